This design comes from an exercise in tuning for small area on the open sky130 flow, not from production work.
Where RTL was checked, it was by simulation tests only, not by an equivalence proof against the original.
Order is by start time. A run may have started before the one above it ended, and the first run may already hold edits.
Some runs may be left out. An edit can pass the tests and still lose a function that they never use.
For runs 1 to 6, only the layout was checked, not whether the RTL still works.
Power and IR drop assume default switching activity.

[flow/design.v]
`timescale 1ns / 1ps
module ddr_ctrl_top(
    input  wire         ui_clk,
    input  wire         rst,
    input  wire         wr_start,
    input  wire [255:0] wr_ddr_data,
    output wire         data_req,
    output wire         wr_done,
    input  wire         rd_start,
    output wire         rd_data_vld,
    output wire [255:0] rd_ddr_data,
    output wire         rd_done,
    output wire         ddr_busy,
    input  wire         app_rdy,
    output wire [2:0]   app_cmd,
    output wire         app_en,
    output wire [28:0]  app_addr,
    input  wire         app_wdf_rdy,
    output wire [255:0] app_wdf_data,
    output wire         app_wdf_wren,
    output wire         app_wdf_end,
    output wire [31:0]  app_wdf_mask,
    input  wire [255:0] app_rd_data,
    input  wire         app_rd_data_vld,
    input  wire         app_rd_data_end
);
reg         wx, wren, wen, wdone;
reg         rp, rr, rdone;
reg  [5:0]  wcnt;
reg  [16:0] waddr;
reg  [16:0] raddr;
reg         vld;
reg [255:0] rdata;
wire w_idle  = ~wx & ~wren & ~wen;
wire w_wait  =  wx & ~wren & ~wen;
wire w_first = ~wx &  wren & ~wen;
wire w_cmd   = ~wx &  wen;           
wire r_idle  = ~rp & ~rr;
wire r_wait  =  rp & ~rr;
wire r_cmd   = ~rp &  rr;            
wire arbit   = ~(wren | wen | wdone | rr | rdone);
wire w_inc   = w_cmd & app_rdy;
wire r_inc   = r_cmd & app_rdy;
wire beat    = wren & app_wdf_rdy;
wire end_cmd = w_inc & (&waddr[5:0]);
wire end_dat = beat & (&wcnt);
wire end_rd  = r_inc & (&raddr[5:0]);
wire wr_end  = (end_cmd | (wx & wren)) & (end_dat | ~wren);
function [16:0] step;
    input [16:0] q;
    input        inc;
    reg   [16:0] t;
    integer      i;
    begin
        t[0] = inc;
        for (i = 1; i < 17; i = i + 1) t[i] = t[i-1] & q[i-1];
        step = q ^ t;
        step[15] = q[15] ^ (t[15] & ~q[16]);
        step[16] = q[16] ? ~(t[15]) : t[16];
    end
endfunction
always @(posedge ui_clk) begin
    if (rst) begin
        wx    <= 1'b0;
        wren  <= 1'b0;
        wen   <= 1'b0;
        wdone <= 1'b0;
        rp    <= 1'b0;
        rr    <= 1'b0;
        rdone <= 1'b0;
        wcnt  <= 6'd0;
        waddr <= 17'd0;
        raddr <= 17'd0;
        vld   <= 1'b0;
    end
    else begin
        wx    <= (w_idle & wr_start) | w_wait | (wren & ~end_dat & (wx | end_cmd));
        wren  <= (wx & wen & ~wren) | (wren & ~end_dat);
        wen   <= (w_wait & arbit) | w_first | (w_cmd & ~end_cmd);
        wdone <= wr_end;
        rp    <= ~rr & (rp | rd_start);
        rr    <= (r_wait & arbit & ~w_wait) | (rp & rr) | (r_cmd & ~end_rd);
        rdone <= end_rd;
        wcnt  <= wcnt + {5'd0, beat};
        waddr <= step(waddr, w_inc);
        raddr <= step(raddr, r_inc);
        vld   <= app_rd_data_vld;
    end
end
always @(posedge ui_clk) rdata <= app_rd_data;
assign data_req     = beat;
assign wr_done      = wdone;
assign rd_done      = rdone;
assign rd_data_vld  = vld;
assign rd_ddr_data  = rdata;
assign ddr_busy     = wren | w_cmd | r_cmd;
assign app_en       = w_cmd | r_cmd;
assign app_cmd      = {2'b00, rr};
assign app_addr     = {9'd0, wen ? waddr : raddr, 3'd0};
assign app_wdf_data = wr_ddr_data;
assign app_wdf_wren = wren;
assign app_wdf_end  = wren;
assign app_wdf_mask = 32'd0;
endmodule  
[flow/run.sh]
#!/bin/bash
# synth_recipe.tcl (not shown) runs the flow's synth.tcl, then flattens the netlist and writes it again
# the make line also repeats each setting of config.mk as NAME=value (left out here)
make -C /OpenROAD-flow-scripts/flow DESIGN_CONFIG=/design/flow/config.mk WORK_HOME=/design/flow/orfs CLKGATE_MAP_FILE= SYNTH_SCRIPT=/design/flow/synth_recipe.tcl finish
[flow/config.mk]
export PLATFORM = sky130hd
export DESIGN_NAME = ddr_ctrl_top
export DESIGN_NICKNAME = ddr_ctrl_top
export VERILOG_FILES = /design/flow/design.v
export SDC_FILE = /design/flow/constraint.sdc
export NUM_CORES = 4
export LEC_CHECK = 0
export CAP_MARGIN = 20
export CORE_AREA = 4 4 196 196
export DIE_AREA = 0 0 200 200
export SLEW_MARGIN = 20
[flow/constraint.sdc]
create_clock -name core_clock -period 10.0 [get_ports {ui_clk}]
set_input_delay 2.0000 -clock core_clock [delete_from_list [all_inputs] [get_ports {ui_clk}]]
set_output_delay 2.0000 -clock core_clock [all_outputs]
set_load 0.01 [all_outputs]
==> run_results.csv, run 1 <==
group,metric,value,unit
synth,synth-edff-count,0,
outcome,stop_error,"[ERROR PPL-0024] Number of IO pins (1104) exceeds maximum number of available positions (718). Increase the die perimeter from 800.00um to 1501.44um.",
synth,async_reset_ff_share,0,%
synth,synthAdderAreaFrac,4.19,%
synth,synthCells,761,
synth,yosysSeqAreaShare,63.6,%
synth,avgSynthCellArea,12.6,µm²
outcome,stop_stage,"3_2_place_iop",
synth,synth_compound_area_share,1.09,%
synth,yosysWarnings,1,
synth,synthSimpleGateAreaFrac,4.17,%
synth,synth.ff_latch_count,304,
synth,synth_area,9560,µm²
outcome,outcome,"aborted with a tool error",
synth,synth_xor_area_share,0.458,%
synth,ys_types,33,
die,die_w,200,µm
die,fp-row-count,70,
die,fp.dieH,200,µm
synth,synth_top_family_by_area,"buffers and inverters",
die,start_util,26.2,%
synth,synth_mux_area_share,2.00,%
synth,synthFlopType,"dfxtp_1",
synth_stat cells, types with 2 or more instances:
| cell | instances | share of area, % |
|---|---|---|
| ha_1 | 32 | 4.2 |
| mux2_2 | 17 | 2.0 |
| clkbuf_1 | 5 | 0.20 |
| buf_4 | 304 | 24 |
| nand2_1 | 4 | 0.16 |
| nor2b_1 | 37 | 2.4 |
| xnor2_1 | 3 | 0.27 |
| nand3_1 | 4 | 0.21 |
| xor2_1 | 2 | 0.18 |
| nand3b_1 | 2 | 0.16 |
| nor2_1 | 10 | 0.39 |
| dfxtp_1 | 304 | 64 |
| inv_1 | 6 | 0.24 |
| nor3_1 | 5 | 0.26 |
| nand4_1 | 3 | 0.20 |
| a21oi_1 | 4 | 0.21 |
| o21ai_0 | 2 | 0.10 |
| buf_2 | 2 | 0.10 |
cells by family after synthesis:
logic type,Yosys count
adders and majority gates,32
xor gates and xnor gates,5
DFF,304
buffers and inverters,317
other,1
and+or+nand+nor,70
AOI/OAI and AO/OA,15
muxes,17
==> run 2: changes to the inputs <==
--- a/flow/config.mk
+++ b/flow/config.mk
@@ -7,5 +7,8 @@
 export LEC_CHECK = 0
 export CAP_MARGIN = 20
 export CORE_AREA = 4 4 196 196
+export CTS_BUF_LIST = sky130_fd_sc_hd__clkbuf_4 sky130_fd_sc_hd__clkbuf_2
+export CTS_CLUSTER_DIAMETER = 60
+export CTS_CLUSTER_SIZE = 30
 export DIE_AREA = 0 0 200 200
 export SLEW_MARGIN = 20
==> run 2 against run 1 <==
Against the previous run: the flow again stops in 3_2_place_iop; area after synthesis unchanged; synthesized cell count unchanged.
==> run_results.csv, run 2 <==
group,metric,value,unit
outcome,outcome,"aborted with a tool error",
outcome,stop_stage,"3_2_place_iop",
outcome,stop_error,"[ERROR PPL-0024] Number of IO pins (1104) exceeds maximum number of available positions (718). Increase the die perimeter from 800.00um to 1501.44um.",
synth,yosysWarnings,1,
synth,async_reset_ff_share,0,%
synth,synthCells,761,
synth,synth.ff_latch_count,304,
die,fp-row-count,70,
synth,avgSynthCellArea,12.6,µm²
synth,yosys-top-cells-count,"buf_4 (304), dfxtp_1 (304), nor2b_1 (37)",
synth,yosysSeqAreaShare,63.6,%
synth,synthFlopType,"dfxtp_1",
synth,synth_top_area_cell,"dfxtp_1",
die,fp.dieH,200,µm
synth,synth_top_area_share,63.6,%
synth,synth_area_leaders,"dfxtp_1 (64%), buf_4 (24%), ha_1 (4.2%)",
synth,synth-edff-count,0,
synth,synth_area,9560,µm²
die,start_util,26.2,%
synth,ys_types,33,
die,die_w,200,µm
==> run 2: cell counts after synthesis <==
Identical to the previous run, type by type.
==> run 2: cells by family after synthesis <==
group / share of synthesized area [%]
buffers and inverters: 24.4
DFF: 63.6
and+or+nand+nor: 4.17
adders and majority gates: 4.19
muxes: 2.00
AOI/OAI and AO/OA: 1.09
xor gates and xnor gates: 0.458
other: 0.0392
==> run 3: changes to the inputs <==
==> flow/config.mk (replaced) <==
export PLATFORM = sky130hd
export DESIGN_NAME = ddr_ctrl_top
export DESIGN_NICKNAME = ddr_ctrl_top
export VERILOG_FILES = /design/flow/design.v
export SDC_FILE = /design/flow/constraint.sdc
export NUM_CORES = 4
export LEC_CHECK = 0
export CAP_MARGIN = 20
export CORE_AREA = 4 4 376 376
export DIE_AREA = 0 0 380 380
export SLEW_MARGIN = 20
==> run 3 against run 2 <==
Against the previous run: now clean on timing, DRC and antenna; area after synthesis unchanged; synthesized cell count unchanged.
==> run_results.csv, run 3 <==
group,metric,value,unit
run,max_cap_viol_count,0,
timing,finalClockSkew,0.0333,ns
synth,synthFlopType,"dfxtp_1",
clock_network,post_cts_resized,0,
die,fp.dieH,380,µm
global_route,first_global_vias,6689,
worst_setup_path,slowest_stage,"clkdlybuf4s50_1",
placed_design,postPlaceCellArea,15100,µm²
layout,fin_area,16600,µm²
clock_network,cts.clk_slew.worst_paths,0.06,ns
synth,yosysSeqAreaShare,63.6,%
timing,rsz0062_at_grt,"false",
outcome,outcome,"finished clean",
timing,finalMaxSlewViolations,0,
timing,finalWorstSetupSlack,4.68,ns
synth,async_reset_ff_share,0,%
clock_network,cts-root-buf,"clkbuf_16",
placed_design,dp_cells,2834,
die,die_w,380,µm
routing,vias_per_cell,2.19,
routing,post-route-drc-count,0,
placed_design,post-dp-hpwl,61300,µm
pwr,power.density,190,nW/µm²
global_route,grt_max_degree,51,
layout,finalNonFillerCells,2942,
synth,yosysWarnings,1,
placed_design,portBuffers,544,
synth,synth_area,9560,µm²
routing,wl,69000,µm
timing,fin_crit_sh,53.2,%
die,start_util,6.95,%
clock_network,numCtsBuffers,42,
worst_setup_path,crit_fanout,2,
synth,synth_area_leaders,"dfxtp_1 (64%), buf_4 (24%), ha_1 (4.2%)",
pwr,ir_drop,0.124,mV
clock_network,htree_levels,2,
worst_setup_path,worst-path-buf-inv,2,
synth,synth-edff-count,0,
worst_setup_path,start_kind,"input port",
synth,synthCells,761,
layout,nets,1636,
clock_network,cts_tree,"done",
worst_setup_path,cp-end-kind,"register",
synth,synth_top_area_cell,"dfxtp_1",
global_route,grt_util_all_layers,9.16,%
clock_network,postCtsHoldBufs,0,
layout,fin_util,12.0,%
synth,synth.ff_latch_count,304,
timing,maxSlewHeadroom,31.9,%
clock_network,clockBufferDepth,3,
routing,wire_per_inst,23.4,µm
worst_setup_path,path_cells,"clkdlybuf4s50_1 > nand3b_1 > inv_1 > ha_1 > ha_1 > ha_1 > ha_1 > ha_1 > ha_1 > ha_1 > ha_1 > ha_1 > ha_1 > ha_1 > ha_1 > ha_1 > ha_1 > ha_1 > nor2b_1 > a21oi_1 > nor2_1",
routing,vias,6457,
layout,largestRegisters,"rdata x256, raddr x17, waddr x17",
timing,tightest_slew,1.02,ns
placed_design,pre_cts_ws,4.05,ns
routing,ant_nets,0,
die,die-area,144000,µm²
die,fp-row-count,136,
global_route,grt_overflow,0,
worst_setup_path,crit_top_cell,"ha_1",
layout,top_register,"rdata",
timing,finalHoldViolations,0,
min_path,min-delay-path-class,"register to register",
timing,setup_viol,0,
worst_setup_path,slowest_delay,0.44,ns
layout,syn2layout_area_growth,73.2,%
synth,avgSynthCellArea,12.6,µm²
worst_setup_path,reg2reg_depth,20,
die,ioPinCount,1104,
layout,drive_gt1_share,7.89,%
pwr,p_leak,6.13,nW
worst_setup_path,cp.depth,21,
min_path,whs_path_depth,2,
layout,largest_reg_flops,256,
timing,finalSetupTns,0,ns
placed_design,place_congestion,0.776,
synth,synth_top_area_share,63.6,%
die,core,137000,µm²
clock_network,clk_latency,0.62,ns
routing,initialDrtViolationCount,212,
synth,ys_types,33,
global_route,antenna_found_initial,96,
layout,final_common_cell,"clkdlybuf4s50_1",
worst_setup_path,arrival,5.77,ns
routing,dr.pass1.iters,4,
global_route,grt_pass1_wl,82600,µm
clock_network,cts_setup_buffers,0,
synth,yosys-top-cells-count,"buf_4 (304), dfxtp_1 (304), nor2b_1 (37)",
worst_setup_path,cp_top_family,"adder cells",
worst_setup_path,cp.required,10.45,ns
timing,max_freq,188,MHz
layout,final_cell_mix,"clkdlybuf4s50_1 (543), dfxtp_1 (304), conb_1 (46), clkbuf_16 (42), nor2b_1 (37)",
clock_network,clock_sinks,304,
worst_setup_path,critical_path_class,"input port to register",
timing,period_needed,5.32,ns
## run 3: cells by family (layout without fill, tap and decap cells)
| logic type | Yosys count | count (layout) | synth area share, % |
|---|---|---|---|
| flops | 304 | 304 | 63.6 |
| buf+inv | 317 | 627 | 24.4 |
| compound gates | 15 | 15 | 1.09 |
| other cells | 1 | 78 | 0.0392 |
| xor+xnor | 5 | 5 | 0.458 |
| mux | 17 | 17 | 2.00 |
| simple gates | 70 | 70 | 4.17 |
| fa+ha+maj | 32 | 32 | 4.19 |
## run 3: per-stage QoR
stage	hold slack [ns]	power, mW
floorplan	0.455	1.51
global placement	0.475	1.67
detailed placement	0.481	1.67
CTS	0.491	3.26
global route	0.525	3.30
finish	0.490	3.14
## run 3: metal layers
layer  routed length (µm)  global-route usage, %  part of all wire (%)  vias to the layer above
li1                     -                      -                     -                     2772
met1                18100                   6.67                    26                     2735
met2                29500                   13.8                    43                      657
met3                18400                   12.1                    27                      211
met4                 2350                   3.15                   3.4                       82
met5                  545                 0.0331                  0.79                        -
## run 3: layout make-up
type | count | area (µm²)
antenna | 32 | 80.1
clock buffer | 57 | 1180
clock inverter | 19 | 188
fill | 15590 | 121000
inverter | 6 | 22.5
multi-input combinational | 185 | 1310
sequential | 304 | 6090
tap | 1794 | 2240
timing repair buffer | 545 | 5450
## run 3: worst paths after layout
| kind | from | end | slack, ns |
|---|---|---|---|
| hold / removal | raddr[3] | rdone | 0.49 |
| setup reg to reg | wen | waddr[16] | 5.72 |
| setup / recovery | app_rdy | waddr[16] | 4.68 |
| hold reg to reg | raddr[3] | rdone | 0.49 |
## run 3: tightest hold or removal path: cells and delay by family, from the launching register on
family           cells  cell delay (ns)
flip-flops           1             0.32
AND/OR/NAND/NOR      2             0.15
## run 3: where the power goes
| part | switching, mW | internal [mW] |
|---|---|---|
| Combinational | 0.129 | 0.201 |
| Clock | 0.645 | 0.861 |
| Sequential | 0.0303 | 1.27 |
==> run 4: changes to the inputs <==
==> flow/flow/run.sh (new file) <==
#!/bin/bash
# Standard ORFS layout, with the port buffers made from the smallest buffer
# cell (sky130_fd_sc_hd__buf_1) instead of the one buffer_ports picks itself.
set -euo pipefail
export BUFFER_PORTS_ARGS="-buffer_cell sky130_fd_sc_hd__buf_1"
bash standard.sh > standard_flow.log 2>&1
==> flow/standard.sh (new file) <==
#!/bin/bash
# synth_recipe.tcl (not shown) runs the flow's synth.tcl, then flattens the netlist and writes it again
# the make line also repeats each setting of config.mk as NAME=value (left out here)
make -C /OpenROAD-flow-scripts/flow DESIGN_CONFIG=/design/flow/config.mk WORK_HOME=/design/flow/orfs CLKGATE_MAP_FILE= SYNTH_SCRIPT=/design/flow/synth_recipe.tcl "${@:-finish}"
removed: flow/run.sh
==> run 4 against run 3 <==
Against the previous run: design area shrank 20%; hold slack better by 0.0043 ns; fmax increased by 7.1%; power fell by 3.2%; critical path depth did not move; combinational power fell by 43%; die area did not move; via count rose by 1.3%; final cell count grew 0.20%; critical path type unchanged; critical endpoint is now waddr[15]; largest power group unchanged.
==> run_results.csv, run 4 <==
group,metric,value,unit
synth,async_reset_ff_share,0,%
synth,avgSynthCellArea,12.6,µm²
layout,final_cell_mix,"buf_1 (543), dfxtp_1 (304), conb_1 (46), clkbuf_16 (41), nor2b_1 (37)",
synth,synthCells,761,
timing,max_freq,201,MHz
clock_network,cts_setup_buffers,0,
worst_setup_path,critical_path_class,"input port to register",
worst_setup_path,cp-end-kind,"register",
synth,ys_types,33,
pwr,power.density,230,nW/µm²
timing,finalClockSkew,0.0122,ns
worst_setup_path,reg2reg_depth,20,
layout,final_common_cell,"buf_1",
worst_setup_path,crit_start,"app_rdy",
layout,regArea,6090,µm²
routing,ant_nets,0,
pwr,p_seq_share,42.9,%
synth,synth_area,9560,µm²
layout,largest_reg_flops,256,
timing,worst_hold_slack,0.495,ns
clock_network,cts_tree,"done",
layout,top_register,"rdata",
synth,synth.ff_latch_count,304,
timing,finalSetupTns,0,ns
timing,finalHoldViolations,0,
layout,multi_input_area,1310,µm²
min_path,worstHoldEndpoint,"wcnt[5]",
clock_network,cts.clk_slew.worst_paths,0.05,ns
clock_network,postCtsHoldBufs,0,
layout,drive_gt1_share,7.91,%
layout,syn2layout_area_growth,38.4,%
synth,synth_area_leaders,"dfxtp_1 (64%), buf_4 (24%), ha_1 (4.2%)",
layout,largestRegisters,"rdata x256, raddr x17, waddr x17",
outcome,outcome,"finished clean",
global_route,antenna_found_initial,108,
placed_design,post-dp-hpwl,61200,µm
worst_setup_path,cp.required,10.46,ns
clock_network,numCtsBuffers,41,
synth,yosys-top-cells-count,"buf_4 (304), dfxtp_1 (304), nor2b_1 (37)",
global_route,grt_max_degree,51,
worst_setup_path,rr_startpoint,"wen",
timing,setup_viol,0,
global_route,first_global_vias,6657,
min_path,whs_path_depth,2,
synth,synth-edff-count,0,
placed_design,postPlaceCellArea,11700,µm²
die,fp-row-count,136,
die,ioPinCount,1104,
routing,wire_per_inst,23.2,µm
placed_design,portBuffers,544,
pwr,switchingPower,0.787,mW
timing,rsz0062_at_grt,"false",
synth,synth_top_area_share,63.6,%
die,core,137000,µm²
global_route,grt_pass1_wl,81200,µm
routing,dr.pass1.iters,4,
global_route,grt_overflow,0,
synth,synthFlopType,"dfxtp_1",
run,max_cap_viol_count,0,
layout,n_fill_cell,15917,
routing,post-route-drc-count,0,
synth,yosysSeqAreaShare,63.6,%
min_path,min-delay-path-class,"register to register",
timing,maxSlewHeadroom,31.5,%
layout,nets,1635,
pwr,clkPwrFrac,50.9,%
clock_network,clock_sinks,304,
worst_setup_path,start_kind,"input port",
clock_network,clockBufferDepth,3,
synth,yosysWarnings,1,
worst_setup_path,rr_endpoint,"waddr[15]",
routing,vias_per_cell,2.22,
global_route,grt_util_all_layers,9.05,%
timing,fin_crit_sh,49.7,%
pwr,ir_drop,0.128,mV
pwr,sw_frac_of_total,25.9,%
worst_setup_path,crit_fanout,2,
pwr,combPwrFrac,6.2,%
clock_network,cts-root-buf,"clkbuf_16",
placed_design,place_congestion,0.810,
timing,tightest_slew,1.03,ns
pwr,p_int,2.25,mW
die,start_util,6.95,%
timing,finalMaxSlewViolations,0,
clock_network,clk_latency,0.60,ns
layout,fin_area,13200,µm²
pwr,p_leak,4.68,nW
worst_setup_path,reg2reg_slack,5.70,ns
worst_setup_path,arrival,5.42,ns
synth,synth_top_area_cell,"dfxtp_1",
routing,wl,68400,µm
layout,fin_util,9.63,%
min_path,hold_start,"wcnt[5]",
pwr,finalPower,3.04,mW
routing,vias,6544,
timing,period_needed,4.97,ns
die,die-area,144000,µm²
die,fp.dieH,380,µm
routing,initialDrtViolationCount,225,
die,die_w,380,µm
clock_network,post_cts_resized,0,
clock_network,htree_levels,2,
run 4: cell types whose count changed in the layout (fill, tap and decap cells not counted), sizes merged:
cell           change
bufinv             +3
clkinvlp           -1
clkbuf             -4
buf              +542
inv                -1
diode             +10
clkdlybuf4s50    -543
run 4: layout make-up:
type | instances | share of cell area [%]
sequential | 304 | 46.0
tap | 1794 | 17.0
timing repair buffer | 545 | 15.5
multi-input combinational | 185 | 9.91
clock buffer | 52 | 8.59
clock inverter | 20 | 2.09
antenna | 42 | 0.794
inverter | 6 | 0.170
run 4: metal layers:
| metal | wire length (µm) | global-route usage [%] |
|---|---|---|
| met4 | 2370 | 3.38 |
| met1 | 18000 | 6.35 |
| met2 | 28800 | 13.3 |
| met3 | 18600 | 12.6 |
| met5 | 561 | 0.0331 |
run 4: worst max-delay path by stage:
stage                            to  cells after the start
after floorplan           raddr[16]                     20
after global placement    waddr[15]                     21
after detailed placement  waddr[16]                     21
after CTS                 waddr[15]                     21
after global routing      waddr[15]                     21
final                     waddr[15]                     21
run 4: cells by family after synthesis:
logic type,share of synthesized area [%]
xor gates and xnor gates,0.458
AOI/OAI and AO/OA,1.09
DFF,63.6
muxes,2.00
adders and majority gates,4.19
buffers and inverters,24.4
other,0.0392
and+or+nand+nor,4.17
run 4: through the flow:
| stage | cells | worst slack [ns] |
|---|---|---|
| after floorplan | 806 | 4.85 |
| after global placement | 2834 | 4.40 |
| after detailed placement | 2834 | 4.39 |
| after CTS | 2906 | 5.07 |
| after global routing | 2909 | 4.81 |
| final | 2948 | 5.03 |
run 4: power groups by stage:
stage | combinational, mW | sequential [mW] | clock (mW)
floorplan | 0.162 | 1.35 | 0
global placement | 0.201 | 1.33 | 0
detailed placement | 0.203 | 1.33 | 0
CTS | 0.203 | 1.30 | 1.65
global route | 0.209 | 1.31 | 1.68
finish | 0.189 | 1.30 | 1.55
run 4: critical path: stages:
cell and delay [ns]:
buf_1 0.09, nand3b_1 0.12, inv_1 0.07, ha_1 0.18
ha_1 0.18, ha_1 0.18, ha_1 0.18, ha_1 0.18
ha_1 0.18, ha_1 0.21, ha_1 0.20, ha_1 0.18
ha_1 0.18, ha_1 0.19, ha_1 0.19, ha_1 0.19
ha_1 0.18, ha_1 0.19, nor2b_1 0.16, xnor2_1 0.16
nor2_1 0.05
==> run 5: changes to the inputs <==
--- a/flow/design.v
+++ b/flow/design.v
@@ -96,7 +96,7 @@
 assign ddr_busy     = wren | w_cmd | r_cmd;
 assign app_en       = w_cmd | r_cmd;
 assign app_cmd      = {2'b00, rr};
-assign app_addr     = {9'd0, wen ? waddr : raddr, 3'd0};
+assign app_addr     = {9'd0, ({17{wen}} & waddr) | ({17{rr}} & raddr), 3'd0};
 assign app_wdf_data = wr_ddr_data;
 assign app_wdf_wren = wren;
 assign app_wdf_end  = wren;
==> flow/flow/run.sh (replaced) <==
#!/bin/bash
# Standard ORFS layout, with the port buffers made from the smallest buffer
# cell (sky130_fd_sc_hd__buf_1) instead of the one buffer_ports picks itself,
# and a clock tree of fewer, larger sink clusters without dummy loads.
set -euo pipefail
export BUFFER_PORTS_ARGS="-buffer_cell sky130_fd_sc_hd__buf_1"
export CTS_ARGS="-sink_clustering_enable -repair_clock_nets -dont_use_dummy_load -buf_list sky130_fd_sc_hd__clkbuf_16 -sink_clustering_size 30 -sink_clustering_max_diameter 100"
bash standard.sh > standard_flow.log 2>&1
==> run 5 against run 4 <==
Against the previous run: still clean on timing, DRC and antenna; via count is 0.32% higher; hold slack about the same; register-to-register slack better by 0.12 ns; core utilization decreased by 0.58 points; synthesized cell count is 0.13% lower; sequential share of layout area is 3.0 points higher; flip-flop and latch count stayed put; count of clock-buffer cells in the layout shrank 26; fmax increased by 0.83%; combinational power down 6%; die area stayed put; design area decreased by 6.0%; critical path type unchanged; largest power group is now sequential cells.
==> run_results.csv, run 5 <==
group,metric,value,unit
global_route,grt_pass1_wl,84500,µm
die,start_util,6.93,%
routing,vias,6565,
synth,avgSynthCellArea,12.5,µm²
die,die_w,380,µm
worst_setup_path,slowest_delay,0.21,ns
synth,synth_top_area_share,63.8,%
worst_setup_path,critical_path_class,"input port to register",
synth,synth_area,9530,µm²
routing,dr.pass1.iters,4,
clock_network,clock_sinks,304,
timing,max_freq,203,MHz
global_route,grt_overflow,0,
placed_design,place_congestion,0.788,
layout,final_cell_mix,"buf_1 (542), dfxtp_1 (304), conb_1 (46), nor2b_1 (37), ha_1 (32)",
pwr,p_leak,4.29,nW
worst_setup_path,reg2reg_slack,5.82,ns
global_route,grt_max_degree,48,
worst_setup_path,reg2reg_depth,20,
routing,vias_per_cell,2.26,
layout,final_common_cell,"buf_1",
synth,ys_types,34,
worst_setup_path,endpoint,"waddr[16]",
timing,maxSlewHeadroom,41.3,%
synth,yosys-top-cells-count,"buf_4 (304), dfxtp_1 (304), nor2b_1 (37)",
layout,nets,1617,
synth,synth_area_leaders,"dfxtp_1 (64%), buf_4 (24%), ha_1 (4.2%)",
outcome,outcome,"finished clean",
layout,multi_input_area,1270,µm²
clock_network,numCtsBuffers,26,
layout,largest_reg_flops,256,
routing,wire_per_inst,24.6,µm
timing,period_needed,4.93,ns
clock_network,postCtsHoldBufs,0,
timing,finalHoldViolations,0,
worst_setup_path,rr_startpoint,"rr",
die,die-area,144000,µm²
clock_network,cts_setup_buffers,0,
layout,largestRegisters,"rdata x256, raddr x17, waddr x17",
pwr,ir_drop,0.138,mV
worst_setup_path,cp.required,10.47,ns
placed_design,portBuffers,544,
worst_setup_path,cp_top_family,"adder cells",
worst_setup_path,cp.depth,20,
timing,fin_crit_sh,49.3,%
clock_network,post_cts_resized,0,
global_route,grt_util_all_layers,9.36,%
synth,yosysSeqAreaShare,63.8,%
die,core,137000,µm²
routing,wl,71300,µm
synth,yosysWarnings,1,
worst_setup_path,rr_endpoint,"raddr[16]",
timing,tightest_slew,0.879,ns
clock_network,cts_tree,"done",
placed_design,post-dp-hpwl,64900,µm
layout,regArea,6090,µm²
synth,synthCells,760,
global_route,antenna_found_initial,119,
clock_network,htree_levels,1,
worst_setup_path,arrival,5.40,ns
worst_setup_path,crit_start,"app_rdy",
clock_network,cts-root-buf,"clkbuf_16",
timing,finalSetupTns,0,ns
routing,initialDrtViolationCount,311,
worst_setup_path,worst-path-buf-inv,1,
synth,synth.ff_latch_count,304,
clock_network,clockBufferDepth,3,
worst_setup_path,cp-end-kind,"register",
run,max_cap_viol_count,0,
synth,synth-edff-count,0,
global_route,first_global_vias,6641,
timing,setup_viol,0,
min_path,min-delay-path-class,"register to register",
layout,syn2layout_area_growth,30.4,%
clock_network,clk_latency,0.63,ns
die,ioPinCount,1104,
worst_setup_path,path_cells,"buf_1 > and3b_2 > ha_1 > ha_1 > ha_1 > ha_1 > ha_1 > ha_1 > ha_1 > ha_1 > ha_1 > ha_1 > ha_1 > ha_1 > ha_1 > ha_1 > ha_1 > nor2b_1 > a21oi_1 > nor2_1",
clock_network,cts.clk_slew.worst_paths,0.07,ns
die,fp-row-count,136,
synth,synth_top_area_cell,"dfxtp_1",
pwr,power.density,194,nW/µm²
worst_setup_path,crit_fanout,2,
die,fp.dieH,380,µm
layout,top_register,"rdata",
timing,finalClockSkew,0.0463,ns
synth,synthFlopType,"dfxtp_1",
synth,async_reset_ff_share,0,%
worst_setup_path,slowest_stage,"and3b_2",
worst_setup_path,start_kind,"input port",
routing,post-route-drc-count,0,
timing,finalMaxSlewViolations,0,
routing,ant_nets,0,
placed_design,dp_cells,2831,
layout,drive_gt1_share,3.20,%
layout,n_fill_cell,15986,
worst_setup_path,crit_top_cell,"ha_1",
layout,finalNonFillerCells,2899,
timing,rsz0062_at_grt,"false",
## run 5: area by class of cell
cell class	count	share of cell area (%)
Sequential cell	304	48.9
Antenna cell	42	0.845
Inverter	5	0.151
Timing Repair Buffer	545	16.5
Clock buffer	26	5.23
Multi-Input combinational cell	183	10.3
Tap cell	1794	18.1
## run 5: routing by layer
metal  vias to the layer above  part of all wire [%]  GRT usage (%)
met3                       245                    26           12.0
met4                       112                   2.9           2.66
met5                         -                  0.99          0.231
met1                      2844                    25           6.50
met2                       630                    45           15.0
li1                       2734                     -              -
## run 5: worst register-to-register path: cells and delay by family (launching register included)
family | cells | cell delay [ns]
compound gates | 1 | 0.14
fa+ha+maj | 15 | 2.70
flops | 1 | 0.61
buf+inv | 1 | 0.07
simple gates | 3 | 0.50
## run 5: kinds of logic (layout without fill, tap and decap cells)
logic type | Yosys count | count (layout) | synth area share (%)
xor+xnor | 5 | 5 | 0.459
other cells | 1 | 88 | 0.0393
simple gates | 68 | 68 | 4.21
fa+ha+maj | 32 | 32 | 4.20
compound gates | 32 | 32 | 2.69
buf+inv | 318 | 576 | 24.6
flops | 304 | 304 | 63.8
## run 5: worst min-delay path by stage
stage                     startpoint       to  slack, ns  cells past startpoint
after global placement       wcnt[5]  wcnt[5]       0.47                      2
after CTS                    wcnt[5]  wcnt[5]       0.49                      2
final                        wcnt[5]  wcnt[5]       0.49                      2
after detailed placement     wcnt[5]  wcnt[5]       0.48                      2
after global routing              wx    wdone       0.55                      2
after floorplan                   rp       rr       0.46                      2
## run 5: through the flow
| step | power [mW] | util [%] | setup WS, ns | cell area [µm²] | hold slack, ns |
|---|---|---|---|---|---|
| final | 2.42 | 9.04 | 5.07 | 12400 | 0.494 |
| after global routing | 2.54 | 8.97 | 4.93 | 12300 | 0.549 |
| after CTS | 2.51 | 8.97 | 5.11 | 12300 | 0.493 |
| after detailed placement | 1.52 | 8.49 | 4.43 | 11700 | 0.483 |
| after global placement | 1.52 | 8.49 | 4.43 | 11700 | 0.472 |
| after floorplan | 1.50 | - | 4.80 | 9700 | 0.457 |
## run 5: where the power goes
group          total, mW  switching, mW  internal (mW)
registers           1.30         0.0316           1.27
logic              0.177          0.123         0.0540
clock network      0.936          0.483          0.453
total               2.42          0.637           1.78
==> run 6: changes to the inputs <==
==> flow/flow/run.sh (replaced) <==
#!/bin/bash
# Standard ORFS layout, with the port buffers made from the smallest buffer
# cell (sky130_fd_sc_hd__buf_1) instead of the one buffer_ports picks itself,
# and a clock tree of fewer, larger sink clusters without dummy loads.
set -euo pipefail
export BUFFER_PORTS_ARGS="-buffer_cell sky130_fd_sc_hd__buf_1"
export CTS_ARGS="-sink_clustering_enable -repair_clock_nets -dont_use_dummy_load -buf_list sky130_fd_sc_hd__clkbuf_8 -sink_clustering_size 20 -sink_clustering_max_diameter 80"
bash standard.sh > standard_flow.log 2>&1
==> run 6 against run 5 <==
Against the previous run: final cell count is 0.48% higher; fmax is 0.37% lower; design area shrank 1.3%; die area unchanged; flip-flop and latch count unchanged; synthesized cell count unchanged; largest power group unchanged; highest routed layer unchanged.
==> run_results.csv, run 6 <==
group,metric,value,unit
routing,post-route-drc-count,0,
pwr,clkPwrFrac,34.3,%
global_route,antenna_found_initial,121,
layout,drive_gt1_share,3.92,%
worst_setup_path,arrival,5.41,ns
worst_setup_path,crit_top_cell,"ha_1",
global_route,first_global_vias,6734,
synth,synth.ff_latch_count,304,
die,ioPinCount,1104,
clock_network,cts-root-buf,"clkbuf_8",
timing,period_needed,4.95,ns
worst_setup_path,path_cells,"buf_1 > and3b_2 > ha_1 > ha_1 > ha_1 > ha_1 > ha_1 > ha_1 > ha_1 > ha_1 > ha_1 > ha_1 > ha_1 > ha_1 > ha_1 > ha_1 > ha_1 > nor2b_1 > a21oi_1 > nor2_1",
pwr,power.density,184,nW/µm²
global_route,grt_pass1_wl,85000,µm
worst_setup_path,slowest_delay,0.21,ns
die,fp.dieH,380,µm
worst_setup_path,cp-end-kind,"register",
synth,synth-edff-count,0,
synth,yosysWarnings,1,
die,core,137000,µm²
routing,wire_per_inst,24.6,µm
synth,synth_area,9530,µm²
clock_network,clk_latency,0.62,ns
timing,worst_hold_slack,0.494,ns
synth,synthCells,760,
routing,vias,6567,
worst_setup_path,slowest_stage,"and3b_2",
clock_network,cts_tree,"done",
synth,synth_top_area_share,63.8,%
layout,syn2layout_area_growth,28.7,%
layout,n_fill_cell,16002,
min_path,min-delay-path-class,"register to register",
clock_network,htree_levels,2,
routing,wl,71700,µm
clock_network,postCtsHoldBufs,0,
synth,synth_top_area_cell,"dfxtp_1",
layout,largest_reg_flops,256,
die,die-area,144000,µm²
worst_setup_path,crit_fanout,2,
pwr,switchingPower,0.627,mW
routing,initialDrtViolationCount,242,
synth,avgSynthCellArea,12.5,µm²
layout,final_cell_mix,"buf_1 (542), dfxtp_1 (304), conb_1 (46), nor2b_1 (37), clkbuf_8 (34)",
timing,finalHoldViolations,0,
routing,ant_nets,0,
synth,yosysSeqAreaShare,63.8,%
clock_network,post_cts_resized,0,
timing,finalClockSkew,0.0313,ns
run,max_cap_viol_count,0,
pwr,p_int,1.63,mW
worst_setup_path,critical_path_class,"input port to register",
synth,synth_area_leaders,"dfxtp_1 (64%), buf_4 (24%), ha_1 (4.2%)",
worst_setup_path,start_kind,"input port",
synth,synthFlopType,"dfxtp_1",
timing,finalSetupTns,0,ns
routing,vias_per_cell,2.25,
timing,tightest_slew,0.879,ns
timing,rsz0062_at_grt,"false",
outcome,outcome,"finished clean",
worst_setup_path,reg2reg_slack,5.80,ns
pwr,p_seq_share,57.8,%
clock_network,clockBufferDepth,3,
synth,yosys-top-cells-count,"buf_4 (304), dfxtp_1 (304), nor2b_1 (37)",
global_route,grt_max_degree,48,
layout,final_common_cell,"buf_1",
worst_setup_path,cp.required,10.46,ns
timing,fin_crit_sh,49.5,%
timing,max_freq,202,MHz
global_route,grt_util_all_layers,9.48,%
synth,async_reset_ff_share,0,%
placed_design,place_congestion,0.788,
timing,finalMaxSlewViolations,0,
timing,setup_viol,0,
layout,top_register,"rdata",
clock_network,cts_setup_buffers,0,
die,die_w,380,µm
layout,nets,1625,
synth,ys_types,34,
global_route,grt_overflow,0,
timing,maxSlewHeadroom,41.3,%
clock_network,numCtsBuffers,34,
pwr,ir_drop,0.0978,mV
clock_network,clock_sinks,304,
pwr,sw_frac_of_total,27.8,%
placed_design,post-dp-hpwl,64900,µm
routing,dr.pass1.iters,4,
die,start_util,6.93,%
die,fp-row-count,136,
layout,largestRegisters,"rdata x256, raddr x17, waddr x17",
pwr,combPwrFrac,7.9,%
placed_design,portBuffers,544,
clock_network,cts.clk_slew.worst_paths,0.08,ns
pwr,p_leak,4.21,nW
[run 6: cell counts after synthesis]
Identical to the previous run, type by type.
[run 6: power by group through the flow]
| stage | combinational (mW) | clock [mW] | sequential (mW) |
|---|---|---|---|
| final | 0.177 | 0.774 | 1.30 |
| after global placement | 0.188 | 0 | 1.33 |
| after global routing | 0.194 | 0.892 | 1.31 |
| after floorplan | 0.155 | 0 | 1.35 |
| after detailed placement | 0.191 | 0 | 1.33 |
| after CTS | 0.191 | 0.866 | 1.30 |
[run 6: routing by layer]
layer  track usage [%]  up-vias  wire (µm)
li1                  -     2747          -
met1              6.35     2836      17700
met2              14.9      638      32000
met3              12.6      236      18800
met4              3.29      110       2470
met5             0.231        -        703
[run 6: cell families (layout without fill, tap and decap cells)]
group | after synthesis | after routing | synth area share, %
xor+xnor | 5 | 5 | 0.459
compound gates | 32 | 32 | 2.69
buf+inv | 318 | 584 | 24.6
other cells | 1 | 94 | 0.0393
flops | 304 | 304 | 63.8
simple gates | 68 | 68 | 4.21
fa+ha+maj | 32 | 32 | 4.20
[run 6: path summary, 6_finish.rpt]
| check | cells after the start | endpoint | startpoint |
|---|---|---|---|
| setup / recovery | 20 | waddr[16] | app_rdy |
| hold / removal | 2 | wcnt[5] | wcnt[5] |
| setup reg to reg | 19 | waddr[16] | wen |
| hold reg to reg | 2 | wcnt[5] | wcnt[5] |
[run 6: per-stage QoR]
step	instances	cell area (µm²)	power, mW	setup slack [ns]	util, %
finish	2913	12300	2.25	5.05	8.92
global placement	2831	11700	1.52	4.43	8.49
detailed placement	2831	11700	1.52	4.43	8.49
CTS	2865	12100	2.36	5.15	8.83
floorplan	805	9700	1.50	4.80	-
global route	2867	12200	2.40	4.96	8.84
[run 6: cell type report]
class	count	area, µm²	share of cell area, %
diodes	48	120	0.979
inverters	5	18.8	0.153
clock buffers	34	468	3.81
repair buffers	545	2050	16.7
well taps	1794	2240	18.3
multi-input cells	183	1270	10.4
flip-flops and latches	304	6090	49.6
[run 6: worst max-delay path: cells and delay by family]
| family | cells | cell delay, ns |
|---|---|---|
| and+or+nand+nor | 3 | 0.41 |
| buffers and inverters | 1 | 0.09 |
| AOI/OAI and AO/OA | 1 | 0.16 |
| adders and majority gates | 15 | 2.76 |
==> run 7: changes to the inputs <==
--- a/flow/design.v
+++ b/flow/design.v
@@ -42,23 +42,32 @@
 wire w_inc   = w_cmd & app_rdy;
 wire r_inc   = r_cmd & app_rdy;
 wire beat    = wren & app_wdf_rdy;
-wire end_cmd = w_inc & (&waddr[5:0]);
-wire end_dat = beat & (&wcnt);
-wire end_rd  = r_inc & (&raddr[5:0]);
+reg  [17:0] wt, rt;
+reg  [6:0]  ct;
+reg  [16:0] waddr_n, raddr_n;
+reg  [5:0]  wcnt_n;
+integer i;
+always @* begin
+    wt[0] = w_inc;
+    rt[0] = r_inc;
+    ct[0] = beat;
+    for (i = 0; i < 17; i = i + 1) begin
+        wt[i+1] = wt[i] & waddr[i];
+        rt[i+1] = rt[i] & raddr[i];
+    end
+    for (i = 0; i < 6; i = i + 1) ct[i+1] = ct[i] & wcnt[i];
+    waddr_n = waddr ^ wt[16:0];
+    raddr_n = raddr ^ rt[16:0];
+    waddr_n[15] = waddr[15] ^ (wt[15] & ~waddr[16]);
+    raddr_n[15] = raddr[15] ^ (rt[15] & ~raddr[16]);
+    waddr_n[16] = waddr[16] ? ~wt[15] : wt[16];
+    raddr_n[16] = raddr[16] ? ~rt[15] : rt[16];
+    wcnt_n = wcnt ^ ct[5:0];
+end
+wire end_cmd = wt[6];
+wire end_dat = ct[6];
+wire end_rd  = rt[6];
 wire wr_end  = (end_cmd | (wx & wren)) & (end_dat | ~wren);
-function [16:0] step;
-    input [16:0] q;
-    input        inc;
-    reg   [16:0] t;
-    integer      i;
-    begin
-        t[0] = inc;
-        for (i = 1; i < 17; i = i + 1) t[i] = t[i-1] & q[i-1];
-        step = q ^ t;
-        step[15] = q[15] ^ (t[15] & ~q[16]);
-        step[16] = q[16] ? ~(t[15]) : t[16];
-    end
-endfunction
 always @(posedge ui_clk) begin
     if (rst) begin
         wx    <= 1'b0;
@@ -81,9 +90,9 @@
         rp    <= ~rr & (rp | rd_start);
         rr    <= (r_wait & arbit & ~w_wait) | (rp & rr) | (r_cmd & ~end_rd);
         rdone <= end_rd;
-        wcnt  <= wcnt + {5'd0, beat};
-        waddr <= step(waddr, w_inc);
-        raddr <= step(raddr, r_inc);
+        wcnt  <= wcnt_n;
+        waddr <= waddr_n;
+        raddr <= raddr_n;
         vld   <= app_rd_data_vld;
     end
 end
==> flow/flow/run.sh (replaced) <==
#!/bin/bash
# Standard ORFS layout, with the port buffers made from the smallest buffer
# cell (sky130_fd_sc_hd__buf_1) instead of the one buffer_ports picks itself,
# and a clock tree of fewer, larger sink clusters without dummy loads.
set -euo pipefail
export BUFFER_PORTS_ARGS="-buffer_cell sky130_fd_sc_hd__buf_1"
export CTS_ARGS="-sink_clustering_enable -repair_clock_nets -dont_use_dummy_load -buf_list sky130_fd_sc_hd__clkbuf_16 -sink_clustering_size 30 -sink_clustering_max_diameter 100"
bash standard.sh > standard_flow.log 2>&1
==> run 7 against run 6 <==
Against the previous run: final cell count decreased by 0.62%; power is 7.9% higher; setup slack better by 0.025 ns; register-to-register slack better by 0.13 ns; sequential share of layout area fell by 0.70 points; critical path depth unchanged; first-iteration DRC count shrank 14%; hold slack gained 0.049 ns; clock skew is 0.047 ns higher; area after synthesis is 0.47% lower; combinational power fell by 3%; count of clock-buffer cells in the layout shrank 6; critical endpoint unchanged; largest power group unchanged.
==> run_results.csv, run 7 <==
group,metric,value,unit
outcome,outcome,"finished clean",
placed_design,pre_cts_ws,4.43,ns
synth,synthCells,746,
routing,ant_nets,0,
global_route,grt_max_degree,49,
synth,synth.ff_latch_count,304,
clock_network,postCtsHoldBufs,0,
timing,finalWorstSetupSlack,5.08,ns
synth,synth_area_leaders,"dfxtp_1 (64%), buf_4 (24%), ha_1 (4.7%)",
clock_network,cts_setup_buffers,0,
synth,synth_top_area_cell,"dfxtp_1",
die,core,137000,µm²
layout,syn2layout_area_growth,31.1,%
min_path,min-delay-path-class,"register to register",
clock_network,clock_sinks,304,
timing,maxSlewHeadroom,46.6,%
placed_design,portBuffers,544,
die,ioPinCount,1104,
die,start_util,6.90,%
run,max_cap_viol_count,0,
worst_setup_path,cp.required,10.47,ns
timing,worst_hold_slack,0.542,ns
layout,drive_gt1_share,3.14,%
clock_network,cts-root-buf,"clkbuf_16",
layout,final_common_cell,"buf_1",
synth,synth_top_area_share,64.1,%
pwr,ir_drop,0.130,mV
routing,post-route-drc-count,0,
routing,wire_per_inst,24.7,µm
synth,yosys-top-cells-count,"buf_4 (305), dfxtp_1 (304), nor2b_1 (40)",
global_route,first_global_vias,6529,
global_route,antenna_found_initial,122,
clock_network,cts.clk_slew.worst_paths,0.10,ns
min_path,hold_start,"rp",
global_route,grt_util_all_layers,9.40,%
synth,avgSynthCellArea,12.7,µm²
timing,finalSetupTns,0,ns
worst_setup_path,arrival,5.39,ns
placed_design,post-dp-hpwl,65200,µm
clock_network,clk_latency,0.63,ns
layout,largest_reg_flops,256,
clock_network,clockBufferDepth,3,
layout,finalNonFillerCells,2895,
worst_setup_path,rr_startpoint,"wen",
layout,top_register,"rdata",
die,die_w,380,µm
timing,max_freq,203,MHz
routing,dr.pass1.iters,4,
layout,largestRegisters,"rdata x256, raddr x17, waddr x17",
layout,fin_util,9.05,%
synth,synthFlopType,"dfxtp_1",
worst_setup_path,start_kind,"input port",
synth,synth-edff-count,0,
timing,tightest_slew,0.800,ns
timing,setup_viol,0,
timing,period_needed,4.92,ns
pwr,p_leak,4.34,nW
placed_design,dp_cells,2817,
placed_design,place_congestion,0.762,
worst_setup_path,cp-end-kind,"register",
worst_setup_path,reg2reg_depth,19,
synth,yosysSeqAreaShare,64.1,%
routing,vias_per_cell,2.23,
pwr,finalPower,2.43,mW
min_path,whs_path_depth,1,
clock_network,post_cts_resized,0,
timing,finalHoldViolations,0,
pwr,power.density,195,nW/µm²
routing,wl,71600,µm
timing,fin_crit_sh,49.2,%
worst_setup_path,crit_fanout,4,
layout,fin_area,12400,µm²
global_route,grt_pass1_wl,84800,µm
synth,post-synth-top-count-cell,"buf_4",
timing,finalMaxSlewViolations,0,
timing,rsz0062_at_grt,"false",
routing,initialDrtViolationCount,207,
die,fp.dieH,380,µm
synth,ys_types,26,
worst_setup_path,crit_start,"app_rdy",
clock_network,numCtsBuffers,28,
timing,finalClockSkew,0.0780,ns
worst_setup_path,critical_path_class,"input port to register",
synth,async_reset_ff_share,0,%
layout,nets,1609,
placed_design,postPlaceCellArea,11600,µm²
die,die-area,144000,µm²
layout,final_cell_mix,"buf_1 (542), dfxtp_1 (304), conb_1 (46), nor2b_1 (40), ha_1 (36)",
synth,synth_area,9490,µm²
synth,yosysWarnings,1,
clock_network,htree_levels,1,
routing,vias,6452,
die,fp-row-count,136,
global_route,grt_overflow,0,
clock_network,cts_tree,"done",
## run 7: routing by layer
layer	share of wire (%)	global-route usage (%)
met4	2.5	2.23
met2	43	14.3
met3	30	13.8
met1	24	6.27
met5	0.84	0.231
## run 7: path summary, 6_finish.rpt
path | endpoint | slack [ns]
min | rp | 0.54
min reg2reg | rp | 0.54
max reg2reg | waddr[16] | 5.93
max | waddr[16] | 5.08
## run 7: layout make-up
type / count / area, µm²
flip-flops and latches: 304 / 6090
fillers: 16011 / 125000
diodes: 50 / 125
well taps: 1794 / 2240
clock buffers: 28 / 701
inverters: 3 / 11.3
multi-input cells: 171 / 1220
repair buffers: 545 / 2050
## run 7: kinds of logic after synthesis
family,Yosys count,share of synthesized area [%]
other,1,0.0395
adder cells (fa/ha/maj),36,4.75
AND/OR/NAND/NOR,58,3.71
buffers and inverters,316,24.8
XOR/XNOR,2,0.185
flip-flops,304,64.1
AO/OA/AOI/OAI,29,2.41
## run 7: power by group
group	internal [mW]	leakage, nW	switching, mW
Sequential	1.27	2.55	0.0287
Clock	0.486	0.345	0.474
Combinational	0.0537	1.45	0.118
## run 7: critical path, stage by stage
cell and delay, ns:
buf_1 0.08, and3_1 0.17, ha_1 0.18, ha_1 0.18, ha_1 0.19, ha_1 0.18
ha_1 0.19, ha_1 0.23, ha_1 0.20, ha_1 0.18, ha_1 0.17, ha_1 0.18
ha_1 0.18, ha_1 0.18, ha_1 0.18, ha_1 0.18, ha_1 0.18, nor2b_1 0.15
a21oi_1 0.15, nor2_1 0.05
==> run 8: changes to the inputs <==
==> flow/flow/run.sh (replaced) <==
#!/bin/bash
# Standard ORFS layout, with the port buffers made from the smallest buffer
# cell (sky130_fd_sc_hd__buf_1) instead of the one buffer_ports picks itself,
# and a clock tree of fewer, larger sink clusters without dummy loads.
set -euo pipefail
export BUFFER_PORTS_ARGS="-buffer_cell sky130_fd_sc_hd__buf_1"
export CTS_ARGS="-sink_clustering_enable -repair_clock_nets -dont_use_dummy_load -buf_list sky130_fd_sc_hd__clkbuf_8 -sink_clustering_size 16 -sink_clustering_max_diameter 60"
bash standard.sh > standard_flow.log 2>&1
==> run 8 against run 7 <==
Against the previous run: still clean on timing, DRC and antenna; sequential power barely moved; die area did not move; clock skew fell by 0.027 ns; via count rose by 1.6%; critical path depth did not move; power fell by 1.7%; core utilization barely moved; routed wire length rose by 0.38%; non-clock buffer count did not move; fmax rose by 0.86%; critical path type unchanged; critical endpoint unchanged; largest power group unchanged; highest routed layer unchanged.
==> run_results.csv, run 8 <==
group,metric,value,unit
outcome,outcome,"finished clean",
timing,finalSetupTns,0,ns
die,ioPinCount,1104,
timing,finalWorstSetupSlack,5.12,ns
synth,synth.ff_latch_count,304,
global_route,first_global_vias,6653,
routing,vias_per_cell,2.25,
routing,wire_per_inst,24.6,µm
timing,finalHoldViolations,0,
clock_network,cts-root-buf,"clkbuf_8",
synth,synthCells,746,
synth,synth-edff-count,0,
die,fp-row-count,136,
routing,vias,6553,
routing,post-route-drc-count,0,
placed_design,portBuffers,544,
clock_network,cts_tree,"done",
synth,synthFlopType,"dfxtp_1",
clock_network,numCtsBuffers,49,
worst_setup_path,reg2reg_depth,19,
clock_network,cts_setup_buffers,0,
synth,synth_area_leaders,"dfxtp_1 (64%), buf_4 (24%), ha_1 (4.7%)",
clock_network,post_cts_resized,0,
die,die_w,380,µm
synth,avgSynthCellArea,12.7,µm²
layout,drive_gt1_share,5.04,%
synth,ys_types,26,
global_route,grt_max_degree,49,
timing,maxSlewHeadroom,46.4,%
layout,fin_area,12400,µm²
pwr,power.density,192,nW/µm²
layout,top_register,"rdata",
die,die-area,144000,µm²
synth,post-synth-top-count-cell,"buf_4",
layout,largest_reg_flops,256,
placed_design,pre_cts_ws,4.43,ns
die,start_util,6.90,%
timing,tightest_slew,0.804,ns
run,max_cap_viol_count,0,
clock_network,postCtsHoldBufs,0,
layout,regArea,6090,µm²
synth,async_reset_ff_share,0,%
layout,final_common_cell,"buf_1",
pwr,finalPower,2.39,mW
min_path,whs_path_depth,2,
synth,synth_top_area_share,64.1,%
worst_setup_path,arrival,5.39,ns
placed_design,place_congestion,0.762,
global_route,grt_pass1_wl,85300,µm
synth,yosysSeqAreaShare,64.1,%
min_path,hold_start,"raddr[15]",
routing,initialDrtViolationCount,235,
timing,max_freq,205,MHz
layout,syn2layout_area_growth,30.9,%
synth,synth_area,9490,µm²
timing,finalClockSkew,0.0505,ns
global_route,grt_overflow,0,
worst_setup_path,rr_startpoint,"wen",
worst_setup_path,cp-end-kind,"register",
worst_setup_path,critical_path_class,"input port to register",
worst_setup_path,crit_start,"app_rdy",
timing,finalMaxSlewViolations,0,
die,core,137000,µm²
routing,wl,71900,µm
global_route,grt_util_all_layers,9.52,%
timing,rsz0062_at_grt,"false",
layout,n_fill_cell,16008,
worst_setup_path,start_kind,"input port",
timing,fin_crit_sh,48.8,%
die,fp.dieH,380,µm
placed_design,post-dp-hpwl,65200,µm
pwr,ir_drop,0.0974,mV
routing,ant_nets,0,
min_path,min-delay-path-class,"register to register",
layout,largestRegisters,"rdata x256, raddr x17, waddr x17",
synth,synth_top_area_cell,"dfxtp_1",
layout,nets,1630,
routing,dr.pass1.iters,4,
global_route,antenna_found_initial,124,
clock_network,htree_levels,2,
timing,period_needed,4.88,ns
clock_network,clock_sinks,304,
pwr,p_leak,4.35,nW
placed_design,postPlaceCellArea,11600,µm²
worst_setup_path,cp.required,10.51,ns
clock_network,cts.clk_slew.worst_paths,0.09,ns
layout,multi_input_area,1220,µm²
synth,yosys-top-cells-count,"buf_4 (305), dfxtp_1 (304), nor2b_1 (40)",
synth,yosysWarnings,1,
layout,final_cell_mix,"buf_1 (542), dfxtp_1 (304), clkbuf_8 (49), conb_1 (46), nor2b_1 (40)",
clock_network,clk_latency,0.65,ns
timing,setup_viol,0,
clock_network,clockBufferDepth,3,
worst_setup_path,crit_fanout,4,
-- run 8: cells by family after synthesis --
logic type	Yosys count	share of synthesized area, %
buffers and inverters	316	24.8
DFF	304	64.1
and+or+nand+nor	58	3.71
adders and majority gates	36	4.75
AOI/OAI and AO/OA	29	2.41
xor gates and xnor gates	2	0.185
other	1	0.0395
-- run 8: area by class of cell --
class / instances / share of cell area (%)
diodes: 51 / 1.03
clock buffers: 49 / 5.43
inverters: 3 / 0.0907
multi-input cells: 171 / 9.83
flip-flops and latches: 304 / 49.0
well taps: 1794 / 18.1
repair buffers: 545 / 16.5
-- run 8: metrics by stage --
stage / hold slack, ns / std cells / util (%)
finish: 0.546 / 2917 / 9.03
floorplan: 0.475 / 791 / -
global placement: 0.506 / 2817 / 8.45
CTS: 0.532 / 2866 / 8.94
detailed placement: 0.508 / 2817 / 8.45
global route: 0.561 / 2870 / 8.95
-- run 8: critical path: stages --
cell	delay (ns)
buf_1	0.08
and3_1	0.17
ha_1	0.18
ha_1	0.18
ha_1	0.19
ha_1	0.18
ha_1	0.19
ha_1	0.23
ha_1	0.20
ha_1	0.18
ha_1	0.17
ha_1	0.18
ha_1	0.18
ha_1	0.18
ha_1	0.18
ha_1	0.18
ha_1	0.18
nor2b_1	0.15
a21oi_1	0.15
nor2_1	0.05
-- run 8: where the power goes --
| part | internal, mW | total [mW] | switching, mW | leakage [nW] |
|---|---|---|---|---|
| Combinational | 0.0537 | 0.172 | 0.118 | 1.45 |
| Sequential | 1.27 | 1.30 | 0.0284 | 2.55 |
| Clock | 0.425 | 0.918 | 0.493 | 0.353 |
-- run 8: per-layer routing --
layer / vias to the layer above / GRT usage, % / part of all wire (%)
met2: 757 / 14.0 / 42
met1: 2761 / 6.10 / 25
met5: - / 0.231 / 0.85
met4: 92 / 3.31 / 3.6
li1: 2723 / - / -
met3: 220 / 14.3 / 29
-- run 8: path summary, 6_finish.rpt --
| kind | to | slack [ns] |
|---|---|---|
| min reg2reg | raddr[16] | 0.55 |
| min | raddr[16] | 0.55 |
| max | waddr[16] | 5.12 |
| max reg2reg | waddr[16] | 5.89 |
==> run 9: changes to the inputs <==
==> flow/flow/run.sh (replaced) <==
#!/bin/bash
# Standard ORFS layout, with the port buffers made from the smallest buffer
# cell (sky130_fd_sc_hd__buf_1) instead of the one buffer_ports picks itself,
# and a clock tree of fewer, larger sink clusters without dummy loads.
set -euo pipefail
export BUFFER_PORTS_ARGS="-buffer_cell sky130_fd_sc_hd__buf_1"
export CTS_ARGS="-sink_clustering_enable -repair_clock_nets -dont_use_dummy_load -buf_list sky130_fd_sc_hd__clkbuf_4 -sink_clustering_size 12 -sink_clustering_max_diameter 60"
bash standard.sh > standard_flow.log 2>&1
--- a/flow/config.mk
+++ b/flow/config.mk
@@ -8,4 +8,5 @@
 export CAP_MARGIN = 20
 export CORE_AREA = 4 4 376 376
 export DIE_AREA = 0 0 380 380
+export PLACE_DENSITY = 0.9
 export SLEW_MARGIN = 20
==> run 9 against run 8 <==
Against the previous run: non-clock buffer count stayed put; flip-flop and latch count unchanged; clock power decreased by 22%; critical path type unchanged.
==> run_results.csv, run 9 <==
group,metric,value,unit
synth,synthCells,746,
outcome,outcome,"finished clean",
timing,fin_crit_sh,48.1,%
placed_design,portBuffers,544,
worst_setup_path,arrival,5.48,ns
synth,yosysSeqAreaShare,64.1,%
layout,n_fill_cell,15976,
pwr,clkPwrFrac,32.4,%
timing,finalHoldViolations,0,
die,die-area,144000,µm²
worst_setup_path,rr_startpoint,"wen",
timing,finalSetupTns,0,ns
global_route,grt_pass1_wl,96900,µm
synth,synth_top_area_share,64.1,%
timing,max_freq,208,MHz
timing,period_needed,4.81,ns
clock_network,numCtsBuffers,51,
timing,finalMaxSlewViolations,0,
layout,top_register,"rdata",
worst_setup_path,slowest_stage,"ha_1",
layout,syn2layout_area_growth,28.0,%
synth,synth.ff_latch_count,304,
pwr,sw_frac_of_total,29.5,%
synth,synth_top_area_cell,"dfxtp_1",
placed_design,pre_cts_ws,4.35,ns
routing,dr.pass1.iters,4,
synth,synthFlopType,"dfxtp_1",
placed_design,post-dp-hpwl,75400,µm
pwr,combPwrFrac,8.6,%
die,fp.dieH,380,µm
worst_setup_path,reg2reg_slack,5.78,ns
clock_network,htree_levels,2,
layout,final_common_cell,"buf_1",
pwr,power.density,181,nW/µm²
timing,maxSlewHeadroom,32.7,%
die,start_util,6.90,%
synth,ys_types,26,
synth,synth_area_leaders,"dfxtp_1 (64%), buf_4 (24%), ha_1 (4.7%)",
worst_setup_path,crit_top_cell,"ha_1",
worst_setup_path,endpoint,"raddr[15]",
synth,yosys-top-cells-count,"buf_4 (305), dfxtp_1 (304), nor2b_1 (40)",
routing,wire_per_inst,28.3,µm
die,ioPinCount,1104,
timing,setup_viol,0,
timing,tightest_slew,1.01,ns
clock_network,clock_sinks,304,
synth,avgSynthCellArea,12.7,µm²
layout,multi_input_area,1220,µm²
clock_network,clockBufferDepth,3,
clock_network,clk_latency,0.89,ns
worst_setup_path,reg2reg_depth,19,
routing,initialDrtViolationCount,281,
placed_design,place_congestion,0.742,
pwr,p_seq_share,59.0,%
min_path,hold_start,"rp",
synth,yosysWarnings,1,
layout,drive_gt1_share,5.12,%
worst_setup_path,cp.required,10.66,ns
die,fp-row-count,136,
synth,async_reset_ff_share,0,%
clock_network,post_cts_resized,0,
timing,finalWorstSetupSlack,5.19,ns
global_route,grt_overflow,0,
layout,largest_reg_flops,256,
worst_setup_path,rr_endpoint,"waddr[16]",
routing,ant_nets,0,
routing,post-route-drc-count,0,
layout,nets,1632,
worst_setup_path,crit_fanout,3,
global_route,first_global_vias,6839,
pwr,p_int,1.55,mW
clock_network,cts.clk_slew.worst_paths,0.12,ns
clock_network,cts-root-buf,"clkbuf_4",
timing,finalClockSkew,0.108,ns
worst_setup_path,slowest_delay,0.22,ns
worst_setup_path,start_kind,"input port",
clock_network,cts_setup_buffers,0,
worst_setup_path,critical_path_class,"input port to register",
timing,rsz0062_at_grt,"false",
worst_setup_path,crit_start,"app_rdy",
min_path,min-delay-path-class,"register to register",
synth,synth-edff-count,0,
routing,wl,82800,µm
synth,post-synth-top-count-cell,"buf_4",
routing,vias_per_cell,2.28,
clock_network,postCtsHoldBufs,0,
pwr,finalPower,2.20,mW
global_route,antenna_found_initial,146,
run,max_cap_viol_count,0,
clock_network,cts_tree,"done",
pwr,p_leak,4.23,nW
layout,largestRegisters,"rdata x256, raddr x17, waddr x17",
layout,regArea,6090,µm²
layout,final_cell_mix,"buf_1 (543), dfxtp_1 (304), clkbuf_4 (51), conb_1 (46), nor2b_1 (40)",
pwr,ir_drop,0.0689,mV
pwr,switchingPower,0.650,mW
worst_setup_path,cp-end-kind,"register",
worst_setup_path,path_cells,"buf_1 > and3_1 > ha_1 > ha_1 > ha_1 > ha_1 > ha_1 > ha_1 > ha_1 > ha_1 > ha_1 > ha_1 > ha_1 > ha_1 > ha_1 > ha_1 > ha_1 > nor2b_1 > xnor2_1 > nor2_1",
die,die_w,380,µm
die,core,137000,µm²
global_route,grt_util_all_layers,11.0,%
global_route,grt_max_degree,49,
synth,synth_area,9490,µm²
routing,vias,6666,
-- run 9: changes by cell type in the layout (fill, tap and decap cells not counted) --
cell	previous run	this run
clkbuf_4	0	51
buf_1	542	543
clkbuf_8	49	0
buf_4	2	1
diode_2	51	61
-- run 9: logic make-up after synthesis --
family / count (synthesis) / synth area share, %
AOI/OAI and AO/OA: 29 / 2.41
adders and majority gates: 36 / 4.75
buffers and inverters: 316 / 24.8
DFF: 304 / 64.1
other: 1 / 0.0395
xor gates and xnor gates: 2 / 0.185
and+or+nand+nor: 58 / 3.71
-- run 9: layout make-up --
cell class | count | area share (%)
sequential | 304 | 50.1
tap | 1794 | 18.5
timing repair buffer | 545 | 16.9
multi-input combinational | 171 | 10.1
clock buffer | 51 | 3.15
antenna | 61 | 1.26
inverter | 3 | 0.0927
-- run 9: how the worst min path moves through the flow --
| stage | cells after the start | endpoint |
|---|---|---|
| finish | 1 | rp |
| global route | 2 | wcnt[0] |
| CTS | 1 | rp |
| detailed placement | 1 | rp |
| global placement | 1 | rp |
| floorplan | 1 | rp |
-- run 9: stage by stage --
step	instance area, µm²	std cells	util, %	hold WS, ns
after floorplan	9660	791	-	0.475
after global placement	11600	2817	8.45	0.495
after detailed placement	11600	2817	8.45	0.513
after CTS	12000	2868	8.73	0.542
after global routing	12000	2881	8.75	0.592
final	12100	2929	8.84	0.549
-- run 9: power groups by stage --
stage	logic, mW	clock network (mW)	registers (mW)
2_1_floorplan	0.154	0	1.35
3_3_place_gp	0.199	0	1.33
3_5_place_dp	0.203	0	1.33
4_1_cts	0.203	0.796	1.30
5_1_grt	0.204	0.832	1.31
6_report	0.189	0.714	1.30
-- run 9: critical path: cells and delay by family --
kind / cells / cell delay (ns)
buffers and inverters: 1 / 0.09
adder cells (fa/ha/maj): 15 / 2.82
XOR/XNOR: 1 / 0.16
AND/OR/NAND/NOR: 3 / 0.41
-- run 9: per-layer routing --
metal  part of all wire (%)  vias up  track usage [%]
li1                       -     2746                -
met1                     25     2817             7.41
met2                     43      707             16.6
met3                     28      270             15.6
met4                    3.2      126             3.47
met5                   0.97        -            0.198
==> run 10: changes to the inputs <==
--- a/flow/config.mk
+++ b/flow/config.mk
@@ -8,5 +8,4 @@
 export CAP_MARGIN = 20
 export CORE_AREA = 4 4 376 376
 export DIE_AREA = 0 0 380 380
-export PLACE_DENSITY = 0.9
 export SLEW_MARGIN = 20
==> run 10 against run 9 <==
Against the previous run: power fell by 1.8%; via count fell by 1.5%; clock skew fell by 0.039 ns; highest routed layer unchanged; sequential share of layout area rose by 0.098 points; register-to-register slack improved by 0.08 ns; setup slack improved by 0.16 ns; area after synthesis did not move; core utilization barely moved; combinational power fell by 9.5%.
==> run_results.csv, run 10 <==
group,metric,value,unit
outcome,outcome,"finished clean",
layout,largestRegisters,"rdata x256, raddr x17, waddr x17",
die,die_w,380,µm
worst_setup_path,slowest_stage,"ha_1",
clock_network,clockBufferDepth,3,
routing,wl,71800,µm
synth,ys_types,26,
clock_network,cts.clk_slew.worst_paths,0.11,ns
pwr,p_leak,4.23,nW
clock_network,cts-root-buf,"clkbuf_4",
worst_setup_path,arrival,5.39,ns
timing,period_needed,4.65,ns
synth,yosysSeqAreaShare,64.1,%
layout,n_fill_cell,16044,
routing,vias_per_cell,2.25,
run,max_cap_viol_count,0,
clock_network,postCtsHoldBufs,0,
worst_setup_path,start_kind,"input port",
synth,yosys-top-cells-count,"buf_4 (305), dfxtp_1 (304), nor2b_1 (40)",
clock_network,numCtsBuffers,51,
synth,synth_top_area_cell,"dfxtp_1",
synth,synth_top_area_share,64.1,%
pwr,sw_frac_of_total,28.2,%
timing,max_freq,215,MHz
worst_setup_path,path_cells,"buf_1 > and3_1 > ha_1 > ha_1 > ha_1 > ha_1 > ha_1 > ha_1 > ha_1 > ha_1 > ha_1 > ha_1 > ha_1 > ha_1 > ha_1 > ha_1 > ha_1 > nor2b_1 > a21oi_1 > nor2_1",
placed_design,portBuffers,544,
layout,largest_reg_flops,256,
clock_network,clk_latency,0.86,ns
layout,drive_gt1_share,5.21,%
worst_setup_path,cp-end-kind,"register",
synth,synth_area_leaders,"dfxtp_1 (64%), buf_4 (24%), ha_1 (4.7%)",
worst_setup_path,critical_path_class,"input port to register",
layout,finalNonFillerCells,2918,
timing,finalMaxSlewViolations,0,
worst_setup_path,crit_top_cell,"ha_1",
timing,setup_viol,0,
synth,synth-edff-count,0,
die,fp.dieH,380,µm
layout,syn2layout_area_growth,27.8,%
timing,tightest_slew,0.906,ns
pwr,p_seq_share,60.0,%
synth,synthCells,746,
global_route,grt_util_all_layers,9.50,%
routing,ant_nets,0,
timing,finalSetupTns,0,ns
layout,top_register,"rdata",
pwr,combPwrFrac,7.9,%
clock_network,clock_sinks,304,
worst_setup_path,cp.required,10.74,ns
die,die-area,144000,µm²
die,core,137000,µm²
synth,synth_area,9490,µm²
min_path,min-delay-path-class,"register to register",
worst_setup_path,worst-path-buf-inv,1,
synth,yosysWarnings,1,
timing,fin_crit_sh,46.5,%
pwr,clkPwrFrac,32.1,%
synth,avgSynthCellArea,12.7,µm²
placed_design,dp_cells,2817,
routing,vias,6568,
routing,initialDrtViolationCount,208,
die,ioPinCount,1104,
placed_design,pre_cts_ws,4.43,ns
worst_setup_path,crit_fanout,4,
timing,finalClockSkew,0.0695,ns
routing,wire_per_inst,24.6,µm
pwr,ir_drop,0.0718,mV
pwr,power.density,178,nW/µm²
global_route,first_global_vias,6668,
placed_design,post-dp-hpwl,65200,µm
synth,async_reset_ff_share,0,%
synth,synth.ff_latch_count,304,
global_route,grt_overflow,0,
layout,nets,1632,
layout,final_common_cell,"buf_1",
clock_network,cts_setup_buffers,0,
clock_network,post_cts_resized,0,
timing,rsz0062_at_grt,"false",
timing,maxSlewHeadroom,39.5,%
synth,synthFlopType,"dfxtp_1",
clock_network,htree_levels,2,
timing,finalWorstSetupSlack,5.35,ns
global_route,grt_pass1_wl,85000,µm
global_route,grt_max_degree,49,
die,start_util,6.90,%
timing,finalHoldViolations,0,
worst_setup_path,slowest_delay,0.23,ns
pwr,switchingPower,0.611,mW
clock_network,cts_tree,"done",
synth,post-synth-top-count-cell,"buf_4",
layout,final_cell_mix,"buf_1 (542), dfxtp_1 (304), clkbuf_4 (51), conb_1 (46), nor2b_1 (40)",
pwr,p_int,1.55,mW
worst_setup_path,cp_top_family,"adder cells",
die,fp-row-count,136,
routing,post-route-drc-count,0,
routing,dr.pass1.iters,4,
global_route,antenna_found_initial,127,
placed_design,place_congestion,0.762,
-- run 10: power groups by stage --
stage / registers, mW / clock network [mW] / logic (mW)
detailed placement: 1.33 / 0 / 0.183
finish: 1.30 / 0.694 / 0.171
global route: 1.31 / 0.809 / 0.189
global placement: 1.33 / 0 / 0.181
CTS: 1.30 / 0.776 / 0.184
floorplan: 1.35 / 0 / 0.154
-- run 10: logic make-up after synthesis --
| group | count (synthesis) | synth area share [%] |
|---|---|---|
| buffers and inverters | 316 | 24.8 |
| DFF | 304 | 64.1 |
| and+or+nand+nor | 58 | 3.71 |
| adders and majority gates | 36 | 4.75 |
| AOI/OAI and AO/OA | 29 | 2.41 |
| xor gates and xnor gates | 2 | 0.185 |
| other | 1 | 0.0395 |
-- run 10: final timing paths --
| check | slack [ns] | start | cells after the start | end |
|---|---|---|---|---|
| setup reg to reg | 5.86 | wen | 19 | waddr[16] |
| setup / recovery | 5.35 | app_rdy | 20 | waddr[16] |
| hold / removal | 0.55 | rp | 1 | rp |
| hold reg to reg | 0.55 | rp | 1 | rp |
-- run 10: per-layer routing --
layer	GRT usage (%)	vias to the layer above	share of wire, %
li1	-	2741	-
met1	6.03	2735	24
met2	14.2	773	43
met3	14.3	221	30
met4	3.09	98	3.0
met5	0.231	-	0.91
-- run 10: final cells by class --
class	count	area [µm²]	area share, %
antenna	50	125	1.03
clock buffer	51	383	3.16
sequential	304	6090	50.2
inverter	3	11.3	0.0929
tap	1794	2240	18.5
timing repair buffer	545	2050	16.9
multi-input combinational	171	1220	10.1
-- run 10: metrics by stage --
step | utilization [%] | hold WS (ns) | area [µm²] | power [mW]
after global placement | 8.45 | 0.506 | 11600 | 1.51
after global routing | 8.74 | 0.569 | 12000 | 2.30
after floorplan | - | 0.475 | 9660 | 1.50
final | 8.82 | 0.553 | 12100 | 2.16
after CTS | 8.73 | 0.540 | 12000 | 2.26
after detailed placement | 8.45 | 0.508 | 11600 | 1.51
-- run 10: worst reg2reg max path, delay by kind of cell (launching register included) --
kind	cells	cell delay [ns]
fa+ha+maj	15	2.79
flops	1	0.59
simple gates	3	0.49
compound gates	1	0.15
==> run 11: changes to the inputs <==
==> flow/flow/run.sh (replaced) <==
#!/bin/bash
# Standard ORFS layout, with the port buffers made from the smallest buffer
# cell (sky130_fd_sc_hd__buf_1) instead of the one buffer_ports picks itself,
# and a clock tree of fewer, larger sink clusters without dummy loads.
set -euo pipefail
export BUFFER_PORTS_ARGS="-buffer_cell sky130_fd_sc_hd__buf_1"
export CTS_ARGS="-sink_clustering_enable -repair_clock_nets -dont_use_dummy_load -buf_list sky130_fd_sc_hd__clkbuf_4 -tree_buf sky130_fd_sc_hd__clkbuf_8 -sink_clustering_size 11 -sink_clustering_max_diameter 60"
bash standard.sh > standard_flow.log 2>&1
--- a/flow/config.mk
+++ b/flow/config.mk
@@ -6,6 +6,6 @@
 export NUM_CORES = 4
 export LEC_CHECK = 0
 export CAP_MARGIN = 20
-export CORE_AREA = 4 4 376 376
+export CORE_AREA = 130 130 250 250
 export DIE_AREA = 0 0 380 380
 export SLEW_MARGIN = 20
==> run 11 against run 10 <==
Against the previous run: still clean on timing, DRC and antenna; critical endpoint unchanged; register-to-register slack worse by 0.08 ns; critical path type unchanged; sequential power hardly changed; combinational power is 59% higher; largest cell class unchanged; area after synthesis stayed put.
==> run_results.csv, run 11 <==
group,metric,value,unit
clock_network,cts.clk_slew.worst_paths,0.11,ns
routing,dr.pass1.iters,5,
placed_design,dp_cells,1202,
timing,finalMaxSlewViolations,0,
synth,synth_xor_area_share,0.185,%
worst_setup_path,cp.required,10.46,ns
synth,synth_top_area_cell,"dfxtp_1",
timing,finalHoldViolations,0,
min_path,min-delay-path-class,"register to register",
pwr,combPwrFrac,13.3,%
synth,synth_area_leaders,"dfxtp_1 (64%), buf_4 (24%), ha_1 (4.7%)",
routing,post-route-drc-count,0,
layout,largest_reg_flops,256,
routing,wire_per_inst,138,µm
min_path,whs_path_depth,2,
worst_setup_path,arrival,5.42,ns
synth,async_reset_ff_share,0,%
placed_design,post-dp-hpwl,173000,µm
clock_network,cts-root-buf,"clkbuf_4",
placed_design,portBuffers,544,
synth,synth.ff_latch_count,304,
worst_setup_path,rr_startpoint,"wen",
routing,vias_per_cell,5.87,
clock_network,cts_setup_buffers,0,
worst_setup_path,cp-end-kind,"register",
clock_network,clock_sinks,304,
worst_setup_path,start_kind,"input port",
synth,yosys-top-cells-count,"buf_4 (305), dfxtp_1 (304), nor2b_1 (40)",
die,core,14000,µm²
layout,nets,1611,
clock_network,clk_latency,0.60,ns
timing,fin_crit_sh,49.5,%
synth,synthFlopType,"dfxtp_1",
timing,maxSlewHeadroom,36.0,%
worst_setup_path,crit_fanout,4,
routing,vias,7554,
timing,finalClockSkew,0.00692,ns
pwr,switchingPower,0.586,mW
die,die_w,380,µm
routing,ant_nets,0,
worst_setup_path,endpoint,"waddr[16]",
synth,ys_types,26,
synth,synth_top_area_share,64.1,%
synth,synthCells,746,
synth,yosysWarnings,1,
clock_network,numCtsBuffers,31,
routing,wl,178000,µm
die,die-area,144000,µm²
clock_network,cts_tree,"done",
pwr,ir_drop,0.142,mV
timing,finalSetupTns,0,ns
global_route,grt_util_all_layers,20.4,%
synth,synth_compound_area_share,2.41,%
global_route,grt_max_degree,49,
placed_design,postPlaceCellArea,9590,µm²
global_route,grt_pass1_wl,194000,µm
timing,setup_viol,0,
synth,synth_top_family_by_area,"buffers and inverters",
run,max_cap_viol_count,0,
pwr,p_seq_share,63.3,%
die,ioPinCount,1104,
layout,largestRegisters,"rdata x256, raddr x17, waddr x17",
worst_setup_path,reg2reg_slack,5.78,ns
worst_setup_path,reg2reg_depth,19,
timing,tightest_slew,0.960,ns
synth,yosysSeqAreaShare,64.1,%
synth,post-synth-top-count-cell,"buf_4",
clock_network,clockBufferDepth,3,
die,fp.dieH,380,µm
layout,syn2layout_area_growth,4.91,%
timing,rsz0062_at_grt,"false",
timing,period_needed,4.95,ns
pwr,p_leak,4.13,nW
global_route,grt_overflow,0,
timing,max_freq,202,MHz
clock_network,htree_levels,1,
synth,synth_area,9490,µm²
pwr,p_int,1.46,mW
routing,initialDrtViolationCount,625,
layout,top_register,"rdata",
layout,fin_area,9950,µm²
layout,finalNonFillerCells,1287,
pwr,power.density,206,nW/µm²
worst_setup_path,rr_endpoint,"waddr[16]",
layout,drive_gt1_share,3.23,%
clock_network,postCtsHoldBufs,0,
synth,avgSynthCellArea,12.7,µm²
layout,final_cell_mix,"buf_1 (543), dfxtp_1 (304), conb_1 (46), nor2b_1 (40), ha_1 (36)",
outcome,outcome,"finished clean",
global_route,antenna_found_initial,256,
layout,final_common_cell,"buf_1",
synth,synth_mux_area_share,0,%
placed_design,place_congestion,0.883,
synth,synthSimpleGateAreaFrac,3.71,%
synth,synth-edff-count,0,
pwr,sw_frac_of_total,28.6,%
die,start_util,67.8,%
synth,synthAdderAreaFrac,4.75,%
worst_setup_path,crit_start,"app_rdy",
worst_setup_path,critical_path_class,"input port to register",
die,fp-row-count,43,
pwr,clkPwrFrac,23.5,%
global_route,first_global_vias,6424,
clock_network,post_cts_resized,0,
==> run 11: cell counts after synthesis <==
No cell type changed its count.
==> run 11: layer usage <==
| layer | routed length [µm] | share of wire [%] | global-route usage [%] |
|---|---|---|---|
| met3 | 50000 | 28 | 31.0 |
| met1 | 34200 | 19 | 10.6 |
| met4 | 3240 | 1.8 | 2.07 |
| met2 | 88900 | 50 | 36.2 |
| met5 | 1890 | 1.1 | 0.812 |
==> run 11: critical path: stages <==
cell and delay, ns:
buf_1 0.08, and3_1 0.16, ha_1 0.18, ha_1 0.19, ha_1 0.19, ha_1 0.18, ha_1 0.18, ha_1 0.23
ha_1 0.20, ha_1 0.21, ha_1 0.19, ha_1 0.18, ha_1 0.18, ha_1 0.18, ha_1 0.18, ha_1 0.18
ha_1 0.19, nor2b_1 0.15, a21oi_1 0.14, nor2_1 0.05
==> run 11: kinds of logic (layout without fill, tap and decap cells) <==
logic type                 count (synthesis)  count (layout)
buffers and inverters                    316             578
DFF                                      304             304
and+or+nand+nor                           58              58
adders and majority gates                 36              36
AOI/OAI and AO/OA                         29              29
xor gates and xnor gates                   2               2
other                                      1             100
==> run 11: metrics by stage <==
step	total power, mW	hold WS [ns]	setup WS (ns)	utilization [%]
after floorplan	1.50	0.475	4.80	-
after global placement	1.61	0.530	4.43	68.5
after detailed placement	1.61	0.533	4.39	68.5
after CTS	2.08	0.559	5.09	70.2
after global routing	2.15	0.586	4.93	70.6
final	2.05	0.557	5.05	71.2
==> run 11: area by class of cell <==
| cell class | instances | area, µm² |
|---|---|---|
| timing repair buffer | 544 | 2040 |
| tap | 180 | 225 |
| antenna | 54 | 135 |
| clock buffer | 31 | 233 |
| fill | 1111 | 4030 |
| multi-input combinational | 171 | 1220 |
| inverter | 3 | 11.3 |
| sequential | 304 | 6090 |
==> run 11: power by group through the flow <==
stage	Combinational, mW	Sequential [mW]	Clock [mW]
floorplan	0.154	1.35	0
global placement	0.284	1.32	0
detailed placement	0.285	1.32	0
CTS	0.286	1.30	0.499
global route	0.296	1.30	0.552
finish	0.272	1.30	0.482
==> run 11: worst min path at each step <==
| stage | start | endpoint | slack, ns |
|---|---|---|---|
| after floorplan | rp | rp | 0.48 |
| after global placement | raddr[15] | raddr[16] | 0.53 |
| after detailed placement | rp | rp | 0.53 |
| after CTS | waddr[15] | waddr[16] | 0.56 |
| after global routing | waddr[15] | waddr[16] | 0.59 |
| final | waddr[15] | waddr[16] | 0.56 |
==> run 12: changes to the inputs <==
==> flow/flow/run.sh (replaced) <==
#!/bin/bash
# Standard ORFS layout, with the port buffers made from the smallest buffer
# cell (sky130_fd_sc_hd__buf_1) instead of the one buffer_ports picks itself,
# and a clock tree of fewer, larger sink clusters without dummy loads.
set -euo pipefail
export BUFFER_PORTS_ARGS="-buffer_cell sky130_fd_sc_hd__buf_1"
export CTS_ARGS="-sink_clustering_enable -repair_clock_nets -dont_use_dummy_load -buf_list sky130_fd_sc_hd__clkbuf_4 -sink_clustering_size 11 -sink_clustering_max_diameter 60"
bash standard.sh > standard_flow.log 2>&1
--- a/flow/config.mk
+++ b/flow/config.mk
@@ -6,6 +6,6 @@
 export NUM_CORES = 4
 export LEC_CHECK = 0
 export CAP_MARGIN = 20
-export CORE_AREA = 130 130 250 250
+export CORE_AREA = 90 90 290 290
 export DIE_AREA = 0 0 380 380
 export SLEW_MARGIN = 20
==> run 12 against run 11 <==
Against the previous run: routed wire length fell by 36%; clock power up 14%; first-iteration DRC count fell by 29%; clock skew rose by 0.046 ns; synthesized cell count is the same; power increased by 1.1%; critical endpoint is now raddr[16]; non-clock buffer count unchanged; flip-flop and latch count unchanged; die area is the same; core utilization shrank 45 points; critical path type unchanged; sequential power about the same; highest routed layer unchanged.
==> run_results.csv, run 12 <==
group,metric,value,unit
outcome,outcome,"finished clean",
timing,period_needed,4.86,ns
pwr,combPwrFrac,10.9,%
global_route,antenna_found_initial,186,
worst_setup_path,crit_top_cell,"ha_1",
routing,wl_met1,23400,µm
layout,final_cell_mix,"buf_1 (543), dfxtp_1 (304), conb_1 (46), nor2b_1 (40), clkbuf_4 (37)",
routing,post-route-drc-count,0,
routing,vias_per_cell,4.17,
worst_setup_path,cp-end-kind,"register",
global_route,grt_overflow,0,
synth,synth_xor_area_share,0.185,%
worst_setup_path,arrival,5.42,ns
layout,fin_util,26.6,%
worst_setup_path,start_kind,"input port",
synth,synthFlopType,"dfxtp_1",
worst_setup_path,worst-path-buf-inv,1,
pwr,p_leak,4.16,nW
layout,nets,1617,
layout,top_register,"rdata",
min_path,min-delay-path-class,"register to register",
synth,synth_area,9490,µm²
synth,synthCells,746,
routing,wl_met2,55500,µm
clock_network,clock_sinks,304,
timing,finalHoldViolations,0,
run,max_cap_viol_count,0,
global_route,first_global_vias,6536,
die,fp-row-count,72,
synth,post-synth-top-count-cell,"buf_4",
routing,dr.pass1.iters,4,
worst_setup_path,cp_top_family,"adder cells",
layout,largest_reg_flops,256,
die,ioPinCount,1104,
routing,vias,6789,
synth,synth_top_area_cell,"dfxtp_1",
placed_design,portBuffers,544,
pwr,switchingPower,0.580,mW
layout,largestRegisters,"rdata x256, raddr x17, waddr x17",
routing,wire_per_inst,69.5,µm
timing,finalClockSkew,0.0533,ns
routing,wl,113000,µm
pwr,p_int,1.49,mW
clock_network,numCtsBuffers,37,
timing,tightest_slew,0.978,ns
synth,avgSynthCellArea,12.7,µm²
pwr,p_seq_share,62.5,%
placed_design,place_congestion,0.900,
die,die-area,144000,µm²
synth,synth-edff-count,0,
synth,yosysSeqAreaShare,64.1,%
timing,rsz0062_at_grt,"false",
timing,finalMaxSlewViolations,0,
pwr,power.density,199,nW/µm²
placed_design,post-dp-hpwl,108000,µm
synth,synthSimpleGateAreaFrac,3.71,%
synth,ys_types,26,
routing,initialDrtViolationCount,446,
clock_network,cts_setup_buffers,0,
worst_setup_path,crit_fanout,3,
worst_setup_path,cp.required,10.57,ns
clock_network,post_cts_resized,0,
synth,synth_top_family_by_area,"buffers and inverters",
routing,highest_layer,"met5",
pwr,ir_drop,0.127,mV
die,start_util,24.3,%
clock_network,cts.clk_slew.worst_paths,0.11,ns
global_route,grt_pass1_wl,127000,µm
die,core,39100,µm²
synth,synthAdderAreaFrac,4.75,%
synth,synth.ff_latch_count,304,
synth,yosys-top-cells-count,"buf_4 (305), dfxtp_1 (304), nor2b_1 (40)",
synth,synth_top_area_share,64.1,%
timing,max_freq,206,MHz
worst_setup_path,path_cells,"buf_1 > and3_1 > ha_1 > ha_1 > ha_1 > ha_1 > ha_1 > ha_1 > ha_1 > ha_1 > ha_1 > ha_1 > ha_1 > ha_1 > ha_1 > ha_1 > ha_1 > nor2b_1 > a21oi_1 > nor2_1",
clock_network,htree_levels,2,
timing,fin_crit_sh,48.6,%
worst_setup_path,slowest_stage,"ha_1",
routing,wl_met3,29800,µm
die,fp.dieH,380,µm
clock_network,cts-root-buf,"clkbuf_4",
synth,async_reset_ff_share,0,%
clock_network,clockBufferDepth,3,
timing,finalSetupTns,0,ns
timing,setup_viol,0,
pwr,sw_frac_of_total,28.0,%
layout,drive_gt1_share,3.78,%
synth,yosysWarnings,1,
global_route,grt_max_degree,49,
worst_setup_path,slowest_delay,0.22,ns
pwr,clkPwrFrac,26.5,%
clock_network,cts_tree,"done",
die,die_w,380,µm
clock_network,clk_latency,0.70,ns
clock_network,postCtsHoldBufs,0,
global_route,grt_util_all_layers,13.3,%
layout,final_common_cell,"buf_1",
worst_setup_path,critical_path_class,"input port to register",
synth,synth_mux_area_share,0,%
layout,syn2layout_area_growth,9.73,%
timing,maxSlewHeadroom,34.8,%
synth,synth_compound_area_share,2.41,%
routing,ant_nets,0,
synth,synth_area_leaders,"dfxtp_1 (64%), buf_4 (24%), ha_1 (4.7%)",
run 12: power by group through the flow:
stage,combinational (mW),clock [mW],sequential [mW]
finish,0.227,0.550,1.30
global route,0.250,0.637,1.30
CTS,0.243,0.592,1.30
detailed placement,0.242,0,1.32
global placement,0.240,0,1.32
floorplan,0.154,0,1.35
run 12: final cells by class:
type / count / area, µm²
fill: 4225 / 28700
sequential: 304 / 6090
antenna: 50 / 125
multi-input combinational: 171 / 1220
clock buffer: 37 / 278
tap: 518 / 648
timing repair buffer: 544 / 2040
inverter: 3 / 11.3
run 12: worst min-delay path: cells and delay by family (launching register included):
family	cells	cell delay [ns]
AND/OR/NAND/NOR	1	0.05
flip-flops	1	0.35
AO/OA/AOI/OAI	1	0.12
run 12: routing by layer:
metal	global-route usage (%)	vias up
met5	0	-
met4	3.11	244
met3	18.6	393
met2	22.9	718
met1	7.62	2744
li1	-	2690
run 12: stage by stage:
step	cells	setup WS, ns	total power, mW	area (µm²)	hold slack, ns
finish	1627	5.14	2.07	10400	0.553
global route	1611	5.05	2.19	10400	0.586
CTS	1577	5.24	2.13	10300	0.540
detailed placement	1540	4.37	1.57	10000	0.528
global placement	1540	4.39	1.56	10000	0.519
floorplan	791	4.80	1.50	9660	0.475
run 12: cell families (layout without fill, tap and decap cells):
group	count (synthesis)	count (layout)
buffers and inverters	316	584
flip-flops	304	304
AND/OR/NAND/NOR	58	58
adder cells (fa/ha/maj)	36	36
AO/OA/AOI/OAI	29	29
XOR/XNOR	2	2
other	1	96
run 12: worst paths after layout:
check,cells after the start,start,to,slack (ns)
setup / recovery,20,app_rdy,raddr[16],5.14
hold / removal,2,raddr[15],raddr[16],0.55
setup reg to reg,19,wen,waddr[16],5.78
hold reg to reg,2,raddr[15],raddr[16],0.55
==> run 13: changes to the inputs <==
==> flow/flow/run.sh (replaced) <==
#!/bin/bash
# Standard ORFS layout, with the port buffers made from the smallest buffer
# cell (sky130_fd_sc_hd__buf_1) instead of the one buffer_ports picks itself,
# and a clock tree of fewer, larger sink clusters without dummy loads
# (clkbuf_4 at the leaves, clkbuf_8 above them).
set -euo pipefail
export BUFFER_PORTS_ARGS="-buffer_cell sky130_fd_sc_hd__buf_1"
export CTS_ARGS="-sink_clustering_enable -repair_clock_nets -dont_use_dummy_load -buf_list sky130_fd_sc_hd__clkbuf_4 -tree_buf sky130_fd_sc_hd__clkbuf_8 -sink_clustering_size 11 -sink_clustering_max_diameter 60"
bash standard.sh > standard_flow.log 2>&1
--- a/flow/config.mk
+++ b/flow/config.mk
@@ -6,6 +6,6 @@
 export NUM_CORES = 4
 export LEC_CHECK = 0
 export CAP_MARGIN = 20
-export CORE_AREA = 90 90 290 290
+export CORE_AREA = 130 130 250 250
 export DIE_AREA = 0 0 380 380
 export SLEW_MARGIN = 20
==> run 13 against run 12 <==
Against the previous run: clock power fell by 12%; register-to-register slack barely moved; first-iteration DRC count rose by 40%; sequential share of layout area rose by 2.7 points.
==> run_results.csv, run 13 <==
group,metric,value,unit
outcome,outcome,"finished clean",
synth,yosysSeqAreaShare,64.1,%
timing,finalSetupTns,0,ns
layout,final_cell_mix,"buf_1 (543), dfxtp_1 (304), conb_1 (46), nor2b_1 (40), ha_1 (36)",
layout,multi_input_area,1220,µm²
die,start_util,67.8,%
die,die_w,380,µm
layout,top_register,"rdata",
synth,synth_area_leaders,"dfxtp_1 (64%), buf_4 (24%), ha_1 (4.7%)",
layout,final_common_cell,"buf_1",
synth,yosys-top-cells-count,"buf_4 (305), dfxtp_1 (304), nor2b_1 (40)",
timing,fin_crit_sh,49.5,%
layout,drive_gt1_share,3.23,%
clock_network,cts.clk_slew.worst_paths,0.11,ns
synth,synth-edff-count,0,
synth,synth_xor_area_share,0.185,%
timing,finalHoldViolations,0,
global_route,grt_pass1_wl,194000,µm
die,fp-row-count,43,
global_route,grt_util_all_layers,20.4,%
timing,maxSlewHeadroom,36.0,%
placed_design,postPlaceCellArea,9590,µm²
synth,synth_top_family_by_area,"buffers and inverters",
global_route,grt_overflow,0,
synth,yosysWarnings,1,
layout,regArea,6090,µm²
layout,nets,1611,
global_route,antenna_found_initial,256,
synth,synth_compound_area_share,2.41,%
routing,ant_nets,0,
timing,tightest_slew,0.960,ns
timing,period_needed,4.95,ns
worst_setup_path,arrival,5.42,ns
routing,vias_per_cell,5.87,
pwr,ir_drop,0.142,mV
placed_design,portBuffers,544,
die,fp.dieH,380,µm
synth,synthSimpleGateAreaFrac,3.71,%
clock_network,clk_latency,0.60,ns
clock_network,htree_levels,1,
layout,largestRegisters,"rdata x256, raddr x17, waddr x17",
synth,synth_top_area_cell,"dfxtp_1",
die,ioPinCount,1104,
worst_setup_path,start_kind,"input port",
synth,avgSynthCellArea,12.7,µm²
clock_network,clock_sinks,304,
synth,synth_top_area_share,64.1,%
clock_network,clockBufferDepth,3,
pwr,p_leak,4.13,nW
synth,synthCells,746,
synth,synthAdderAreaFrac,4.75,%
worst_setup_path,cp.required,10.46,ns
timing,max_freq,202,MHz
layout,finalNonFillerCells,1287,
timing,finalClockSkew,0.00692,ns
die,core,14000,µm²
global_route,grt_max_degree,49,
placed_design,post-dp-hpwl,173000,µm
timing,finalMaxSlewViolations,0,
clock_network,cts-root-buf,"clkbuf_4",
global_route,first_global_vias,6424,
synth,synth_mux_area_share,0,%
synth,ys_types,26,
routing,wl,178000,µm
timing,rsz0062_at_grt,"false",
timing,worst_hold_slack,0.557,ns
pwr,finalPower,2.05,mW
routing,vias,7554,
placed_design,dp_cells,1202,
placed_design,place_congestion,0.883,
run,max_cap_viol_count,0,
synth,synth_area,9490,µm²
min_path,min-delay-path-class,"register to register",
routing,wire_per_inst,138,µm
worst_setup_path,cp-end-kind,"register",
synth,async_reset_ff_share,0,%
clock_network,postCtsHoldBufs,0,
clock_network,post_cts_resized,0,
clock_network,numCtsBuffers,31,
timing,setup_viol,0,
die,die-area,144000,µm²
routing,initialDrtViolationCount,625,
clock_network,cts_setup_buffers,0,
synth,synthFlopType,"dfxtp_1",
clock_network,cts_tree,"done",
synth,post-synth-top-count-cell,"buf_4",
worst_setup_path,critical_path_class,"input port to register",
routing,post-route-drc-count,0,
layout,syn2layout_area_growth,4.91,%
synth,synth.ff_latch_count,304,
layout,fin_area,9950,µm²
layout,n_fill_cell,1111,
layout,largest_reg_flops,256,
routing,dr.pass1.iters,5,
pwr,power.density,206,nW/µm²
worst_setup_path,crit_fanout,4,
run 13: changes by cell type in the layout (fill, tap and decap cells not counted):
cell and change:
clkbuf_4 -6, diode_2 +4
run 13: logic make-up after synthesis:
family	after synthesis
AOI/OAI and AO/OA	29
xor gates and xnor gates	2
adders and majority gates	36
buffers and inverters	316
DFF	304
other	1
and+or+nand+nor	58
run 13: power breakdown:
part	switching, mW	leakage (nW)	total [mW]	internal [mW]
logic	0.219	1.44	0.272	0.0528
registers	0.0280	2.55	1.30	1.27
clock network	0.339	0.143	0.482	0.143
total	0.586	4.13	2.05	1.46
run 13: critical path: stages:
cell and delay, ns:
buf_1 0.08, and3_1 0.16, ha_1 0.18, ha_1 0.19, ha_1 0.19, ha_1 0.18, ha_1 0.18, ha_1 0.23
ha_1 0.20, ha_1 0.21, ha_1 0.19, ha_1 0.18, ha_1 0.18, ha_1 0.18, ha_1 0.18, ha_1 0.18
ha_1 0.19, nor2b_1 0.15, a21oi_1 0.14, nor2_1 0.05
run 13: worst paths after layout:
check / depth (start not counted) / start / to / slack, ns
worst max-delay path: 20 / app_rdy / waddr[16] / 5.05
worst min-delay path: 2 / waddr[15] / waddr[16] / 0.56
worst min register to register: 2 / waddr[15] / waddr[16] / 0.56
worst max register to register: 19 / wen / waddr[16] / 5.78
run 13: routing by layer:
metal	GRT usage, %	part of all wire [%]	up-vias
li1	-	-	2684
met1	10.6	19	3041
met2	36.2	50	1124
met3	31.0	28	461
met4	2.07	1.8	244
met5	0.812	1.1	-
run 13: through the flow:
| stage | setup slack (ns) | util (%) |
|---|---|---|
| 6_report | 5.05 | 71.2 |
| 4_1_cts | 5.09 | 70.2 |
| 3_3_place_gp | 4.43 | 68.5 |
| 2_1_floorplan | 4.80 | - |
| 3_5_place_dp | 4.39 | 68.5 |
| 5_1_grt | 4.93 | 70.6 |
run 13: final cells by class:
type	instances	share of cell area, %
clock buffer	31	2.34
tap	180	2.26
multi-input combinational	171	12.3
antenna	54	1.36
inverter	3	0.113
sequential	304	61.1
timing repair buffer	544	20.5
==> run 14: changes to the inputs <==
==> flow/run.sh (new file) <==
#!/bin/bash
# synth_recipe.tcl (not shown) runs the flow's synth.tcl, then flattens the netlist and writes it again
# the make line also repeats each setting of config.mk as NAME=value (left out here)
make -C /OpenROAD-flow-scripts/flow DESIGN_CONFIG=/design/flow/config.mk WORK_HOME=/design/flow/orfs CLKGATE_MAP_FILE= SYNTH_SCRIPT=/design/flow/synth_recipe.tcl finish
--- a/flow/config.mk
+++ b/flow/config.mk
@@ -6,6 +6,9 @@
 export NUM_CORES = 4
 export LEC_CHECK = 0
 export CAP_MARGIN = 20
-export CORE_AREA = 130 130 250 250
+export CORE_AREA = 90 90 290 290
+export CTS_BUF_LIST = sky130_fd_sc_hd__clkbuf_4
+export CTS_CLUSTER_DIAMETER = 60
+export CTS_CLUSTER_SIZE = 11
 export DIE_AREA = 0 0 380 380
 export SLEW_MARGIN = 20
removed: flow/flow/run.sh
removed: flow/standard.sh
==> run 14 against run 13 <==
Against the previous run: still clean; core utilization down 36 points; count of clock-buffer cells in the layout is 8 higher; clock power is 29% higher; combinational power is 35% higher; final cell count grew 27%; hold slack worse by 0.0025 ns; sequential power barely moved; clock skew up 0.0086 ns; die area is the same; fmax decreased by 5.0%; critical path type unchanged; highest routed layer unchanged.
==> run_results.csv, run 14 <==
group,metric,value,unit
worst_setup_path,critical_path_class,"input port to register",
synth,yosys-top-cells-count,"buf_4 (305), dfxtp_1 (304), nor2b_1 (40)",
worst_setup_path,slowest_delay,0.42,ns
timing,setup_viol,0,
die,ioPinCount,1104,
routing,vias,6808,
worst_setup_path,cp.required,10.56,ns
timing,finalClockSkew,0.0155,ns
placed_design,portBuffers,544,
clock_network,postCtsHoldBufs,0,
min_path,min-delay-path-class,"register to register",
synth,yosysSeqAreaShare,64.1,%
layout,regArea,6090,µm²
worst_setup_path,arrival,5.77,ns
layout,fin_util,35.5,%
clock_network,cts_tree,"done",
routing,wl,118000,µm
clock_network,htree_levels,2,
global_route,grt_pass1_wl,133000,µm
die,fp-row-count,72,
clock_network,post_cts_resized,0,
worst_setup_path,cp_top_family,"adder cells",
global_route,first_global_vias,6628,
worst_setup_path,cp-end-kind,"register",
placed_design,post-dp-hpwl,112000,µm
global_route,grt_util_all_layers,13.9,%
clock_network,numCtsBuffers,37,
layout,finalNonFillerCells,1635,
clock_network,cts.clk_slew.worst_paths,0.11,ns
layout,n_fill_cell,3849,
synth,avgSynthCellArea,12.7,µm²
timing,tightest_slew,0.874,ns
timing,finalHoldViolations,0,
timing,fin_crit_sh,52.2,%
synth,post-synth-top-count-cell,"buf_4",
routing,wire_per_inst,72.2,µm
placed_design,dp_cells,1540,
timing,maxSlewHeadroom,41.7,%
routing,vias_per_cell,4.16,
placed_design,place_congestion,0.878,
timing,finalMaxSlewViolations,0,
synth,synth_top_area_cell,"dfxtp_1",
worst_setup_path,slowest_stage,"clkdlybuf4s50_1",
timing,rsz0062_at_grt,"false",
global_route,grt_max_degree,49,
routing,dr.pass1.iters,4,
synth,ys_types,26,
layout,syn2layout_area_growth,46.4,%
placed_design,postPlaceCellArea,13400,µm²
pwr,power.density,165,nW/µm²
synth,synth.ff_latch_count,304,
synth,synth-edff-count,0,
global_route,antenna_found_initial,190,
worst_setup_path,rr_startpoint,"wen",
pwr,p_leak,5.68,nW
die,fp.dieH,380,µm
layout,multi_input_area,1220,µm²
placed_design,pre_cts_ws,4.02,ns
die,core,39100,µm²
global_route,grt_overflow,0,
outcome,outcome,"finished clean",
timing,worst_hold_slack,0.554,ns
synth,synthFlopType,"dfxtp_1",
timing,finalWorstSetupSlack,4.78,ns
worst_setup_path,crit_top_cell,"ha_1",
worst_setup_path,path_cells,"clkdlybuf4s50_1 > and3_1 > ha_1 > ha_1 > ha_1 > ha_1 > ha_1 > ha_1 > ha_1 > ha_1 > ha_1 > ha_1 > ha_1 > ha_1 > ha_1 > ha_1 > ha_1 > nor2b_1 > a21oi_1 > nor2_1",
clock_network,clk_latency,0.69,ns
timing,finalSetupTns,0,ns
synth,synth_area_leaders,"dfxtp_1 (64%), buf_4 (24%), ha_1 (4.7%)",
synth,synthCells,746,
clock_network,cts_setup_buffers,0,
synth,async_reset_ff_share,0,%
worst_setup_path,start_kind,"input port",
layout,final_common_cell,"clkdlybuf4s50_1",
pwr,ir_drop,0.136,mV
die,die-area,144000,µm²
worst_setup_path,reg2reg_depth,19,
worst_setup_path,reg2reg_slack,5.78,ns
layout,largestRegisters,"rdata x256, raddr x17, waddr x17",
worst_setup_path,crit_start,"app_rdy",
worst_setup_path,endpoint,"waddr[16]",
worst_setup_path,worst-path-buf-inv,1,
layout,drive_gt1_share,4.66,%
synth,synth_top_area_share,64.1,%
clock_network,cts-root-buf,"clkbuf_4",
pwr,finalPower,2.29,mW
timing,max_freq,192,MHz
run,max_cap_viol_count,0,
routing,post-route-drc-count,0,
routing,ant_nets,0,
layout,nets,1617,
layout,final_cell_mix,"clkdlybuf4s50_1 (543), dfxtp_1 (304), conb_1 (46), nor2b_1 (40), clkbuf_4 (39)",
synth,yosysWarnings,1,
timing,period_needed,5.22,ns
layout,top_register,"rdata",
worst_setup_path,cp.depth,20,
routing,initialDrtViolationCount,368,
layout,fin_area,13900,µm²
layout,largest_reg_flops,256,
worst_setup_path,crit_fanout,4,
worst_setup_path,rr_endpoint,"waddr[16]",
die,die_w,380,µm
clock_network,clockBufferDepth,3,
clock_network,clock_sinks,304,
synth,synth_area,9490,µm²
die,start_util,24.3,%
==> run 14: cell counts after synthesis <==
No cell type changed its count.
==> run 14: layout make-up <==
cell class / count / share of cell area [%]
multi-input cells: 171 / 8.79
clock inverters: 11 / 0.603
repair buffers: 544 / 39.2
diodes: 45 / 0.810
flip-flops and latches: 304 / 43.8
inverters: 3 / 0.0810
clock buffers: 39 / 2.11
well taps: 518 / 4.66
==> run 14: report_power, final <==
group	leakage (nW)	internal [mW]	switching (mW)
Combinational	2.91	0.190	0.177
Sequential	2.55	1.27	0.0279
Clock	0.221	0.197	0.424
==> run 14: how the worst min path moves through the flow <==
| stage | endpoint | depth (start not counted) | start |
|---|---|---|---|
| after floorplan | rp | 1 | rp |
| after global placement | rp | 1 | rp |
| after detailed placement | rp | 1 | rp |
| after CTS | rp | 1 | rp |
| after global routing | raddr[16] | 2 | raddr[15] |
| final | rp | 1 | rp |
==> run 14: routing by layer <==
metal / wire, µm / global-route usage [%]
met4: 2270 / 2.64
met3: 29400 / 18.4
met5: 1600 / 0
met2: 58000 / 24.1
met1: 26700 / 8.70
==> run 14: logic make-up (layout without fill, tap and decap cells) <==
family	after synthesis	count (layout)	synth area share (%)
other	1	91	0.0395
XOR/XNOR	2	2	0.185
AND/OR/NAND/NOR	58	58	3.71
flip-flops	304	304	64.1
AO/OA/AOI/OAI	29	29	2.41
buffers and inverters	316	597	24.8
adder cells (fa/ha/maj)	36	36	4.75
==> run 14: worst reg2reg max path, cell delays in order (launching register included) <==
cell and delay (ns):
dfxtp_1 0.61, and3_1 0.30, ha_1 0.18, ha_1 0.18, ha_1 0.18, ha_1 0.18
ha_1 0.18, ha_1 0.24, ha_1 0.21, ha_1 0.19, ha_1 0.19, ha_1 0.18
ha_1 0.18, ha_1 0.19, ha_1 0.18, ha_1 0.19, ha_1 0.19, nor2b_1 0.15
a21oi_1 0.15, nor2_1 0.05
==> run 15: changes to the inputs <==
--- a/flow/design.v
+++ b/flow/design.v
@@ -27,8 +27,9 @@
 reg         wx, wren, wen, wdone;
 reg         rp, rr, rdone;
 reg  [5:0]  wcnt;
-reg  [16:0] waddr;
-reg  [16:0] raddr;
+reg  [5:0]  cmdc;
+reg  [10:0] whi;
+reg  [10:0] rhi;
 reg         vld;
 reg [255:0] rdata;
 wire w_idle  = ~wx & ~wren & ~wen;
@@ -42,31 +43,36 @@
 wire w_inc   = w_cmd & app_rdy;
 wire r_inc   = r_cmd & app_rdy;
 wire beat    = wren & app_wdf_rdy;
-reg  [17:0] wt, rt;
-reg  [6:0]  ct;
-reg  [16:0] waddr_n, raddr_n;
-reg  [5:0]  wcnt_n;
+reg  [6:0]  kt, ct;
+reg  [11:0] wt, rt;
+reg  [5:0]  cmdc_n, wcnt_n;
+reg  [10:0] whi_n, rhi_n;
 integer i;
 always @* begin
-    wt[0] = w_inc;
-    rt[0] = r_inc;
+    kt[0] = w_inc | r_inc;
     ct[0] = beat;
-    for (i = 0; i < 17; i = i + 1) begin
-        wt[i+1] = wt[i] & waddr[i];
-        rt[i+1] = rt[i] & raddr[i];
+    for (i = 0; i < 6; i = i + 1) begin
+        kt[i+1] = kt[i] & cmdc[i];
+        ct[i+1] = ct[i] & wcnt[i];
     end
-    for (i = 0; i < 6; i = i + 1) ct[i+1] = ct[i] & wcnt[i];
-    waddr_n = waddr ^ wt[16:0];
-    raddr_n = raddr ^ rt[16:0];
-    waddr_n[15] = waddr[15] ^ (wt[15] & ~waddr[16]);
-    raddr_n[15] = raddr[15] ^ (rt[15] & ~raddr[16]);
-    waddr_n[16] = waddr[16] ? ~wt[15] : wt[16];
-    raddr_n[16] = raddr[16] ? ~rt[15] : rt[16];
+    wt[0] = kt[6] & wen;
+    rt[0] = kt[6] & rr;
+    for (i = 0; i < 11; i = i + 1) begin
+        wt[i+1] = wt[i] & whi[i];
+        rt[i+1] = rt[i] & rhi[i];
+    end
+    cmdc_n = cmdc ^ kt[5:0];
     wcnt_n = wcnt ^ ct[5:0];
+    whi_n = whi ^ wt[10:0];
+    rhi_n = rhi ^ rt[10:0];
+    whi_n[9]  = whi[9] ^ (wt[9] & ~whi[10]);
+    rhi_n[9]  = rhi[9] ^ (rt[9] & ~rhi[10]);
+    whi_n[10] = whi[10] ? ~wt[9] : wt[10];
+    rhi_n[10] = rhi[10] ? ~rt[9] : rt[10];
 end
-wire end_cmd = wt[6];
+wire end_cmd = kt[6] & wen;
 wire end_dat = ct[6];
-wire end_rd  = rt[6];
+wire end_rd  = kt[6] & rr;
 wire wr_end  = (end_cmd | (wx & wren)) & (end_dat | ~wren);
 always @(posedge ui_clk) begin
     if (rst) begin
@@ -78,8 +84,9 @@
         rr    <= 1'b0;
         rdone <= 1'b0;
         wcnt  <= 6'd0;
-        waddr <= 17'd0;
-        raddr <= 17'd0;
+        cmdc  <= 6'd0;
+        whi   <= 11'd0;
+        rhi   <= 11'd0;
         vld   <= 1'b0;
     end
     else begin
@@ -91,8 +98,9 @@
         rr    <= (r_wait & arbit & ~w_wait) | (rp & rr) | (r_cmd & ~end_rd);
         rdone <= end_rd;
         wcnt  <= wcnt_n;
-        waddr <= waddr_n;
-        raddr <= raddr_n;
+        cmdc  <= cmdc_n;
+        whi   <= whi_n;
+        rhi   <= rhi_n;
         vld   <= app_rd_data_vld;
     end
 end
@@ -105,7 +113,7 @@
 assign ddr_busy     = wren | w_cmd | r_cmd;
 assign app_en       = w_cmd | r_cmd;
 assign app_cmd      = {2'b00, rr};
-assign app_addr     = {9'd0, ({17{wen}} & waddr) | ({17{rr}} & raddr), 3'd0};
+assign app_addr     = {9'd0, ({11{wen}} & whi) | ({11{rr}} & rhi), cmdc, 3'd0};
 assign app_wdf_data = wr_ddr_data;
 assign app_wdf_wren = wren;
 assign app_wdf_end  = wren;
==> flow/flow/run.sh (new file) <==
#!/bin/bash
# Standard ORFS layout, with the port buffers made from the smallest buffer
# cell (sky130_fd_sc_hd__buf_1) instead of the one buffer_ports picks itself,
# and a clock tree of fewer, larger sink clusters without dummy loads
# (clkbuf_4 at the leaves, clkbuf_8 above them).
set -euo pipefail
export BUFFER_PORTS_ARGS="-buffer_cell sky130_fd_sc_hd__buf_1"
export CTS_ARGS="-sink_clustering_enable -repair_clock_nets -dont_use_dummy_load -buf_list sky130_fd_sc_hd__clkbuf_4 -tree_buf sky130_fd_sc_hd__clkbuf_8 -sink_clustering_size 11 -sink_clustering_max_diameter 60"
bash standard.sh > standard_flow.log 2>&1
==> flow/standard.sh (new file) <==
#!/bin/bash
# synth_recipe.tcl (not shown) runs the flow's synth.tcl, then flattens the netlist and writes it again
# the make line also repeats each setting of config.mk as NAME=value (left out here)
make -C /OpenROAD-flow-scripts/flow DESIGN_CONFIG=/design/flow/config.mk WORK_HOME=/design/flow/orfs CLKGATE_MAP_FILE= SYNTH_SCRIPT=/design/flow/synth_recipe.tcl "${@:-finish}"
==> flow/config.mk (replaced) <==
export PLATFORM = sky130hd
export DESIGN_NAME = ddr_ctrl_top
export DESIGN_NICKNAME = ddr_ctrl_top
export VERILOG_FILES = /design/flow/design.v
export SDC_FILE = /design/flow/constraint.sdc
export NUM_CORES = 4
export LEC_CHECK = 0
export CAP_MARGIN = 20
export CORE_AREA = 130 130 250 250
export DIE_AREA = 0 0 380 380
export SLEW_MARGIN = 20
removed: flow/run.sh
==> run 15 against run 14 <==
Against the previous run: still clean; non-clock buffer count unchanged; synthesized cell count fell by 3.2%; register-to-register slack got worse by 0.16 ns; final cell count decreased by 22%; first-iteration DRC count is 51% higher; power fell by 12%; routed wire length is 53% higher; design area decreased by 30%; clock power is 23% lower; combinational power is 27% lower; sequential share of layout area grew 18 points; core utilization increased by 34 points; critical path type unchanged; critical endpoint is now rhi[10].
==> run_results.csv, run 15 <==
group,metric,value,unit
timing,worst_hold_slack,0.540,ns
die,die-area,144000,µm²
synth,avgSynthCellArea,12.7,µm²
clock_network,cts-root-buf,"clkbuf_4",
synth,synth-edff-count,0,
layout,final_common_cell,"buf_1",
layout,final_cell_mix,"buf_1 (543), dfxtp_1 (298), conb_1 (46), nor2b_1 (36), clkbuf_4 (31)",
routing,vias_per_cell,5.79,
clock_network,clock_sinks,298,
synth,synth_mux_area_share,0,%
global_route,first_global_vias,6485,
pwr,power.density,208,nW/µm²
worst_setup_path,cp-end-kind,"register",
timing,finalWorstSetupSlack,5.07,ns
die,fp-row-count,43,
timing,max_freq,203,MHz
worst_setup_path,cp.required,10.49,ns
worst_setup_path,arrival,5.42,ns
layout,drive_gt1_share,3.20,%
synth,synth_compound_area_share,1.71,%
synth,synthCells,722,
synth,yosysWarnings,1,
pwr,ir_drop,0.163,mV
timing,fin_crit_sh,49.3,%
clock_network,clockBufferDepth,3,
die,core,14000,µm²
synth,synthAdderAreaFrac,4.10,%
synth,ys_types,23,
synth,synth_top_family_by_area,"buffers and inverters",
die,fp.dieH,380,µm
placed_design,post-dp-hpwl,176000,µm
timing,setup_viol,0,
die,die_w,380,µm
global_route,antenna_found_initial,256,
synth,yosysSeqAreaShare,65.1,%
clock_network,cts.clk_slew.worst_paths,0.11,ns
timing,maxSlewHeadroom,39.8,%
clock_network,numCtsBuffers,31,
synth,synth_xor_area_share,0.191,%
synth,synth.ff_latch_count,298,
die,ioPinCount,1104,
placed_design,portBuffers,544,
routing,wire_per_inst,141,µm
routing,dr.pass1.iters,5,
synth,async_reset_ff_share,0,%
outcome,outcome,"finished clean",
die,start_util,65.5,%
global_route,grt_overflow,0,
layout,largest_reg_flops,256,
routing,wl,181000,µm
global_route,grt_util_all_layers,20.6,%
placed_design,pre_cts_ws,4.40,ns
worst_setup_path,start_kind,"input port",
routing,initialDrtViolationCount,555,
layout,nets,1584,
timing,finalMaxSlewViolations,0,
min_path,min-delay-path-class,"register to register",
layout,largestRegisters,"rdata x256, rhi x11, whi x11",
clock_network,clk_latency,0.68,ns
synth,synth_area_leaders,"dfxtp_1 (65%), buf_4 (25%), ha_1 (4.1%)",
synth,yosys-top-cells-count,"buf_4 (304), dfxtp_1 (298), nor2b_1 (36)",
pwr,p_leak,3.96,nW
run,max_cap_viol_count,0,
timing,finalHoldViolations,0,
global_route,grt_pass1_wl,196000,µm
clock_network,cts_setup_buffers,0,
layout,top_register,"rdata",
routing,vias,7411,
synth,synth_top_area_cell,"dfxtp_1",
timing,rsz0062_at_grt,"false",
clock_network,postCtsHoldBufs,0,
routing,ant_nets,0,
timing,period_needed,4.93,ns
timing,finalSetupTns,0,ns
clock_network,cts_tree,"done",
synth,synth_top_area_share,65.1,%
worst_setup_path,crit_fanout,3,
synth,post-synth-top-count-cell,"buf_4",
clock_network,post_cts_resized,0,
global_route,grt_max_degree,43,
placed_design,place_congestion,0.828,
timing,finalClockSkew,0.0573,ns
routing,post-route-drc-count,0,
layout,syn2layout_area_growth,5.82,%
worst_setup_path,critical_path_class,"input port to register",
synth,synthSimpleGateAreaFrac,3.52,%
clock_network,htree_levels,1,
synth,synth_area,9160,µm²
synth,synthFlopType,"dfxtp_1",
timing,tightest_slew,0.907,ns
## run 15: cell count changes in the layout (fill, tap and decap cells not counted), moves of 4 or more
| cell | change |
|---|---|
| a22o_1 | -7 |
| buf_1 | +543 |
| clkbuf_4 | -8 |
| clkdlybuf4s50_1 | -543 |
| clkinv_4 | -4 |
| dfxtp_1 | -6 |
| diode_2 | +23 |
| ha_1 | -6 |
| nor2b_1 | -4 |
## run 15: per-layer routing
metal  GRT usage [%]  vias up  part of all wire, %
met1            10.1     3078                   18
met5           0.682        -                 0.95
met4            2.64      226                  1.9
met2            37.9     1073                   52
li1                -     2613                    -
met3            30.5      421                   27
## run 15: final timing paths
| kind | cells past startpoint | start | slack, ns | endpoint |
|---|---|---|---|---|
| hold reg to reg | 2 | rp | 0.54 | rr |
| hold / removal | 2 | rp | 0.54 | rr |
| setup / recovery | 22 | app_rdy | 5.07 | rhi[10] |
| setup reg to reg | 23 | rr | 5.62 | rhi[10] |
## run 15: worst max-delay path, cell delays in order
cell     delay, ns
buf_1         0.07
and2_1        0.13
ha_1          0.17
ha_1          0.18
ha_1          0.18
ha_1          0.17
ha_1          0.18
ha_1          0.19
inv_1         0.09
nor2_1        0.06
ha_1          0.18
ha_1          0.18
ha_1          0.18
ha_1          0.18
ha_1          0.19
ha_1          0.19
ha_1          0.18
ha_1          0.19
ha_1          0.19
nor2b_1       0.15
a21oi_1       0.15
nor2_1        0.05
## run 15: cells by family (layout without fill, tap and decap cells)
| family | count (synthesis) | after routing |
|---|---|---|
| other | 1 | 114 |
| buffers and inverters | 314 | 579 |
| AOI/OAI and AO/OA | 22 | 22 |
| and+or+nand+nor | 55 | 55 |
| DFF | 298 | 298 |
| adders and majority gates | 30 | 30 |
| xor gates and xnor gates | 2 | 2 |
## run 15: power by group
part	switching (mW)	internal [mW]
logic	0.218	0.0501
registers	0.0241	1.25
clock network	0.338	0.142
total	0.580	1.44
## run 15: layout make-up
| type | instances | area (µm²) |
|---|---|---|
| inverters | 4 | 15.0 |
| multi-input cells | 155 | 1040 |
| fillers | 1117 | 4290 |
| clock buffers | 31 | 233 |
| well taps | 180 | 225 |
| repair buffers | 544 | 2040 |
| flip-flops and latches | 298 | 5970 |
| diodes | 68 | 170 |
## run 15: stage by stage
step	area, µm²	std cells	power, mW	utilization [%]
after detailed placement	9290	1181	1.57	66.4
after CTS	9530	1212	2.04	68.1
after floorplan	9330	767	1.46	-
after global routing	9600	1243	2.10	68.7
final	9700	1280	2.02	69.3
after global placement	9290	1181	1.57	66.4
==> run 16: changes to the inputs <==
==> flow/flow/run.sh (replaced) <==
#!/bin/bash
# Standard ORFS layout, with the port buffers made from the smallest buffer
# cell (sky130_fd_sc_hd__buf_1) instead of the one buffer_ports picks itself,
# and a clock tree of fewer, larger sink clusters without dummy loads.
set -euo pipefail
export BUFFER_PORTS_ARGS="-buffer_cell sky130_fd_sc_hd__buf_1"
export CTS_ARGS="-sink_clustering_enable -repair_clock_nets -dont_use_dummy_load -buf_list sky130_fd_sc_hd__clkbuf_4 -sink_clustering_size 12 -sink_clustering_max_diameter 50"
bash standard.sh > standard_flow.log 2>&1
==> run 16 against run 15 <==
Against the previous run: global-route usage is essentially flat; critical path depth unchanged; combinational power is essentially flat; register-to-register slack got worse by 0.02 ns; design area fell by 0.34%; critical endpoint unchanged; largest cell class unchanged.
==> run_results.csv, run 16 <==
group,metric,value,unit
outcome,outcome,"finished clean",
min_path,worstHoldEndpoint,"rr",
pwr,power.density,208,nW/µm²
synth,synth_area_leaders,"dfxtp_1 (65%), buf_4 (25%), ha_1 (4.1%)",
run,max_cap_viol_count,0,
placed_design,post-dp-hpwl,176000,µm
min_path,hold_start,"rp",
worst_setup_path,arrival,5.43,ns
timing,tightest_slew,0.824,ns
routing,ant_nets,0,
timing,rsz0062_at_grt,"false",
timing,fin_crit_sh,49.4,%
layout,nets,1582,
global_route,grt_max_degree,43,
layout,drive_gt1_share,3.01,%
synth,synth_top_area_cell,"dfxtp_1",
timing,finalSetupTns,0,ns
routing,dr.pass1.iters,5,
clock_network,clock_sinks,298,
worst_setup_path,start_kind,"input port",
timing,maxSlewHeadroom,45.3,%
clock_network,cts.clk_slew.worst_paths,0.12,ns
timing,finalMaxSlewViolations,0,
synth,synth_top_area_share,65.1,%
clock_network,cts_tree,"done",
die,fp.dieH,380,µm
synth,avgSynthCellArea,12.7,µm²
timing,setup_viol,0,
die,ioPinCount,1104,
layout,largest_reg_flops,256,
synth,synth-edff-count,0,
worst_setup_path,rr_endpoint,"rhi[10]",
layout,top_register,"rdata",
worst_setup_path,cp-end-kind,"register",
timing,worst_hold_slack,0.544,ns
worst_setup_path,reg2reg_depth,23,
layout,final_cell_mix,"buf_1 (543), dfxtp_1 (298), conb_1 (46), nor2b_1 (36), ha_1 (30)",
layout,fin_util,69.1,%
die,die_w,380,µm
die,core,14000,µm²
global_route,first_global_vias,6399,
clock_network,numCtsBuffers,29,
clock_network,post_cts_resized,0,
timing,finalClockSkew,0.0611,ns
synth,yosysSeqAreaShare,65.1,%
worst_setup_path,cp.required,10.49,ns
layout,syn2layout_area_growth,5.46,%
placed_design,portBuffers,544,
worst_setup_path,crit_fanout,3,
clock_network,postCtsHoldBufs,0,
clock_network,clockBufferDepth,3,
routing,post-route-drc-count,0,
routing,wl,181000,µm
routing,vias_per_cell,5.78,
timing,max_freq,203,MHz
min_path,whs_path_depth,2,
synth,synth.ff_latch_count,298,
synth,post-synth-top-count-cell,"buf_4",
synth,yosysWarnings,1,
layout,largestRegisters,"rdata x256, rhi x11, whi x11",
timing,finalHoldViolations,0,
min_path,min-delay-path-class,"register to register",
die,die-area,144000,µm²
global_route,antenna_found_initial,259,
synth,synthFlopType,"dfxtp_1",
synth,ys_types,23,
global_route,grt_overflow,0,
layout,regArea,5970,µm²
clock_network,htree_levels,1,
placed_design,place_congestion,0.828,
layout,n_fill_cell,1111,
worst_setup_path,critical_path_class,"input port to register",
pwr,ir_drop,0.154,mV
placed_design,postPlaceCellArea,9290,µm²
clock_network,clk_latency,0.66,ns
worst_setup_path,rr_startpoint,"rr",
die,fp-row-count,43,
placed_design,dp_cells,1181,
layout,finalNonFillerCells,1271,
layout,fin_area,9660,µm²
synth,async_reset_ff_share,0,%
synth,synthCells,722,
layout,multi_input_area,1040,µm²
routing,vias,7344,
routing,initialDrtViolationCount,600,
synth,synth_area,9160,µm²
routing,wire_per_inst,143,µm
layout,final_common_cell,"buf_1",
clock_network,cts-root-buf,"clkbuf_4",
worst_setup_path,reg2reg_slack,5.60,ns
global_route,grt_pass1_wl,196000,µm
synth,yosys-top-cells-count,"buf_4 (304), dfxtp_1 (298), nor2b_1 (36)",
global_route,grt_util_all_layers,20.6,%
clock_network,cts_setup_buffers,0,
timing,period_needed,4.94,ns
die,start_util,65.5,%
pwr,p_leak,3.95,nW
[run 16: kinds of logic after synthesis]
kind of cell	Yosys count	share of synthesized area (%)
adders and majority gates	30	4.10
other	1	0.0409
buffers and inverters	314	25.3
DFF	298	65.1
AOI/OAI and AO/OA	22	1.71
xor gates and xnor gates	2	0.191
and+or+nand+nor	55	3.52
[run 16: worst max-delay path by stage]
stage	from	endpoint	slack, ns	cells past startpoint
global placement	app_rdy	rhi[10]	4.42	22
CTS	app_rdy	rhi[10]	5.11	22
finish	app_rdy	rhi[10]	5.06	22
global route	app_rdy	rhi[9]	4.93	22
floorplan	app_rdy	whi[10]	4.69	20
detailed placement	app_rdy	rhi[10]	4.40	22
[run 16: layout make-up]
type                    count  share of cell area (%)
clock buffers              29                    2.25
well taps                 180                    2.33
flip-flops and latches    298                    61.7
repair buffers            544                    21.1
diodes                     61                    1.58
multi-input cells         155                    10.8
inverters                   4                   0.155
[run 16: power breakdown]
part           switching [mW]  internal [mW]  total (mW)  leakage (nW)
clock network           0.338          0.134       0.471         0.134
logic                   0.216         0.0501       0.266          1.32
registers              0.0241           1.25        1.27          2.50
total                   0.578           1.43        2.01          3.95
[run 16: worst max-delay path: stages]
cell and delay (ns):
buf_1 0.07, and2_1 0.13, ha_1 0.17, ha_1 0.18, ha_1 0.18, ha_1 0.18, ha_1 0.18, ha_1 0.19
inv_1 0.10, nor2_1 0.06, ha_1 0.18, ha_1 0.17, ha_1 0.18, ha_1 0.18, ha_1 0.19, ha_1 0.19
ha_1 0.18, ha_1 0.18, ha_1 0.19, nor2b_1 0.15, a21oi_1 0.15, nor2_1 0.05
[run 16: routing by layer]
layer / GRT usage, % / part of all wire [%] / up-vias
met5: 0.682 / 0.96 / -
met1: 10.3 / 18 / 3078
met2: 37.7 / 51 / 1003
li1: - / - / 2594
met4: 3.00 / 2.1 / 228
met3: 30.0 / 27 / 441
[run 16: per-stage QoR]
| stage | power (mW) | worst slack, ns |
|---|---|---|
| after CTS | 2.03 | 5.11 |
| after global routing | 2.09 | 4.93 |
| after floorplan | 1.46 | 4.69 |
| after detailed placement | 1.57 | 4.40 |
| after global placement | 1.57 | 4.42 |
| final | 2.01 | 5.06 |
==> run 17: changes to the inputs <==
==> flow/flow/run.sh (replaced) <==
#!/bin/bash
# Standard ORFS layout, with the port buffers made from the smallest buffer
# cell (sky130_fd_sc_hd__buf_1) instead of the one buffer_ports picks itself,
# and a clock tree of fewer, larger sink clusters without dummy loads.
set -euo pipefail
export BUFFER_PORTS_ARGS="-buffer_cell sky130_fd_sc_hd__buf_1"
export CTS_ARGS="-sink_clustering_enable -repair_clock_nets -dont_use_dummy_load -buf_list sky130_fd_sc_hd__clkbuf_4 -sink_clustering_size 12 -sink_clustering_max_diameter 60"
bash standard.sh > standard_flow.log 2>&1
--- a/flow/config.mk
+++ b/flow/config.mk
@@ -6,6 +6,6 @@
 export NUM_CORES = 4
 export LEC_CHECK = 0
 export CAP_MARGIN = 20
-export CORE_AREA = 130 130 250 250
+export CORE_AREA = 120 120 260 260
 export DIE_AREA = 0 0 380 380
 export SLEW_MARGIN = 20
==> run 17 against run 16 <==
Against the previous run: power is 0.39% lower; critical endpoint unchanged; clock skew down 0.016 ns; final cell count grew 6.1%; fmax is 0.19% lower; synthesized cell count is the same; critical path type unchanged; still clean; register-to-register slack lost 0.10 ns.
==> run_results.csv, run 17 <==
group,metric,value,unit
routing,initialDrtViolationCount,535,
clock_network,clock_sinks,298,
pwr,combPwrFrac,12.8,%
layout,syn2layout_area_growth,6.50,%
global_route,grt_util_all_layers,19.6,%
placed_design,postPlaceCellArea,9390,µm²
routing,wl,171000,µm
pwr,p_seq_share,63.4,%
pwr,sw_frac_of_total,28.5,%
clock_network,htree_levels,1,
timing,finalClockSkew,0.0449,ns
layout,fin_area,9760,µm²
synth,avgSynthCellArea,12.7,µm²
pwr,finalPower,2.00,mW
run,max_cap_viol_count,0,
pwr,p_int,1.43,mW
layout,final_cell_mix,"buf_1 (543), dfxtp_1 (298), conb_1 (46), nor2b_1 (36), ha_1 (30)",
worst_setup_path,reg2reg_depth,23,
min_path,worstHoldEndpoint,"rr",
routing,vias_per_cell,5.27,
routing,post-route-drc-count,0,
die,die-area,144000,µm²
placed_design,pre_cts_ws,4.34,ns
synth,synth_top_area_cell,"dfxtp_1",
outcome,outcome,"finished clean",
timing,period_needed,4.94,ns
synth,synth_area,9160,µm²
clock_network,clockBufferDepth,3,
synth,yosysWarnings,1,
die,ioPinCount,1104,
die,die_w,380,µm
timing,tightest_slew,0.826,ns
placed_design,place_congestion,0.892,
clock_network,cts.clk_slew.worst_paths,0.12,ns
worst_setup_path,cp-end-kind,"register",
worst_setup_path,rr_endpoint,"rhi[10]",
pwr,power.density,205,nW/µm²
clock_network,cts-root-buf,"clkbuf_4",
timing,finalMaxSlewViolations,0,
placed_design,portBuffers,544,
global_route,grt_overflow,0,
clock_network,postCtsHoldBufs,0,
worst_setup_path,reg2reg_slack,5.50,ns
layout,drive_gt1_share,3.01,%
clock_network,numCtsBuffers,29,
routing,wire_per_inst,127,µm
synth,synth_top_area_share,65.1,%
clock_network,clk_latency,0.67,ns
synth,yosys-top-cells-count,"buf_4 (304), dfxtp_1 (298), nor2b_1 (36)",
layout,top_register,"rdata",
layout,largest_reg_flops,256,
synth,synthFlopType,"dfxtp_1",
worst_setup_path,rr_startpoint,"rr",
synth,post-synth-top-count-cell,"buf_4",
die,core,19000,µm²
global_route,grt_pass1_wl,186000,µm
die,fp-row-count,50,
pwr,switchingPower,0.570,mW
timing,finalSetupTns,0,ns
global_route,first_global_vias,6069,
pwr,ir_drop,0.134,mV
clock_network,cts_setup_buffers,0,
die,fp.dieH,380,µm
layout,final_common_cell,"buf_1",
timing,max_freq,202,MHz
timing,rsz0062_at_grt,"false",
layout,largestRegisters,"rdata x256, rhi x11, whi x11",
worst_setup_path,cp.required,10.51,ns
placed_design,post-dp-hpwl,166000,µm
clock_network,cts_tree,"done",
min_path,whs_path_depth,2,
synth,synth-edff-count,0,
min_path,min-delay-path-class,"register to register",
die,start_util,48.2,%
routing,dr.pass1.iters,5,
synth,synth.ff_latch_count,298,
pwr,clkPwrFrac,23.8,%
routing,ant_nets,0,
synth,yosysSeqAreaShare,65.1,%
worst_setup_path,critical_path_class,"input port to register",
timing,setup_viol,0,
global_route,antenna_found_initial,250,
worst_setup_path,arrival,5.46,ns
layout,nets,1582,
routing,vias,7113,
synth,async_reset_ff_share,0,%
synth,synth_area_leaders,"dfxtp_1 (65%), buf_4 (25%), ha_1 (4.1%)",
clock_network,post_cts_resized,0,
min_path,hold_start,"rp",
worst_setup_path,start_kind,"input port",
timing,finalHoldViolations,0,
synth,synthCells,722,
timing,fin_crit_sh,49.4,%
layout,fin_util,51.3,%
worst_setup_path,crit_fanout,3,
pwr,p_leak,3.95,nW
global_route,grt_max_degree,43,
synth,ys_types,23,
timing,finalWorstSetupSlack,5.06,ns
timing,maxSlewHeadroom,44.9,%
run 17: final cells by class:
cell class              instances  area (µm²)
diodes                         59         148
clock buffers                  29         218
fillers                      1779        9260
inverters                       4        15.0
multi-input cells             155        1040
flip-flops and latches        298        5970
well taps                     260         325
repair buffers                544        2040
run 17: worst max path at each step:
stage,from,endpoint,slack (ns),cells after the start
after floorplan,app_rdy,whi[10],4.69,20
after global placement,app_rdy,rhi[10],4.38,22
after detailed placement,app_rdy,rhi[10],4.34,22
after CTS,app_rdy,rhi[10],5.08,22
after global routing,app_rdy,whi[10],4.96,21
final,app_rdy,rhi[10],5.06,22
run 17: power groups by stage:
| stage | combinational (mW) | sequential (mW) | clock, mW |
|---|---|---|---|
| detailed placement | 0.268 | 1.29 | 0 |
| floorplan | 0.143 | 1.32 | 0 |
| finish | 0.256 | 1.27 | 0.476 |
| CTS | 0.269 | 1.27 | 0.496 |
| global placement | 0.268 | 1.29 | 0 |
| global route | 0.277 | 1.27 | 0.544 |
run 17: logic make-up (layout without fill, tap and decap cells):
group / Yosys count / in the layout / share of synthesized area [%]
buffers and inverters: 314 / 577 / 25.3
DFF: 298 / 298 / 65.1
and+or+nand+nor: 55 / 55 / 3.52
adders and majority gates: 30 / 30 / 4.10
AOI/OAI and AO/OA: 22 / 22 / 1.71
xor gates and xnor gates: 2 / 2 / 0.191
other: 1 / 105 / 0.0409
run 17: worst max-delay path: stages:
cell,delay [ns]
buf_1,0.08
and2_1,0.13
ha_1,0.18
ha_1,0.17
ha_1,0.17
ha_1,0.20
ha_1,0.18
ha_1,0.19
inv_1,0.09
nor2_1,0.05
ha_1,0.18
ha_1,0.18
ha_1,0.19
ha_1,0.18
ha_1,0.18
ha_1,0.20
ha_1,0.18
ha_1,0.18
ha_1,0.18
nor2b_1,0.15
a21oi_1,0.15
nor2_1,0.05
run 17: per-stage QoR:
stage          hold slack (ns)  instances
6_report                 0.525       1349
2_1_floorplan            0.489        767
4_1_cts                  0.528       1290
3_3_place_gp             0.512       1261
3_5_place_dp             0.525       1261
5_1_grt                  0.550       1313
run 17: routing by layer:
layer / global-route usage [%] / vias to the layer above / share of wire [%]
met5: 0.780 / - / 0.97
met4: 1.63 / 214 / 1.2
met3: 29.6 / 400 / 29
met2: 35.5 / 995 / 51
met1: 9.85 / 2909 / 18
li1: - / 2595 / -
==> run 18: changes to the inputs <==
==> flow/flow/run.sh (replaced) <==
#!/bin/bash
# Standard ORFS layout, with the port buffers made from the smallest buffer
# cell (sky130_fd_sc_hd__buf_1) instead of the one buffer_ports picks itself,
# and a clock tree of fewer, larger sink clusters without dummy loads.
set -euo pipefail
export BUFFER_PORTS_ARGS="-buffer_cell sky130_fd_sc_hd__buf_1"
export CTS_ARGS="-sink_clustering_enable -repair_clock_nets -dont_use_dummy_load -buf_list {sky130_fd_sc_hd__clkbuf_4 sky130_fd_sc_hd__clkbuf_8} -sink_clustering_size 16 -sink_clustering_max_diameter 60"
bash standard.sh > standard_flow.log 2>&1
--- a/flow/config.mk
+++ b/flow/config.mk
@@ -6,6 +6,6 @@
 export NUM_CORES = 4
 export LEC_CHECK = 0
 export CAP_MARGIN = 20
-export CORE_AREA = 120 120 260 260
+export CORE_AREA = 130 130 250 250
 export DIE_AREA = 0 0 380 380
 export SLEW_MARGIN = 20
==> run 18 against run 17 <==
Against the previous run: routed wire length rose by 5.9%; power up 3.5%; synthesized cell count stayed put; final cell count decreased by 6.4%; core utilization rose by 18 points; setup slack lost 0.13 ns; register-to-register slack gained 0.09 ns; clock power increased by 12%; sequential share of layout area up 0.094 points.
==> run_results.csv, run 18 <==
group,metric,value,unit
timing,tightest_slew,0.811,ns
clock_network,clock_sinks,298,
routing,post-route-drc-count,0,
die,core,14000,µm²
global_route,grt_overflow,0,
timing,rsz0062_at_grt,"false",
routing,initialDrtViolationCount,622,
layout,final_common_cell,"buf_1",
pwr,switchingPower,0.577,mW
timing,setup_viol,0,
layout,largest_reg_flops,256,
timing,finalWorstSetupSlack,4.93,ns
placed_design,portBuffers,544,
synth,synthCells,722,
clock_network,clockBufferDepth,3,
worst_setup_path,rr_startpoint,"rr",
min_path,min-delay-path-class,"register to register",
routing,dr.pass1.iters,5,
timing,finalSetupTns,0,ns
pwr,sw_frac_of_total,27.9,%
layout,top_register,"rdata",
clock_network,numCtsBuffers,22,
synth,synth_top_area_cell,"dfxtp_1",
clock_network,cts.clk_slew.worst_paths,0.09,ns
synth,synthFlopType,"dfxtp_1",
outcome,outcome,"finished clean",
synth,synth_compound_area_share,1.71,%
min_path,worstHoldEndpoint,"rr",
global_route,antenna_found_initial,258,
die,die_w,380,µm
synth,synth_mux_area_share,0,%
clock_network,cts-root-buf,"clkbuf_8",
global_route,grt_util_all_layers,20.6,%
layout,final_cell_mix,"buf_1 (543), dfxtp_1 (298), conb_1 (46), nor2b_1 (36), ha_1 (30)",
worst_setup_path,arrival,5.43,ns
clock_network,cts_tree,"done",
global_route,first_global_vias,6376,
synth,async_reset_ff_share,0,%
synth,synthSimpleGateAreaFrac,3.52,%
die,ioPinCount,1104,
routing,wire_per_inst,143,µm
layout,syn2layout_area_growth,6.34,%
routing,vias,7321,
placed_design,place_congestion,0.828,
die,die-area,144000,µm²
die,fp.dieH,380,µm
worst_setup_path,crit_fanout,3,
layout,drive_gt1_share,2.35,%
clock_network,post_cts_resized,0,
synth,synth_xor_area_share,0.191,%
synth,synthAdderAreaFrac,4.10,%
routing,vias_per_cell,5.80,
timing,finalMaxSlewViolations,0,
layout,largestRegisters,"rdata x256, rhi x11, whi x11",
min_path,hold_start,"rp",
die,fp-row-count,43,
synth,synth_top_family_by_area,"buffers and inverters",
worst_setup_path,cp.required,10.36,ns
routing,wl,181000,µm
clock_network,clk_latency,0.54,ns
worst_setup_path,rr_endpoint,"rhi[10]",
pwr,ir_drop,0.148,mV
clock_network,htree_levels,1,
timing,finalClockSkew,0.0516,ns
placed_design,pre_cts_ws,4.40,ns
synth,yosys-top-cells-count,"buf_4 (304), dfxtp_1 (298), nor2b_1 (36)",
layout,n_fill_cell,1089,
synth,synth_area_leaders,"dfxtp_1 (65%), buf_4 (25%), ha_1 (4.1%)",
global_route,grt_pass1_wl,196000,µm
worst_setup_path,critical_path_class,"input port to register",
synth,synth.ff_latch_count,298,
synth,synth_top_area_share,65.1,%
clock_network,postCtsHoldBufs,0,
pwr,p_seq_share,61.3,%
layout,nets,1575,
synth,post-synth-top-count-cell,"buf_4",
pwr,combPwrFrac,12.9,%
synth,yosysSeqAreaShare,65.1,%
clock_network,cts_setup_buffers,0,
timing,maxSlewHeadroom,45.9,%
die,start_util,65.5,%
worst_setup_path,reg2reg_depth,23,
routing,ant_nets,0,
min_path,whs_path_depth,2,
timing,period_needed,5.07,ns
synth,synth-edff-count,0,
timing,fin_crit_sh,50.7,%
pwr,clkPwrFrac,25.8,%
pwr,p_int,1.49,mW
synth,synth_area,9160,µm²
pwr,power.density,212,nW/µm²
global_route,grt_max_degree,43,
worst_setup_path,start_kind,"input port",
synth,avgSynthCellArea,12.7,µm²
synth,ys_types,23,
worst_setup_path,cp-end-kind,"register",
synth,yosysWarnings,1,
placed_design,post-dp-hpwl,176000,µm
run,max_cap_viol_count,0,
worst_setup_path,reg2reg_slack,5.59,ns
timing,max_freq,197,MHz
timing,finalHoldViolations,0,
pwr,p_leak,3.98,nW
-- run 18: critical path, cell delays in order --
cell	delay, ns
buf_1	0.07
and2_1	0.13
ha_1	0.18
ha_1	0.18
ha_1	0.18
ha_1	0.18
ha_1	0.18
ha_1	0.19
inv_1	0.09
nor2_1	0.06
ha_1	0.18
ha_1	0.17
ha_1	0.18
ha_1	0.18
ha_1	0.19
ha_1	0.19
ha_1	0.18
ha_1	0.18
ha_1	0.19
nor2b_1	0.15
a21oi_1	0.15
nor2_1	0.05
-- run 18: logic make-up (layout without fill, tap and decap cells) --
group / count (synthesis) / count (layout)
compound gates: 22 / 22
xor+xnor: 2 / 2
fa+ha+maj: 30 / 30
buf+inv: 314 / 570
flops: 298 / 298
other cells: 1 / 105
simple gates: 55 / 55
-- run 18: worst max path at each step --
stage	cells after the start	slack (ns)	from	to
final	22	4.93	app_rdy	rhi[10]
after global placement	22	4.42	app_rdy	rhi[10]
after detailed placement	22	4.40	app_rdy	rhi[10]
after floorplan	20	4.69	app_rdy	whi[10]
after global routing	22	4.77	app_rdy	rhi[9]
after CTS	22	4.94	app_rdy	rhi[10]
-- run 18: power groups by stage --
stage / clock network, mW / logic [mW] / registers (mW)
finish: 0.535 / 0.266 / 1.27
global route: 0.593 / 0.287 / 1.27
CTS: 0.548 / 0.276 / 1.27
detailed placement: 0 / 0.275 / 1.30
global placement: 0 / 0.274 / 1.29
floorplan: 0 / 0.143 / 1.32
-- run 18: through the flow --
step                instances  total power [mW]  hold slack (ns)  area, µm²  utilization [%]
CTS                      1203              2.09            0.539       9600             68.6
global route             1228              2.15            0.585       9660             69.1
global placement         1181              1.57            0.511       9290             66.4
detailed placement       1181              1.57            0.515       9290             66.4
finish                   1262              2.07            0.538       9740             69.7
floorplan                 767              1.46            0.489       9330                -
-- run 18: area by class of cell --
| cell class | instances | area, µm² | area share [%] |
|---|---|---|---|
| diodes | 59 | 148 | 1.52 |
| inverters | 4 | 15.0 | 0.154 |
| repair buffers | 544 | 2040 | 21.0 |
| clock buffers | 22 | 303 | 3.11 |
| flip-flops and latches | 298 | 5970 | 61.2 |
| well taps | 180 | 225 | 2.31 |
| multi-input cells | 155 | 1040 | 10.7 |
-- run 18: routing by layer --
metal  vias up  global-route usage, %  part of all wire, %
met5         -                  0.682                 0.94
met4       240                   2.97                  2.0
met3       458                   30.5                   27
met2      1000                   37.7                   52
met1      3056                   10.0                   18
li1       2567                      -                    -

==> port drivers added, routing unchanged <==
The results above use ideal ports. As a check the final layouts listed here were re-extracted and re-timed, cells and wires unchanged.
Step 1: set_driving_cell puts a clkbuf_16 on ui_clk and a buf_2 on each other input, an assumption about the parent block.
Step 2 also shifts input and output timing later by t, the mid clock arrival at the registers, as if the neighbouring blocks saw the same clock.
Three values: ideal, step 1, step 2; two values: the first two.
| run | t (ns) | setup slack, ns | latest minus earliest clock arrival (ns) | worst register clock-pin slew, ns |
|---|---|---|---|---|
| run 3 | 0.668 | 4.679 / 4.685 / 4.016 | 0.041 / 0.041 | 0.06 / 0.06 |
| run 4 | 0.666 | 5.031 / 5.042 / 4.376 | 0.035 / 0.034 | 0.06 / 0.06 |
| run 5 | 0.653 | 5.072 / 5.086 / 4.433 | 0.070 / 0.070 | 0.11 / 0.11 |
| run 6 | 0.686 | 5.053 / 5.070 / 4.384 | 0.152 / 0.153 | 0.12 / 0.12 |
| run 7 | 0.665 | 5.078 / 5.119 / 4.454 | 0.148 / 0.149 | 0.11 / 0.11 |
| run 8 | 0.705 | 5.120 / 5.154 / 4.449 | 0.122 / 0.122 | 0.10 / 0.10 |
| run 9 | 0.902 | 5.185 / 5.155 / 4.327 | 0.210 / 0.210 | 0.12 / 0.12 |
| run 10 | 0.910 | 5.347 / 5.378 / 4.468 | 0.129 / 0.129 | 0.12 / 0.12 |
| run 11 | 0.698 | 5.046 / 5.039 / 4.341 | 0.087 / 0.087 | 0.11 / 0.11 |
| run 12 | 0.725 | 5.144 / 5.141 / 4.416 | 0.071 / 0.070 | 0.11 / 0.11 |
| run 13 | 0.698 | 5.046 / 5.039 / 4.341 | 0.087 / 0.087 | 0.11 / 0.11 |
| run 14 | 0.766 | 4.784 / 4.726 / 4.018 | 0.068 / 0.068 | 0.12 / 0.12 |
| run 15 | 0.708 | 5.067 / 5.005 / 4.297 | 0.070 / 0.070 | 0.12 / 0.12 |
| run 16 | 0.700 | 5.065 / 5.000 / 4.301 | 0.067 / 0.067 | 0.12 / 0.12 |
| run 17 | 0.702 | 5.055 / 5.009 / 4.307 | 0.070 / 0.070 | 0.12 / 0.12 |
| run 18 | 0.581 | 4.928 / 4.873 / 4.292 | 0.061 / 0.061 | 0.10 / 0.10 |
After both steps setup and hold are still met in every run listed. For run 10, which loses most, drivers alone change the setup slack by +0.031 ns; drivers and shift together by -0.879 ns.
